Source: an optimization exercise on an open RTL-to-GDS flow (aim: small area). Production flows keep margins and buffers that such runs may drop.
The RTL was checked by simulation tests, not by an equivalence proof against the original design.
Order is by start time. A run may have started before the one above it ended, and the first run may already hold edits.
Not every run is shown, and edits may drop behaviour that the tests do not exercise.
The clock input has no modelled driver; a real chip could not lean on it and would need a root buffer or a full tree.
Power figures rest on the tool's default switching activity, not on a simulated workload.

<file path="design.v">
`timescale 1ns / 1ps
module one_sec_gen(
    clk,
    reset,
	i_run_en,
	i_freq,
    o_one_sec_tick
    );
parameter P_COUNT_BIT = 30;  
input 						clk;
input 						reset;
input 						i_run_en;
input [P_COUNT_BIT-1:0]		i_freq;
output reg					o_one_sec_tick;
	reg 	[P_COUNT_BIT-1:0] 	r_counter; 
	always @(posedge clk) begin
	    if(reset) begin
			r_counter <= {P_COUNT_BIT{1'b0}};
			o_one_sec_tick <= 1'b0;
	    end else if (i_run_en) begin
			if(r_counter == i_freq -1) begin
				r_counter <= 0;
				o_one_sec_tick <= 1'b1;
			end else begin
				r_counter <= r_counter + 1'b1;
				o_one_sec_tick <= 1'b0;
			end
		end else begin
			o_one_sec_tick <= 1'b0;
		end
	end
endmodule
`timescale 1ns / 1ps
module watch_top(
    clk,
    reset,
	i_run_en,
	i_freq,
    o_sec,
    o_min,
    o_hour
    );
parameter P_COUNT_BIT = 30;  
parameter P_SEC_BIT	 = 6;  
parameter P_MIN_BIT	 = 6;  
parameter P_HOUR_BIT = 5;  
input 							clk;
input 							reset;
input 							i_run_en;
input		[P_COUNT_BIT-1:0]	i_freq;
output reg 	[P_SEC_BIT-1:0]		o_sec;
output reg 	[P_MIN_BIT-1:0]		o_min;
output reg 	[P_HOUR_BIT-1:0]	o_hour;
wire w_one_sec_tick;
one_sec_gen 
# (
	.P_COUNT_BIT	(P_COUNT_BIT) 
) u_one_sec_gen(
	.clk 				(clk			),
	.reset 				(reset			),
	.i_run_en			(i_run_en		),
	.i_freq				(i_freq			),
	.o_one_sec_tick 	(w_one_sec_tick	)
);
reg [17-1:0] r_sec_cnt;  
wire [6-1:0] sec_val = r_sec_cnt % 60;
wire [6-1:0] min_val = (r_sec_cnt/60) % 60;
wire [5-1:0] hour_val = (r_sec_cnt/(60*60)) % 24;
	always @(posedge clk) begin
	    if(reset) begin
			o_sec		<= 0;
			o_min		<= 0;
			o_hour		<= 0;
			r_sec_cnt 	<= 0;
		end else if(w_one_sec_tick) begin
			if (r_sec_cnt == 24*60*60-1)  begin
				r_sec_cnt 	<= 0;
			end else begin
				r_sec_cnt <= r_sec_cnt + 1'b1;
			end
			o_sec		<= sec_val ;
			o_min		<= min_val ;
			o_hour		<= hour_val;
		end
	end
endmodule
</file>
<file path="run.sh">
#!/bin/bash
# synth_recipe.tcl (not shown) runs the flow's synth.tcl, then flattens the netlist and writes it again
# the make line also repeats each setting of config.mk as NAME=value (left out here)
make -C /OpenROAD-flow-scripts/flow DESIGN_CONFIG=/design/flow/config.mk WORK_HOME=/design/flow/orfs CLKGATE_MAP_FILE= SYNTH_SCRIPT=/design/flow/synth_recipe.tcl finish
</file>
<file path="config.mk">
export PLATFORM = sky130hd
export DESIGN_NAME = watch_top
export DESIGN_NICKNAME = watch_top
export VERILOG_FILES = /design/flow/design.v
export SDC_FILE = /design/flow/constraint.sdc
export NUM_CORES = 4
export LEC_CHECK = 0
export CAP_MARGIN = 20
export CORE_MARGIN = 2
export CORE_UTILIZATION = 40
export SLEW_MARGIN = 20
</file>
<file path="constraint.sdc">
create_clock -name core_clock -period 10.0 [get_ports {clk}]
set_input_delay 2.0000 -clock core_clock [delete_from_list [all_inputs] [get_ports {clk}]]
set_output_delay 2.0000 -clock core_clock [all_outputs]
set_load 0.01 [all_outputs]
</file>
==> reports/metrics.csv, run 1 <==
metric,value,unit
clkLatencyLatePin,0.34,ns
min_delay_path_depth,2,
timing.critical_path.slowest_cell_delay,0.71,ns
cp_max_stage_cell,nand2_1,
fmax,150,MHz
setup_repair_after_global_routing_missed_its_margin,no,
post_cts_clock_slew_at_the_launch_and_capture_registers_of_the_worst_setup_and_hold_paths,0.06,ns
yosys.area.top_type,dfxtp_1,
synth-main-ff-cell,dfxtp_1,
total_power,678,uW
preCtsSetupSlack,2.94,ns
post_synth.cell_area_avg,7.47,sq um
finalWorstSetupSlack,3.35,ns
critical_path_arrival,6.83,ns
crit_chain,"clkdlybuf4s50_1, or4_1, or3_1, or2_2, or3_1, nor4_1, nand3b_1, nor4b_1, xnor2_1, o21ai_0, a2111oi_0, and4_1, nand2_1, nand2_1, nor2_1",
power_density,90.6,mW/mm^2
cts_resized,0,
io_pins,50,
slew_violations,0,
syn-instance-count,873,
cts.hold.buffers_added,0,
synth_area,0.00653,sq mm
antenna_found_initial,0,
finalHoldViolations,0,
die_height,132,um
antenna_diode_count,0,
pwr-share-comb,6.4,%
worstPathRequired,10.18,ns
finalNetCount,938,
globalplace.congestion,0.890,
dr.first_iter.drc_count,525,
tritoncts.num_buffers,9,
timing.max_slew.rel_slack,37.0,%
vias_per_cell,5.80,
synth_cell_types,102,
grtUsageTotal,19.6,%
postRouteAntennaNets,0,
drt_first_pass_iters,5,
seq_area_frac_synth,19.9,%
grt_first_pass_wirelength,28900,um
yosys-top-cells-area,"dfxtp_1, xnor2_1, nor2_1",
crit_path_max_fanout,29,
ctsRootBufferMaster,clkbuf_16,
intPower,528,uW
postLayoutCellArea,0.00748,sq mm
synth.yosys.warnings,2,
dp.final_hpwl,13000,um
numPortBuffers,49,
clkSinkCount,65,
setup_violations,0,
startpoint_class_of_the_critical_path,input pin,
cap_violations,0,
placed_cell_area,0.00713,sq mm
max_clock_buf_depth,2,
post_cts.repair.setup_buffers,0,
area.growth.synth_to_final,14.7,%
route.vias.total,6493,
setup_total_negative_slack,0,ns
die_area,0.0174,sq mm
grt_total_ovfl,0,
cell_depth_of_the_worst_flop_to_flop_path,17,
grt_pass1_vias,6027,
clkPwrFrac,55.1,%
yosys_register_bits,65,
power.static_leakage,0.00245,uW
drt_wl_total,17100,um
ctsHtreeMaxLevel,3,
outcome,no timing/DRC/antenna violations,
grt_start_max_net_pins,32,
fraction_of_layout_cells_with_a_size_suffix_above_1,7.09,%
postSynthNetCount,913,
worst_clock_skew,0.00741,ns
starting_density_of_the_core,40.9,%
synthArstFlopShare,0,%
seq_power_share,38.5,%
final_routed_drc_violation_total,0,
p_sw_share,22.2,%
timing.setup.critical_path_class,input pin to flip-flop,
endpoint_kind,flip-flop,
row_count,46,
yosys.area.top_type_share,19.9,%
min_period,6.65,ns
p_switching,150,uW
avgRoutedWirePerCell,15.2,um
worst_ir_drop_vdd,72.7,uV
core_area,0.0159,sq mm
chipWidth,132,um
cts_tree,done,
synth_enable_flop_cells,0,
hold_path_class,flip-flop to flip-flop,
transition_at_the_pin_with_the_smallest_max_transition_slack,0.943,ns
period_share,66.5,%
flip-flops by register name (all words and copies together), names as in the netlist:
name / count
o_min: 6
u_one_sec_gen.r_counter: 30
u_one_sec_gen.o_one_sec_tick: 1
r_sec_cnt: 17
o_sec: 6
o_hour: 5
layer usage:
metal / track usage [%] / share of wire, %
met2: 32.7 / 46
met4: 6.22 / 1.8
met5: 0 / 0
met3: 3.32 / 4.3
met1: 25.9 / 47
kinds of logic (layout without fill, tap and decap cells):
family	Yosys count	in the layout	synth area share, %
compound gates	247	247	29.8
flops	65	65	19.9
buf+inv	66	96	4.26
simple gates	370	370	28.2
fa+ha+maj	9	9	1.67
xor+xnor	100	100	13.4
mux	16	16	2.78
path summary, 6_finish.rpt:
check / from / to / slack, ns
min reg2reg: o_min[3]$_SDFFE_PP0P_ / o_min[3]$_SDFFE_PP0P_ / 0.47
max: i_freq[3] / u_one_sec_gen.r_counter[19]$_SDFFE_PP0P_ / 3.35
min: o_min[3]$_SDFFE_PP0P_ / o_min[3]$_SDFFE_PP0P_ / 0.47
max reg2reg: r_sec_cnt[12]$_SDFFE_PP0P_ / o_sec[2]$_SDFFE_PP0P_ / 3.85
Yosys cell counts (all sizes together), types with 5 or more instances:
| cell | number |
|---|---|
| nor2 | 111 |
| a211oi | 18 |
| xor2 | 41 |
| and3 | 12 |
| ha | 7 |
| nor4 | 16 |
| buf | 17 |
| a21oi | 39 |
| o211a | 9 |
| o211ai | 19 |
| o21ai | 41 |
| a21o | 12 |
| inv | 25 |
| a31oi | 11 |
| clkbuf | 20 |
| nand2b | 6 |
| a211o | 7 |
| o22ai | 6 |
| o221ai | 6 |
| nor3b | 5 |
| or3 | 8 |
| nor2b | 8 |
| and2 | 11 |
| o21a | 7 |
| o32ai | 6 |
| or2 | 6 |
| nand3 | 29 |
| nand2 | 86 |
| o2111ai | 5 |
| nand4 | 20 |
| dfxtp | 65 |
| o31ai | 10 |
| xnor2 | 59 |
| nor3 | 34 |
| mux2i | 12 |
power by group through the flow:
stage	logic (uW)	registers [uW]	clock network (uW)
6_report	43.1	261	374
3_5_place_dp	43.3	267	0
5_1_grt	48.0	261	390
4_1_cts	43.5	261	382
3_3_place_gp	43.5	267	0
2_1_floorplan	20.5	266	0
critical path: cells and delay by family:
kind,cells,cell delay [ns]
AOI/OAI and AO/OA,2,0.42
and+or+nand+nor,11,3.75
buffers and inverters,1,0.49
xor gates and xnor gates,1,0.16
cells in the final DEF (no fill, tap or decap), types with 15 or more instances in the layout:
| cell | netlist | final |
|---|---|---|
| nor2_1 | 109 | 109 |
| nand2_1 | 86 | 86 |
| dfxtp_1 | 65 | 65 |
| xnor2_1 | 59 | 59 |
| clkdlybuf4s50_1 | 0 | 49 |
| xor2_1 | 41 | 41 |
| a21oi_1 | 38 | 38 |
| nor3_1 | 33 | 33 |
| o21ai_0 | 33 | 33 |
| nand3_1 | 28 | 28 |
| inv_1 | 25 | 25 |
| nand4_1 | 20 | 20 |
| o211ai_1 | 17 | 17 |
| nor4_1 | 15 | 15 |
per-stage QoR:
step           instances  hold slack, ns  util, %
5_1_grt             1119           0.499     46.9
4_1_cts             1119           0.467     46.9
3_3_place_gp        1103           0.454     44.7
6_report            1119           0.468     46.9
3_5_place_dp        1103           0.454     44.7
2_1_floorplan        873           0.483        -
final cells by class:
cell class,count,area (sq um)
Fill cell,1609,8460
Multi-Input combinational cell,742,4950
Sequential cell,65,1300
Timing Repair Buffer,51,505
Tap cell,216,270
Clock buffer,9,225
Clock inverter,7,126
Inverter,29,109
==> run 2, diff against run 1 <==
==> design.v (replaced) <==
`timescale 1ns / 1ps
module one_sec_gen(
    clk,
    reset,
	i_run_en,
	i_freq,
    o_one_sec_tick
    );
parameter P_COUNT_BIT = 30;  
input 						clk;
input 						reset;
input 						i_run_en;
input [P_COUNT_BIT-1:0]		i_freq;
output reg					o_one_sec_tick;
	reg 	[P_COUNT_BIT-1:0] 	r_left;
	wire w_upper_zero = ~|r_left[P_COUNT_BIT-1:1];
	wire w_wrap = i_run_en & w_upper_zero & r_left[0];
	wire w_load = reset | (w_upper_zero & (i_run_en | ~r_left[0]));
	always @(posedge clk) begin
		r_left <= w_load ? i_freq : r_left - {{(P_COUNT_BIT-1){1'b0}}, i_run_en};
		o_one_sec_tick <= ~reset & w_wrap;
	end
endmodule
`timescale 1ns / 1ps
module watch_top(
    clk,
    reset,
	i_run_en,
	i_freq,
    o_sec,
    o_min,
    o_hour
    );
parameter P_COUNT_BIT = 30;  
parameter P_SEC_BIT	 = 6;  
parameter P_MIN_BIT	 = 6;  
parameter P_HOUR_BIT = 5;  
input 							clk;
input 							reset;
input 							i_run_en;
input		[P_COUNT_BIT-1:0]	i_freq;
output reg 	[P_SEC_BIT-1:0]		o_sec;
output reg 	[P_MIN_BIT-1:0]		o_min;
output reg 	[P_HOUR_BIT-1:0]	o_hour;
wire w_one_sec_tick;
one_sec_gen 
# (
	.P_COUNT_BIT	(P_COUNT_BIT) 
) u_one_sec_gen(
	.clk 				(clk			),
	.reset 				(reset			),
	.i_run_en			(i_run_en		),
	.i_freq				(i_freq			),
	.o_one_sec_tick 	(w_one_sec_tick	)
);
reg r_started;
wire w_sec_last  = &{o_sec[5:3], o_sec[1:0]};
wire w_min_last  = &{o_min[5:3], o_min[1:0]};
wire w_hour_last = &{o_hour[4], o_hour[2:0]};
	always @(posedge clk) begin
	    if(reset) begin
			o_sec		<= 0;
			o_min		<= 0;
			o_hour		<= 0;
			r_started	<= 1'b0;
		end else if(w_one_sec_tick) begin
			r_started	<= 1'b1;
			if (r_started) begin
				if (w_sec_last) begin
					o_sec <= 0;
					if (w_min_last) begin
						o_min <= 0;
						if (w_hour_last)
							o_hour <= 0;
						else
							o_hour <= o_hour + 1'b1;
					end else begin
						o_min <= o_min + 1'b1;
					end
				end else begin
					o_sec <= o_sec + 1'b1;
				end
			end
		end
	end
endmodule
==> flow/run.sh (new file) <==
#!/bin/bash
# Standard layout, unchanged.
bash standard.sh > standard.log 2>&1
==> standard.sh (new file) <==
#!/bin/bash
# synth_recipe.tcl (not shown) runs the flow's synth.tcl, then flattens the netlist and writes it again
# the make line also repeats each setting of config.mk as NAME=value (left out here)
make -C /OpenROAD-flow-scripts/flow DESIGN_CONFIG=/design/flow/config.mk WORK_HOME=/design/flow/orfs CLKGATE_MAP_FILE= SYNTH_SCRIPT=/design/flow/synth_recipe.tcl "${@:-finish}"
removed: run.sh
==> run 2 against run 1 <==
  * Wire length down 73%
  * Design area down 60%
  * Total power is 40% lower
  * Largest cell class unchanged
  * Via count fell by 70%
  * Utilization rose by 5.2 points
==> reports/metrics.csv, run 2 <==
metric,value,unit
outcome,no timing/DRC/antenna violations,
layout.area.seq,981,sq um
io_pins,50,
synth_area,0.00237,sq mm
setup_repair_after_global_routing_missed_its_margin,no,
multiInputGateArea,0.00133,sq mm
synthXorXnorAreaFrac,13.7,%
total_power,410,uW
finalWorstSetupSlack,5.72,ns
numPortBuffers,49,
ctsRootBufferMaster,clkbuf_8,
final_routed_drc_violation_total,0,
postSynthNetCount,315,
vias_per_cell,4.97,
period_share,42.8,%
postRouteAntennaNets,0,
synthArstFlopShare,0,%
synth_compound_area_share,9.50,%
post_cts.repair.setup_buffers,0,
crit_path_max_fanout,8,
transition_at_the_pin_with_the_smallest_max_transition_slack,0.933,ns
worst_path_most_repeated_cell,ha_1,
synth.most_common_cell,dfxtp_1,
synth-main-ff-cell,dfxtp_1,
seq_area_frac_synth,41.4,%
cts_tree,done,
yosys-top-cells-count,"dfxtp_1, nand2_1, o21ai_0",
synthMuxAreaShare,0.422,%
setup_total_negative_slack,0,ns
chipWidth,81.0,um
yosys-top-cells-area,"dfxtp_1, xor2_1, nand2_1",
clkLatencyLatePin,0.31,ns
syn-instance-count,276,
die_height,81.0,um
die_area,0.00656,sq mm
grtUsageTotal,14.9,%
finalHoldViolations,0,
endpoint_of_the_worst_hold_path,o_hour[3]$_SDFFE_PP0P_,
post_cts_clock_slew_at_the_launch_and_capture_registers_of_the_worst_setup_and_hold_paths,0.09,ns
worst_clock_skew,0.0124,ns
clkSinkCount,49,
post_synth.cell_area_avg,8.59,sq um
hold_path.startpoint,o_hour[3]$_SDFFE_PP0P_,
cp_max_stage_cell,or4b_1,
grt_first_pass_wirelength,7730,um
hold_path_class,flip-flop to flip-flop,
grt_total_ovfl,0,
antenna_diode_count,0,
crit_chain,"clkdlybuf4s50_1, ha_1, ha_1, or4b_1, nor4_4, and4bb_2, xnor2_1, o21ai_1",
drt_wl_total,4650,um
core_area,0.00582,sq mm
slew_violations,0,
post-place-cells,390,
yosys_register_bits,49,
largest_register_ffs,30,
finalNetCount,361,
antenna_found_initial,0,
area.growth.synth_to_final,27.8,%
cts.hold.buffers_added,0,
combinational_family_with_the_most_area_after_synthesis,simple AND/OR/NAND/NOR gates,
fraction_of_layout_cells_with_a_size_suffix_above_1,5.26,%
dr.first_iter.drc_count,70,
max_clock_buf_depth,2,
cap_violations,0,
final_cell_mix,"clkdlybuf4s50_1, dfxtp_1, nand2_1, o21ai_0, xor2_1",
min_period,4.28,ns
cts_resized,0,
globalplace.congestion,0.715,
setup_violations,0,
r2r_start,u_one_sec_gen.r_left[6]$_DFF_P_,
yosys.area.top_type,dfxtp_1,
cell_depth_of_the_worst_flop_to_flop_path,6,
post-route-util,52.1,%
reg2reg_to,u_one_sec_gen.r_left[26]$_DFF_P_,
starting_density_of_the_core,40.8,%
worstPathRequired,10.19,ns
avgRoutedWirePerCell,11.7,um
worst_ir_drop_vdd,64.1,uV
filler_cell_count,609,
synth_enable_flop_cells,0,
grt_start_max_net_pins,41,
tritoncts.num_buffers,5,
fmax,233,MHz
dp.final_hpwl,3320,um
timing.critical_path.slowest_cell_delay,0.61,ns
synth_adder_area_share,3.17,%
power_density,135,mW/mm^2
reg.largest.list,"u_one_sec_gen.r_left x30, o_min x6, o_sec x6",
preCtsSetupSlack,5.38,ns
endpoint_kind,flip-flop,
timing.setup.critical_path_class,input pin to flip-flop,
worst-r2r-setup-slack,7.23,ns
startpoint_class_of_the_critical_path,input pin,
min_delay_path_depth,2,
drt_first_pass_iters,4,
grt_pass1_vias,1847,
number_of_cells_in_the_finished_layout_apart_from_fillers,398,
ctsHtreeMaxLevel,2,
synth.yosys.warnings,2,
synth_simple_gate_area_share,28.8,%
yosys.area.top_type_share,41.4,%
row_count,28,
synth_cell_types,38,
max_flop_register,u_one_sec_gen.r_left,
route.vias.total,1980,
timing.max_slew.rel_slack,37.6,%
power.static_leakage,0.00109,uW
critical_path_arrival,4.47,ns
## run 2: routing by layer
metal | GRT usage (%) | vias to the layer above | part of all wire, %
li1 | - | 1060 | -
met1 | 18.9 | 881 | 51
met2 | 24.9 | 34 | 44
met3 | 3.78 | 5 | 4.5
met4 | 4.58 | 0 | 1.1
met5 | 0 | - | 0
## run 2: worst max-delay path: cells and delay by family
kind            cells  cell delay, ns
xor+xnor            1            0.12
buf+inv             1            0.52
compound gates      1            0.07
simple gates        3            1.31
fa+ha+maj           2            0.45
## run 2: cell type report
class,instances,share of cell area (%)
Inverter,5,0.619
Timing Repair Buffer,50,16.4
Clock inverter,2,1.28
Clock buffer,6,2.39
Tap cell,75,3.10
Sequential cell,49,32.4
Multi-Input combinational cell,211,43.8
## run 2: cell families after synthesis
family,after synthesis
DFF,49
AOI/OAI and AO/OA,42
buffers and inverters,16
muxes,1
xor gates and xnor gates,37
and+or+nand+nor,125
adders and majority gates,6
## run 2: worst max path at each step
stage                   from                          endpoint  slack [ns]  depth (start not counted)
floorplan           i_run_en  u_one_sec_gen.r_left[28]$_DFF_P_        6.23                          8
global placement    i_run_en  u_one_sec_gen.r_left[28]$_DFF_P_        5.45                          8
detailed placement  i_run_en  u_one_sec_gen.r_left[28]$_DFF_P_        5.38                          8
CTS                 i_run_en  u_one_sec_gen.r_left[28]$_DFF_P_        5.70                          8
global route        i_run_en  u_one_sec_gen.r_left[28]$_DFF_P_        5.54                          8
finish              i_run_en  u_one_sec_gen.r_left[28]$_DFF_P_        5.72                          8
## run 2: per-stage QoR
step	cell area (sq um)	hold WS (ns)
after floorplan	2370	0.466
after global placement	2920	0.485
after detailed placement	2920	0.491
after CTS	3030	0.507
after global routing	3030	0.540
final	3030	0.504
## run 2: power breakdown
part           internal [uW]  switching [uW]
clock                   75.1            66.2
combinational           27.2            20.9
sequential               208            12.5
==> run 3, diff against run 2 <==
==> run.sh (new file) <==
#!/bin/bash
# synth_recipe.tcl (not shown) runs the flow's synth.tcl, then flattens the netlist and writes it again
# the make line also repeats each setting of config.mk as NAME=value (left out here)
make -C /OpenROAD-flow-scripts/flow DESIGN_CONFIG=/design/flow/config.mk WORK_HOME=/design/flow/orfs CLKGATE_MAP_FILE= SYNTH_SCRIPT=/design/flow/synth_recipe.tcl finish
removed: flow/run.sh
removed: standard.sh
==> run 3 against run 2 <==
  * Combinational power barely moved
  * Utilization did not move
  * Maximum frequency did not move
  * Via count did not move
  * Non-clock buffer count did not move
  * Design area did not move
  * Worst setup slack did not move
  * Critical path depth did not move
  * Sequential cell count did not move
  * Critical path type unchanged
  * Largest cell class unchanged
  * Highest routed layer unchanged
==> reports/metrics.csv, run 3 <==
metric,value,unit
timing.max_slew.rel_slack,37.6,%
synth_area,0.00237,sq mm
power.static_leakage,0.00109,uW
period_share,42.8,%
fraction_of_layout_cells_with_a_size_suffix_above_1,5.26,%
outcome,no timing/DRC/antenna violations,
final_cell_mix,"clkdlybuf4s50_1, dfxtp_1, nand2_1, o21ai_0, xor2_1",
synth_enable_flop_cells,0,
min_period,4.28,ns
dp.final_hpwl,3320,um
vias_per_cell,4.97,
crit_path_start,i_run_en,
yosys.area.top_type_share,41.4,%
max_clock_buf_depth,2,
io_pins,50,
starting_density_of_the_core,40.8,%
final_routed_drc_violation_total,0,
dr.first_iter.drc_count,70,
filler_cell_count,609,
worst_ir_drop_vdd,64.1,uV
finalHoldViolations,0,
numPortBuffers,49,
grt_pass1_vias,1847,
postRouteAntennaNets,0,
yosys_register_bits,49,
hold_path_class,flip-flop to flip-flop,
max_flop_register,u_one_sec_gen.r_left,
clkSinkCount,49,
reg.largest.list,"u_one_sec_gen.r_left x30, o_min x6, o_sec x6",
antenna_found_initial,0,
largest_register_ffs,30,
grt_start_max_net_pins,41,
r2r_start,u_one_sec_gen.r_left[6]$_DFF_P_,
post_synth.cell_area_avg,8.59,sq um
grt_total_ovfl,0,
synth.yosys.warnings,2,
setup_violations,0,
drt_first_pass_iters,4,
critical_path_arrival,4.47,ns
worst_path_most_repeated_cell,ha_1,
avgRoutedWirePerCell,11.7,um
tritoncts.num_buffers,5,
cp_max_stage_cell,or4b_1,
setup_total_negative_slack,0,ns
syn-instance-count,276,
fmax,233,MHz
power_density,135,mW/mm^2
startpoint_class_of_the_critical_path,input pin,
seq_area_frac_synth,41.4,%
ctsHtreeMaxLevel,2,
post_cts_clock_slew_at_the_launch_and_capture_registers_of_the_worst_setup_and_hold_paths,0.09,ns
die_height,81.0,um
yosys-top-cells-count,"dfxtp_1, nand2_1, o21ai_0",
timing.critical_path.slowest_cell_delay,0.61,ns
cap_violations,0,
core_area,0.00582,sq mm
postSynthNetCount,315,
hold_path.startpoint,o_hour[3]$_SDFFE_PP0P_,
total_power,410,uW
setup_repair_after_global_routing_missed_its_margin,no,
chipWidth,81.0,um
worstPathRequired,10.19,ns
yosys-top-cells-area,"dfxtp_1, xor2_1, nand2_1",
worst_clock_skew,0.0124,ns
area.growth.synth_to_final,27.8,%
die_area,0.00656,sq mm
finalNetCount,361,
grtUsageTotal,14.9,%
yosys.area.top_type,dfxtp_1,
cts.hold.buffers_added,0,
finalHoldWorstSlack,0.504,ns
timing.setup.critical_path_class,input pin to flip-flop,
globalplace.congestion,0.715,
crit_chain,"clkdlybuf4s50_1, ha_1, ha_1, or4b_1, nor4_4, and4bb_2, xnor2_1, o21ai_1",
cts_resized,0,
crit_path_max_fanout,8,
synth.most_common_cell,dfxtp_1,
slew_violations,0,
ctsRootBufferMaster,clkbuf_8,
cts_tree,done,
endpoint_kind,flip-flop,
drt_wl_total,4650,um
synth-main-ff-cell,dfxtp_1,
row_count,28,
antenna_diode_count,0,
grt_first_pass_wirelength,7730,um
synthArstFlopShare,0,%
route.vias.total,1980,
synth_cell_types,38,
transition_at_the_pin_with_the_smallest_max_transition_slack,0.933,ns
post_cts.repair.setup_buffers,0,
clkLatencyLatePin,0.31,ns
==> run 3: cell type report <==
type / instances / area [sq um] / area share, %
Inverter: 5 / 18.8 / 0.619
Tap cell: 75 / 93.8 / 3.10
Multi-Input combinational cell: 211 / 1330 / 43.8
Clock inverter: 2 / 38.8 / 1.28
Timing Repair Buffer: 50 / 498 / 16.4
Sequential cell: 49 / 981 / 32.4
Clock buffer: 6 / 72.6 / 2.39
==> run 3: cells by family (layout without fill, tap and decap cells) <==
group                    Yosys count  after routing  synth area share [%]
multiplexers                       1              1                 0.422
AND/OR/NAND/NOR                  125            125                  28.8
AO/OA/AOI/OAI                     42             42                  9.50
buffers and inverters             16             63                  3.11
XOR/XNOR                          37             37                  13.7
flip-flops                        49             49                  41.4
adder cells (fa/ha/maj)            6              6                  3.17
==> run 3: stage by stage <==
step	instance area, sq um	utilization, %	setup WS, ns	std cells
after floorplan	2370	-	6.23	276
after global placement	2920	50.2	5.45	390
after detailed placement	2920	50.2	5.38	390
after CTS	3030	52.1	5.70	398
after global routing	3030	52.1	5.54	398
final	3030	52.1	5.72	398
==> run 3: path summary, 6_finish.rpt <==
kind,cells after the start,slack [ns],end
worst max register to register,6,7.23,u_one_sec_gen.r_left[26]$_DFF_P_
worst min-delay path,2,0.50,o_hour[3]$_SDFFE_PP0P_
worst max-delay path,8,5.72,u_one_sec_gen.r_left[28]$_DFF_P_
worst min register to register,2,0.50,o_hour[3]$_SDFFE_PP0P_
==> run 3: power by group <==
part / switching [uW] / internal [uW] / leakage [uW] / total, uW
registers: 12.5 / 208 / 0.000406 / 220
clock network: 66.2 / 75.1 / 0.0000554 / 141
logic: 20.9 / 27.2 / 0.000631 / 48.1
total: 99.6 / 310 / 0.00109 / 410
==> run 3: critical path, delay by kind of cell <==
kind,cells,cell delay (ns)
and+or+nand+nor,3,1.31
buffers and inverters,1,0.52
adders and majority gates,2,0.45
xor gates and xnor gates,1,0.12
AOI/OAI and AO/OA,1,0.07
==> run 3: metal layers <==
metal / track usage, % / up-vias / routed length [um]
li1: - / 1060 / -
met1: 18.9 / 881 / 2360
met2: 24.9 / 34 / 2030
met3: 3.78 / 5 / 207
met4: 4.58 / 0 / 49
met5: 0 / - / 0
==> run 4, diff against run 3 <==
==> flow/run.sh (new file) <==
#!/bin/bash
# Standard synthesis, then an area re-mapping of its combinational logic,
# then the standard layout with small port buffers and a small clock tree.
set -euo pipefail
W=$PWD
RES=$W/orfs/results/$FLOW_PLATFORM/watch_top/base
LIB=$FLOW_HOME/platforms/$FLOW_PLATFORM/lib/sky130_fd_sc_hd__tt_025C_1v80.lib

# 1. the standard synthesis, unchanged
bash standard.sh $RES/1_2_yosys.v > $W/synth.log 2>&1

# 2. re-map the combinational logic for area
cp $RES/1_2_yosys.v $W/1_2_yosys_std.v
seq=$(grep -o 'sky130_fd_sc_hd__[a-z0-9]*_[0-9]*' $W/1_2_yosys_std.v | sort -u | grep -E '__(df|edf|sdf|dl)' || true)
bb=""; for c in $seq; do bb="$bb blackbox $c;"; done
sed -e "s#@LIB@#$LIB#g" -e "s#@BLACKBOX@#$bb#" -e "s#@IN@#$W/1_2_yosys_std.v#" \
    -e "s#@TOP@#$FLOW_TOP#" -e "s#@ABC@#$W/flow/area.abc#" -e "s#@STAT@#$W/resyn_stat.txt#" \
    -e "s#@OUT@#$RES/1_2_yosys.v#" $W/flow/resyn.ys.in > $W/resyn.ys
yosys -s $W/resyn.ys > $W/resyn.log 2>&1

# 3. the standard layout from the re-mapped netlist
bash standard.sh finish \
  BUFFER_PORTS_ARGS="-buffer_cell sky130_fd_sc_hd__buf_1" \
  CTS_ARGS="-sink_clustering_enable -repair_clock_nets -dont_use_dummy_load -buf_list {sky130_fd_sc_hd__clkbuf_4 sky130_fd_sc_hd__clkbuf_8} -root_buf sky130_fd_sc_hd__clkbuf_8" \
  > $W/layout.log 2>&1
==> flow/area.abc (new file) <==
strash
&get -n
&st
&dch
&nf -R 1000
&put
topo
==> flow/resyn.ys.in (new file) <==
# Re-map the combinational logic of the standard synthesis netlist for area.
# The flip-flop cells are kept as black boxes, so every register keeps its
# instance name and cell type.
read_liberty -ignore_miss_func @LIB@
@BLACKBOX@
read_verilog @IN@
hierarchy -top @TOP@
flatten
opt -purge
abc -script @ABC@ -liberty @LIB@ -dont_use *probe* -dont_use *lpflow* -D 10000
read_liberty -lib -ignore_redef @LIB@
opt_clean -purge
splitnets
opt_clean -purge
hilomap -singleton -hicell sky130_fd_sc_hd__conb_1 HI -locell sky130_fd_sc_hd__conb_1 LO
check -assert -mapped
tee -o @STAT@ stat -liberty @LIB@
write_verilog -noattr -nohex -nodec @OUT@
==> standard.sh (new file) <==
#!/bin/bash
# synth_recipe.tcl (not shown) runs the flow's synth.tcl, then flattens the netlist and writes it again
# the make line also repeats each setting of config.mk as NAME=value (left out here)
make -C /OpenROAD-flow-scripts/flow DESIGN_CONFIG=/design/flow/config.mk WORK_HOME=/design/flow/orfs CLKGATE_MAP_FILE= SYNTH_SCRIPT=/design/flow/synth_recipe.tcl "${@:-finish}"
removed: run.sh
==> run 4 against run 3 <==
  * Die area down 15%
  * Register-to-register slack worse by 0.27 ns
  * Critical endpoint is now u_one_sec_gen.r_left[12]$_DFF_P_
  * Count of clock-buffer cells in the layout down 1
  * First-iteration DRC count down 29%
  * Sequential cell count unchanged
  * Design area down 22%
  * Clock skew up 0.0033 ns
  * Clock power down 26%
  * Global-route usage up 0.34 points
  * Highest routed layer unchanged
  * Sequential share of layout area up 9.4 points
  * Still clean
  * Final cell count down 12%
==> reports/metrics.csv, run 4 <==
metric,value,unit
worst-path-buf-inv,1,
crit_chain,"buf_1, nand2b_1, or2_0, or4_1, or4_1, nor3_1, nand2b_1, o21ai_0, a31oi_1",
postSynthNetCount,263,
startpoint_class_of_the_critical_path,input pin,
finalWorstSetupSlack,5.86,ns
cts_tree,done,
ctsRootBufferMaster,clkbuf_8,
mostFrequentLayoutCell,nor2_1,
drt_wl_total,3830,um
postRouteAntennaNets,0,
die_height,74.6,um
route.vias.total,1713,
final_cell_mix,"nor2_1, buf_1, dfxtp_1, a21oi_1, xnor2_1",
grt_first_pass_wirelength,6560,um
numPortBuffers,49,
finalHoldViolations,0,
post_synth.cell_area_avg,8.67,sq um
setup_total_negative_slack,0,ns
io_pins,50,
worstPathRequired,10.16,ns
critical_path_arrival,4.30,ns
outcome,no timing/DRC/antenna violations,
max_clock_buf_depth,2,
setup_violations,0,
antenna_diode_count,0,
cts_resized,0,
avgRoutedWirePerCell,10.9,um
worst_ir_drop_vdd,95.9,uV
fraction_of_layout_cells_with_a_size_suffix_above_1,2.46,%
starting_density_of_the_core,41.9,%
post_cts.repair.setup_buffers,0,
min_period,4.14,ns
row_count,25,
largest_register_ffs,30,
synth_area,0.00199,sq mm
globalplace.congestion,0.743,
cap_violations,0,
power_density,149,mW/mm^2
reg.largest.list,"u_one_sec_gen.r_left x30, o_min x6, o_sec x6",
timing.max_slew.rel_slack,54.4,%
grt_start_max_net_pins,61,
die_area,0.00557,sq mm
timing.critical_path.slowest_cell_delay,0.53,ns
synth.yosys.warnings,2,
area.growth.synth_to_final,17.8,%
transition_at_the_pin_with_the_smallest_max_transition_slack,0.677,ns
chipWidth,74.6,um
clkSinkCount,49,
setup_repair_after_global_routing_missed_its_margin,no,
power.static_leakage,0.000792,uW
tritoncts.num_buffers,5,
clkLatencyLatePin,0.30,ns
core_area,0.00475,sq mm
endpoint_kind,flip-flop,
hold_path_class,flip-flop to flip-flop,
finalNetCount,320,
grtUsageTotal,15.2,%
cts.hold.buffers_added,0,
vias_per_cell,4.87,
post_cts_clock_slew_at_the_launch_and_capture_registers_of_the_worst_setup_and_hold_paths,0.09,ns
crit_path_max_fanout,6,
final_routed_drc_violation_total,0,
drt_first_pass_iters,4,
max_flop_register,u_one_sec_gen.r_left,
cp_max_stage_cell,or4_1,
dr.first_iter.drc_count,50,
grt_total_ovfl,0,
ctsHtreeMaxLevel,2,
antenna_found_initial,0,
slew_violations,0,
timing.critical_path.max_delay_family,simple AND/OR/NAND/NOR gates,
preCtsSetupSlack,5.53,ns
syn-instance-count,230,
worst_clock_skew,0.0157,ns
grt_pass1_vias,1556,
timing.setup.critical_path_class,input pin to flip-flop,
period_share,41.4,%
fmax,242,MHz
dp.final_hpwl,2720,um
==> run 4: changes by cell type in the layout (fill, tap and decap cells not counted), sizes merged, moves of 13 or more <==
cell           before  now
o21ai              32    2
nor2               16   52
xor2               22    9
nand2              43    4
clkdlybuf4s50      49    0
buf                 1   50
a21oi               7   34
==> run 4: layout make-up <==
cell class                      count  area [sq um]
Timing Repair Buffer               50           191
Tap cell                           67          83.8
Inverter                            1          3.75
Fill cell                         512          2400
Multi-Input combinational cell    180          1020
Clock buffer                        5          68.8
Sequential cell                    49           981
==> run 4: report_power, final <==
part | internal, uW | total, uW | switching [uW]
clock | 45.2 | 104 | 58.4
sequential | 207 | 217 | 10.2
combinational | 15.2 | 29.9 | 14.7
==> run 4: final timing paths <==
kind              cells past startpoint  slack (ns)                        startpoint                          endpoint
setup / recovery                      9        5.86                          i_run_en  u_one_sec_gen.r_left[12]$_DFF_P_
hold / removal                        2        0.49            r_started$_SDFFE_PP0P_            r_started$_SDFFE_PP0P_
setup reg to reg                      9        6.96  u_one_sec_gen.r_left[15]$_DFF_P_  u_one_sec_gen.r_left[12]$_DFF_P_
hold reg to reg                       2        0.49            r_started$_SDFFE_PP0P_            r_started$_SDFFE_PP0P_
==> run 4: tightest hold or removal path, stage by stage, from the launching register on <==
cell     delay (ns)
dfxtp_1        0.32
nor2_1         0.08
nor2_1         0.04
==> run 4: layer usage <==
| metal | wire length, um | global-route usage, % | vias up |
|---|---|---|---|
| met3 | 193 | 4.28 | 8 |
| met2 | 1660 | 25.8 | 35 |
| met4 | 72 | 5.95 | 0 |
| met1 | 1900 | 18.4 | 739 |
| li1 | - | - | 931 |
| met5 | 0 | 0 | - |
==> run 4: metrics by stage <==
step	cells	cell area [sq um]	util, %	total power (uW)	hold WS (ns)
finish	352	2350	49.4	351	0.486
global route	352	2350	49.4	371	0.524
CTS	352	2350	49.4	356	0.485
detailed placement	347	2280	48.0	252	0.470
global placement	347	2280	48.0	251	0.463
floorplan	230	1990	-	241	0.449
==> run 5, diff against run 4 <==
--- a/design.v
+++ b/design.v
@@ -13,10 +13,23 @@
 input [P_COUNT_BIT-1:0]		i_freq;
 output reg					o_one_sec_tick;
-	reg 	[P_COUNT_BIT-1:0] 	r_left;
+	localparam [P_COUNT_BIT-1:0] P_INV = {(P_COUNT_BIT/2+1){2'b10}};
+	reg 	[P_COUNT_BIT-1:0] 	r_left_q;
+	wire	[P_COUNT_BIT-1:0] 	r_left = r_left_q ^ P_INV;
 	wire w_upper_zero = ~|r_left[P_COUNT_BIT-1:1];
+	wire w_zero = w_upper_zero & ~r_left[0];
 	wire w_wrap = i_run_en & w_upper_zero & r_left[0];
-	wire w_load = reset | (w_upper_zero & (i_run_en | ~r_left[0]));
+	wire w_load = reset | w_wrap | w_zero;
+	wire [P_COUNT_BIT:0] w_borrow;
+	wire [P_COUNT_BIT-1:0] w_next;
+	assign w_borrow[0] = i_run_en & ~w_zero;
+	genvar i;
+	generate
+		for (i = 0; i < P_COUNT_BIT; i = i + 1) begin : g_bit
+			assign w_borrow[i+1] = w_borrow[i] & ~r_left[i];
+			assign w_next[i] = w_borrow[i+1] | (r_left[i] & ~w_borrow[i]);
+		end
+	endgenerate
 	always @(posedge clk) begin
-		r_left <= w_load ? i_freq : r_left - {{(P_COUNT_BIT-1){1'b0}}, i_run_en};
+		r_left_q <= ((w_next & {P_COUNT_BIT{~reset}}) | (i_freq & {P_COUNT_BIT{w_load}})) ^ P_INV;
 		o_one_sec_tick <= ~reset & w_wrap;
 	end
==> flow/run.sh (replaced) <==
#!/bin/bash
# Standard synthesis; then the tick divider re-written as hand-mapped cells
# (proved equivalent to the standard netlist, else an abc area re-mapping is
# used); then the standard layout with small port buffers and clock tree.
set -euo pipefail
W=$PWD
RES=$W/orfs/results/$FLOW_PLATFORM/watch_top/base
LIB=$FLOW_HOME/platforms/$FLOW_PLATFORM/lib/sky130_fd_sc_hd__tt_025C_1v80.lib
sub() { sed -e "s#@LIB@#$LIB#g" -e "s#@TOP@#$FLOW_TOP#g" -e "s#@ABC@#$W/flow/area.abc#g" "$@"; }

# 1. the standard synthesis, unchanged
bash standard.sh $RES/1_2_yosys.v > $W/synth.log 2>&1
cp $RES/1_2_yosys.v $W/1_2_yosys_std.v

ok=0
if python3 $W/flow/handmap.py $W/1_2_yosys_std.v $W/hand.v > $W/handmap.log 2>&1; then
  sub -e "s#@IN@#$W/hand.v#" -e "s#@STAT@#$W/hand_stat.txt#" -e "s#@OUT@#$W/hand_mapped.v#" \
    $W/flow/map.ys.in > $W/map.ys
  sub -e "s#@GOLD@#$W/1_2_yosys_std.v#" -e "s#@GATE@#$W/hand_mapped.v#" $W/flow/eq.ys.in > $W/eq.ys
  if yosys -s $W/map.ys > $W/map.log 2>&1 && yosys -s $W/eq.ys > $W/eq.log 2>&1; then
    ok=1
  fi
fi
if [ $ok = 1 ]; then
  echo "using the hand-mapped netlist" > $W/netlist_choice.txt
  cp $W/hand_mapped.v $RES/1_2_yosys.v
else
  echo "using the abc re-mapped netlist" > $W/netlist_choice.txt
  seq=$(grep -o 'sky130_fd_sc_hd__[a-z0-9]*_[0-9]*' $W/1_2_yosys_std.v | sort -u | grep -E '__(df|edf|sdf|dl)' || true)
  bb=""; for c in $seq; do bb="$bb blackbox $c;"; done
  sub -e "s#@BLACKBOX@#$bb#" -e "s#@IN@#$W/1_2_yosys_std.v#" -e "s#@STAT@#$W/resyn_stat.txt#" \
    -e "s#@OUT@#$RES/1_2_yosys.v#" $W/flow/resyn.ys.in > $W/resyn.ys
  yosys -s $W/resyn.ys > $W/resyn.log 2>&1
fi

# 3. the standard layout from the new netlist
bash standard.sh finish \
  BUFFER_PORTS_ARGS="-buffer_cell sky130_fd_sc_hd__buf_1" \
  CTS_ARGS="-sink_clustering_enable -repair_clock_nets -dont_use_dummy_load -buf_list sky130_fd_sc_hd__clkbuf_8 -root_buf sky130_fd_sc_hd__clkbuf_8" \
  > $W/layout.log 2>&1
==> flow/area.abc (replaced) <==
strash
&get -n
&st
&deepsyn -T 20
&dch -f
&nf -p -R 1000
&put
topo
==> flow/eq.ys.in (new file) <==
# Prove the hand-mapped netlist equivalent to the standard synthesis netlist,
# register for register (the flip-flops keep their instance names).
read_liberty -ignore_miss_func @LIB@
read_verilog @GOLD@
rename @TOP@ gold
read_verilog @GATE@
rename @TOP@ gate
flatten
opt_clean
equiv_make gold gate equiv
hierarchy -top equiv
equiv_simple
equiv_induct
equiv_status -assert
==> flow/handmap.py (new file) <==
#!/usr/bin/env python3
"""Write the watch_top netlist with a hand-mapped tick divider.

usage: handmap.py STD_NETLIST OUT_NETLIST

STD_NETLIST is the standard synthesis netlist (1_2_yosys.v). Its flip-flop
instances are kept with the same names and cell types; their D inputs are
driven by the logic written here. The divider (r_left_q, odd bits stored
inverted, and the tick flop) is written as sky130 cells; the display is
written as plain assigns for yosys/abc to map.
"""
import re, sys

std, out = sys.argv[1], sys.argv[2]
txt = open(std).read()
flops = re.findall(r'(sky130_fd_sc_hd__\w*df\w*)\s+(\\\S+|\w+)\s*\(', txt)
N = 30
P = 'sky130_fd_sc_hd__'
cells = []
wires = set()
def w(n):
    wires.add(n); return n
cnt = [0]
def cell(typ, **pins):
    cnt[0] += 1
    name = f'hm_{cnt[0]}'
    cells.append(f'  {P}{typ} {name} (' + ', '.join(f'.{p}({v})' for p, v in pins.items()) + ');')

# flip-flops: name -> (cell, D, Q)
ffs = []
for typ, inst in flops:
    nm = inst.lstrip('\\').split('$')[0]
    m = re.fullmatch(r'u_one_sec_gen\.r_left_q\[(\d+)\]', nm)
    if m:
        i = int(m.group(1)); d, q = f'dv_d{i}', f'dv_q{i}'
    elif nm == 'u_one_sec_gen.o_one_sec_tick':
        d, q = 'tick_d', 'tick_q'
    elif nm == 'r_started':
        d, q = 'st_d', 'st_q'
    else:
        m = re.fullmatch(r'(o_sec|o_min|o_hour)\[(\d+)\]', nm)
        assert m, nm
        d, q = f'{m.group(1)}_d{m.group(2)}', f'{m.group(1)}[{m.group(2)}]'
    if not q.startswith('o_'):
        w(q)
    w(d)
    ffs.append((typ, inst, d, q))
assert len(ffs) == 49, len(ffs)

q = [f'dv_q{i}' for i in range(N)]
f = [f'i_freq[{i}]' for i in range(N)]
R, E = 'reset', 'i_run_en'

# upper bits zero: odd q all 1, even q (2..28) all 0
odd = list(range(1, N, 2)); even = list(range(2, N, 2))
a = []
for k in range(0, len(odd), 4):
    g = odd[k:k+4]; o = w(f'uz_a{k}'); a.append(o)
    t = {4: 'nand4_1', 3: 'nand3_1', 2: 'nand2_1'}[len(g)]
    cell(t, **{p: q[i] for p, i in zip('ABCD', g)}, Y=o)
b = []
for k in range(0, len(even), 4):
    g = even[k:k+4]; o = w(f'uz_b{k}'); b.append(o)
    t = {4: 'nor4_1', 3: 'nor3_1', 2: 'nor2_1'}[len(g)]
    cell(t, **{p: q[i] for p, i in zip('ABCD', g)}, Y=o)
assert len(a) == 4 and len(b) == 4
c0, c1, nuz = w('uz_c0'), w('uz_c1'), w('nuz')
cell('nor4_1', A=a[0], B=a[1], C=a[2], D=a[3], Y=c0)      # odd bits all 1
cell('nand4_1', A=b[0], B=b[1], C=b[2], D=b[3], Y=c1)     # low: even bits all 0
cell('nand2b_1', A_N=c1, B=c0, Y=nuz)                     # ~upper_zero
# tick: ~reset & run_en & upper_zero & r0
cell('and4bb_1', A_N=R, B_N=nuz, C=E, D=q[0], X='tick_d')
# load = reset | upper_zero & (run_en | ~r0)
k, L = w('ld_k'), w('ld')
cell('nor2b_1', A=E, B_N=q[0], Y=k)                       # ~run_en & r0
cell('o21bai_1', A1=nuz, A2=k, B1_N=R, Y=L)
nR = w('nreset')
cell('inv_1', A=R, Y=nR)
# borrow into bit 0: run_en & ~(upper_zero & ~r0)
nb = w('nb0')
cell('o21ai_0', A1=nuz, A2=q[0], B1=E, Y=nb)
bb = None
for i in range(N):
    if i % 2 == 0:          # stored true; borrow in as nb
        bn = w(f'b{i+1}'); xn = w(f'xn{i}'); lf = w(f'nlf{i}')
        cell('nor2_1', A=nb, B=q[i], Y=bn)
        cell('a21oi_1', A1=q[i], A2=nb, B1=bn, Y=xn)
        cell('nand2_1', A=L, B=f[i], Y=lf)
        cell('o21ai_0', A1=xn, A2=R, B1=lf, Y=f'dv_d{i}')
        bb = bn
    else:                   # stored inverted; borrow in as bb (true)
        nbn = w(f'nb{i+1}'); x = w(f'x{i}')
        cell('nand2_1', A=bb, B=q[i], Y=nbn)
        cell('o21ai_0', A1=q[i], A2=bb, B1=nbn, Y=x)
        cell('a22oi_1', A1=x, A2=nR, B1=L, B2=f[i], Y=f'dv_d{i}')
        nb = nbn

# display (plain logic)
disp = '''
  wire adv = tick_q & st_q;
  assign st_d = ~reset & (tick_q | st_q);
  wire sec_last  = &{o_sec[5:3], o_sec[1:0]};
  wire min_last  = &{o_min[5:3], o_min[1:0]};
  wire hour_last = &{o_hour[4], o_hour[2:0]};
  wire [5:0] sec_n  = reset ? 6'd0 : !adv ? o_sec : sec_last ? 6'd0 : o_sec + 6'd1;
  wire adv_m = adv & sec_last;
  wire [5:0] min_n  = reset ? 6'd0 : !adv_m ? o_min : min_last ? 6'd0 : o_min + 6'd1;
  wire adv_h = adv_m & min_last;
  wire [4:0] hour_n = reset ? 5'd0 : !adv_h ? o_hour : hour_last ? 5'd0 : o_hour + 5'd1;
'''
for i in range(6):
    disp += f'  assign o_sec_d{i} = sec_n[{i}];\n  assign o_min_d{i} = min_n[{i}];\n'
for i in range(5):
    disp += f'  assign o_hour_d{i} = hour_n[{i}];\n'

o = ['module watch_top(clk, reset, i_run_en, i_freq, o_sec, o_min, o_hour);',
     '  input clk;', '  input reset;', '  input i_run_en;', '  input [29:0] i_freq;',
     '  output [5:0] o_sec;', '  output [5:0] o_min;', '  output [4:0] o_hour;']
o += [f'  wire {n};' for n in sorted(wires)]
for typ, inst, d, qq in ffs:
    o.append(f'  {typ} {inst} (.CLK(clk), .D({d}), .Q({qq}));')
o += cells
o.append(disp)
o.append('endmodule')
open(out, 'w').write('\n'.join(o) + '\n')
==> flow/map.ys.in (new file) <==
# Map the display logic of the hand-written netlist; the divider cells and
# the flip-flops are already cells of the library and stay as written.
read_liberty -lib @LIB@
read_verilog @IN@
hierarchy -top @TOP@
proc; opt_expr; opt_clean
techmap; opt -fast
abc -script @ABC@ -liberty @LIB@ -dont_use *probe* -dont_use *lpflow* -D 10000
opt_clean -purge
splitnets
opt_clean -purge
hilomap -singleton -hicell sky130_fd_sc_hd__conb_1 HI -locell sky130_fd_sc_hd__conb_1 LO
check -assert -mapped
tee -o @STAT@ stat -liberty @LIB@
write_verilog -noattr -nohex -nodec @OUT@
==> run 5 against run 4 <==
  * Sequential share of layout area up 2.9 points
  * Still clean
  * Hold slack worse by 0.0033 ns
  * Register-to-register slack worse by 2.2 ns
  * Utilization rose by 0.35 points
  * Global-route usage up 0.16 points
  * Critical endpoint is now u_one_sec_gen.r_left_q[29]$_DFF_P_
  * Largest power group unchanged
==> reports/metrics.csv, run 5 <==
metric,value,unit
intPower,266,uW
pwr-share-comb,8.2,%
setup_repair_after_global_routing_missed_its_margin,no,
fraction_of_layout_cells_with_a_size_suffix_above_1,2.88,%
crit_path_start,i_run_en,
period_share,63.9,%
r2r_start,u_one_sec_gen.r_left_q[18]$_DFF_P_,
min_period,6.39,ns
crit_path_max_fanout,3,
area.growth.synth_to_final,18.1,%
tritoncts.num_buffers,5,
finalHoldWorstSlack,0.483,ns
largest_register_ffs,30,
worst_ir_drop_vdd,67.2,uV
grt_first_pass_wirelength,6260,um
cts.hold.buffers_added,0,
reg2reg_to,u_one_sec_gen.r_left_q[29]$_DFF_P_,
global_route.peak_usage_layer,met2,
grt_util_met1,20.7,%
cp_max_stage_cell,nor2_1,
finalHoldViolations,0,
cap_violations,0,
post-place-cells,325,
outcome,no timing/DRC/antenna violations,
cell_depth_of_the_worst_flop_to_flop_path,36,
post_cts.repair.setup_buffers,0,
antenna_diode_count,0,
use_met2,23.2,%
number_of_cells_in_the_finished_layout_apart_from_fillers,330,
setup_violations,0,
worst_clock_skew,0.00599,ns
numPortBuffers,49,
cts_resized,0,
timing.setup.critical_path_class,input pin to flip-flop,
io_pins,50,
starting_density_of_the_core,42.1,%
worst-r2r-setup-slack,4.73,ns
ctsRootBufferMaster,clkbuf_8,
p_sw_share,23.5,%
max_flop_register,u_one_sec_gen.r_left_q,
postSynthNetCount,255,
avgRoutedWirePerCell,11.7,um
post_synth.cell_area_avg,8.38,sq um
drt_wl_total,3870,um
post-route-util,49.8,%
vias_per_cell,5.11,
hold_path_class,flip-flop to flip-flop,
slew_violations,0,
finalNetCount,313,
final_routed_drc_violation_total,0,
syn-instance-count,222,
hold_path.startpoint,o_hour[4]$_SDFFE_PP0P_,
row_count,24,
grt_total_ovfl,0,
cts_tree,done,
ctsHtreeMaxLevel,2,
max_clock_buf_depth,2,
core_area,0.00441,sq mm
dr.first_iter.drc_count,65,
setup_total_negative_slack,0,ns
timing.critical_path.slowest_cell_delay,0.18,ns
grt_pass1_vias,1461,
grt_use_met3,4.72,%
post_cts_clock_slew_at_the_launch_and_capture_registers_of_the_worst_setup_and_hold_paths,0.08,ns
transition_at_the_pin_with_the_smallest_max_transition_slack,0.514,ns
clkPwrFrac,29.6,%
endpoint_kind,flip-flop,
p_switching,81.6,uW
seq_power_share,62.2,%
finalWorstSetupSlack,3.61,ns
globalplace.congestion,0.734,
chipWidth,72.2,um
grt_start_max_net_pins,30,
postRouteAntennaNets,0,
fmax,157,MHz
power.static_leakage,0.000800,uW
power_density,158,mW/mm^2
drt_first_pass_iters,4,
final_cell_mix,"buf_1, dfxtp_1, o21ai_0, nand2_1, nor2_1",
preCtsSetupSlack,3.33,ns
clkSinkCount,49,
dp.final_hpwl,2760,um
worstPathRequired,10.16,ns
reg.largest.list,"u_one_sec_gen.r_left_q x30, o_min x6, o_sec x6",
clkLatencyLatePin,0.29,ns
timing.max_slew.rel_slack,65.7,%
route.vias.total,1686,
grtUsageTotal,15.4,%
die_area,0.00521,sq mm
startpoint_class_of_the_critical_path,input pin,
die_height,72.2,um
antenna_found_initial,0,
critical_path_arrival,6.55,ns
synth.yosys.warnings,2,
critPathCapture,u_one_sec_gen.r_left_q[29]$_DFF_P_,
synth_area,0.00186,sq mm
run 5: cell types whose count changed in the layout (fill, tap and decap cells not counted), moves of 3 or more:
cell,previous run,this run
a22oi_1,0,15
a31oi_1,6,0
nand2b_1,6,2
xnor2_1,16,4
nand2_1,4,32
nor2_1,52,30
or4_1,6,0
a21oi_1,33,22
nand4_1,1,5
o31ai_1,3,0
o21ai_0,2,33
nor3_1,14,7
xor2_1,9,0
run 5: layer usage:
layer	part of all wire, %	wire (um)
met5	0	0
met4	1.2	46
met3	4.6	178
met2	45	1750
met1	49	1900
run 5: worst min-delay path by stage:
stage / cells past startpoint / end / slack (ns)
CTS: 2 / o_hour[4]$_SDFFE_PP0P_ / 0.49
detailed placement: 2 / o_hour[4]$_SDFFE_PP0P_ / 0.47
global placement: 2 / r_started$_SDFFE_PP0P_ / 0.47
floorplan: 2 / r_started$_SDFFE_PP0P_ / 0.45
finish: 2 / o_hour[4]$_SDFFE_PP0P_ / 0.48
global route: 2 / r_started$_SDFFE_PP0P_ / 0.52
run 5: stage by stage:
step,total power [uW],area (sq um)
floorplan,236,1860
global placement,249,2130
detailed placement,249,2130
CTS,352,2200
global route,364,2200
finish,347,2200
run 5: cell type report:
class	instances	area [sq um]
tap	52	65.1
sequential	49	981
multi-input combinational	170	872
fill	463	2220
inverter	3	11.3
clock buffer	5	68.8
timing repair buffer	51	199
run 5: power by group through the flow:
| stage | Combinational [uW] | Clock, uW | Sequential (uW) |
|---|---|---|---|
| after global routing | 33.0 | 113 | 218 |
| after detailed placement | 28.8 | 0 | 220 |
| after global placement | 28.6 | 0 | 220 |
| after CTS | 28.9 | 107 | 216 |
| after floorplan | 18.0 | 0 | 218 |
| final | 28.6 | 103 | 216 |
run 5: critical path: cells and delay by family:
| kind | cells | cell delay, ns |
|---|---|---|
| buffers and inverters | 1 | 0.11 |
| AOI/OAI and AO/OA | 3 | 0.29 |
| and+or+nand+nor | 30 | 4.14 |
==> run 6, diff against run 5 <==
--- a/flow/run.sh
+++ b/flow/run.sh
@@ -37,4 +37,4 @@
 bash standard.sh finish \
   BUFFER_PORTS_ARGS="-buffer_cell sky130_fd_sc_hd__buf_1" \
-  CTS_ARGS="-sink_clustering_enable -repair_clock_nets -dont_use_dummy_load -buf_list sky130_fd_sc_hd__clkbuf_8 -root_buf sky130_fd_sc_hd__clkbuf_8" \
+  CTS_ARGS="-sink_clustering_enable -repair_clock_nets -dont_use_dummy_load -buf_list sky130_fd_sc_hd__clkbuf_4 -root_buf sky130_fd_sc_hd__clkbuf_8" \
   > $W/layout.log 2>&1
--- a/config.mk
+++ b/config.mk
@@ -8,4 +8,4 @@
 export CAP_MARGIN = 20
 export CORE_MARGIN = 2
-export CORE_UTILIZATION = 40
+export CORE_UTILIZATION = 65
 export SLEW_MARGIN = 20
==> run 6 against run 5 <==
  * Still clean on timing, DRC and antenna
  * Global-route usage up 9.6 points
  * First-iteration DRC count increased by 52%
  * Via count up 2.8%
  * Die area decreased by 37%
  * Sequential share of layout area grew 0.54 points
  * Sequential power about the same
  * Final cell count shrank 6.7%
  * Largest cell class unchanged
  * Highest routed layer unchanged
==> reports/metrics.csv, run 6 <==
metric,value,unit
outcome,no timing/DRC/antenna violations,
post_cts_clock_slew_at_the_launch_and_capture_registers_of_the_worst_setup_and_hold_paths,0.07,ns
max_clock_buf_depth,2,
starting_density_of_the_core,68.1,%
dp.final_hpwl,2710,um
syn-instance-count,222,
cts.hold.buffers_added,0,
synth_area,0.00186,sq mm
post_synth.cell_area_avg,8.38,sq um
crit_path_max_fanout,3,
endpoint_kind,flip-flop,
globalplace.congestion,0.817,
timing.critical_path.slowest_cell_delay,0.20,ns
grt_pass1_vias,1537,
route.vias.total,1734,
power.static_leakage,0.000796,uW
timing.max_slew.rel_slack,54.4,%
postRouteAntennaNets,0,
fmax,154,MHz
worst_ir_drop_vdd,151,uV
io_pins,50,
max_flop_register,u_one_sec_gen.r_left_q,
setup_total_negative_slack,0,ns
transition_at_the_pin_with_the_smallest_max_transition_slack,0.683,ns
largest_register_ffs,30,
period_share,64.8,%
chipWidth,57.5,um
timing.critical_path.max_delay_family,simple AND/OR/NAND/NOR gates,
avgRoutedWirePerCell,12.3,um
total_power,346,uW
grt_start_max_net_pins,31,
clkLatencyLatePin,0.31,ns
startpoint_class_of_the_critical_path,input pin,
timing.setup.critical_path_class,input pin to flip-flop,
cp_max_stage_cell,nor2_1,
setup_violations,0,
die_height,57.5,um
finalHoldWorstSlack,0.487,ns
power_density,159,mW/mm^2
slew_violations,0,
vias_per_cell,5.63,
critical_path_arrival,6.62,ns
final_routed_drc_violation_total,0,
cts_resized,0,
core_area,0.00273,sq mm
r2r_start,u_one_sec_gen.r_left_q[18]$_DFF_P_,
drt_first_pass_iters,4,
reg.largest.list,"u_one_sec_gen.r_left_q x30, o_min x6, o_sec x6",
numPortBuffers,49,
grt_first_pass_wirelength,6410,um
finalNetCount,312,
post-route-util,79.4,%
die_area,0.00331,sq mm
final_cell_mix,"buf_1, dfxtp_1, o21ai_0, nand2_1, nor2_1",
hold_path.startpoint,o_hour[4]$_SDFFE_PP0P_,
grtUsageTotal,25.0,%
hold_path_class,flip-flop to flip-flop,
ctsHtreeMaxLevel,2,
area.growth.synth_to_final,16.7,%
crit_path_start,i_run_en,
fraction_of_layout_cells_with_a_size_suffix_above_1,2.53,%
grt_total_ovfl,0,
drt_wl_total,3800,um
antenna_found_initial,0,
cap_violations,0,
worst_clock_skew,0.0202,ns
post-place-cells,303,
synth.yosys.warnings,2,
dr.first_iter.drc_count,99,
ctsRootBufferMaster,clkbuf_8,
cts_tree,done,
antenna_diode_count,0,
postSynthNetCount,255,
worst-r2r-setup-slack,4.57,ns
worstPathRequired,10.14,ns
post_cts.repair.setup_buffers,0,
finalHoldViolations,0,
row_count,19,
clkSinkCount,49,
tritoncts.num_buffers,5,
setup_repair_after_global_routing_missed_its_margin,no,
min_period,6.48,ns
worst-path-buf-inv,1,
number_of_cells_in_the_finished_layout_apart_from_fillers,308,
run 6: changes by cell type in the layout (fill, tap and decap cells not counted), sizes merged:
cell / previous run / this run
buf: 51 / 50
run 6: layer usage:
layer,track usage [%],wire length (um),vias up
li1,-,-,912
met3,7.94,324,7
met4,8.97,53,0
met5,0,0,-
met2,40.3,1730,59
met1,31.6,1680,756
run 6: cell type report:
class | count | area [sq um]
clock buffer | 5 | 68.8
fill | 207 | 563
inverter | 3 | 11.3
multi-input combinational | 170 | 880
sequential | 49 | 981
tap | 31 | 38.8
timing repair buffer | 50 | 191
run 6: final timing paths:
kind | end | cells past startpoint
worst max-delay path | u_one_sec_gen.r_left_q[29]$_DFF_P_ | 34
worst min-delay path | o_hour[4]$_SDFFE_PP0P_ | 2
worst max register to register | u_one_sec_gen.r_left_q[29]$_DFF_P_ | 36
worst min register to register | o_hour[4]$_SDFFE_PP0P_ | 2
run 6: per-stage QoR:
stage | instance area [sq um] | setup WS [ns]
3_3_place_gp | 2090 | 3.56
2_1_floorplan | 1860 | 3.96
6_report | 2170 | 3.52
5_1_grt | 2170 | 2.63
3_5_place_dp | 2090 | 3.25
4_1_cts | 2160 | 3.54
run 6: worst min-delay path, delay by kind of cell, from the launching register on:
| kind | cells | cell delay [ns] |
|---|---|---|
| compound gates | 1 | 0.06 |
| flops | 1 | 0.33 |
| simple gates | 1 | 0.05 |
run 6: report_power, final:
part	leakage (uW)	total (uW)	internal (uW)	switching, uW
clock	0.0000359	101	45.1	56.1
sequential	0.000406	216	207	9.11
combinational	0.000354	28.7	13.3	15.4
total	0.000796	346	266	80.6
==> run 7, diff against run 6 <==
--- a/flow/run.sh
+++ b/flow/run.sh
@@ -37,4 +37,4 @@
 bash standard.sh finish \
   BUFFER_PORTS_ARGS="-buffer_cell sky130_fd_sc_hd__buf_1" \
-  CTS_ARGS="-sink_clustering_enable -repair_clock_nets -dont_use_dummy_load -buf_list sky130_fd_sc_hd__clkbuf_4 -root_buf sky130_fd_sc_hd__clkbuf_8" \
+  CTS_ARGS="-sink_clustering_enable -repair_clock_nets -dont_use_dummy_load -buf_list sky130_fd_sc_hd__clkbuf_4 -root_buf sky130_fd_sc_hd__clkbuf_8 -tree_buf sky130_fd_sc_hd__clkbuf_4" \
   > $W/layout.log 2>&1
==> run 7 against run 6 <==
  * Still clean
  * First-iteration DRC count is the same
  * Design area stayed put
  * Sequential cell count stayed put
  * Hold slack did not move
  * Via count stayed put
  * Global-route usage stayed put
  * Clock power hardly changed
  * Critical path depth is the same
  * Count of clock-buffer cells in the layout unchanged
  * Largest power group unchanged
==> reports/metrics.csv, run 7 <==
metric,value,unit
postLayoutCellArea,0.00217,sq mm
setup_repair_after_global_routing_missed_its_margin,no,
cp_max_stage_cell,nor2_1,
postRouteAntennaNets,0,
grt_total_ovfl,0,
power.static_leakage,0.000796,uW
die_area,0.00331,sq mm
min_period,6.48,ns
core_area,0.00273,sq mm
io_pins,50,
dr.first_iter.drc_count,99,
largest_register_ffs,30,
setup_total_negative_slack,0,ns
grtUsageTotal,25.0,%
max_clock_buf_depth,2,
preCtsSetupSlack,3.25,ns
setup_violations,0,
vias_per_cell,5.63,
slew_violations,0,
final_cell_mix,"buf_1, dfxtp_1, o21ai_0, nand2_1, nor2_1",
antenna_found_initial,0,
starting_density_of_the_core,68.1,%
timing.max_slew.rel_slack,54.4,%
worst-path-buf-inv,1,
cts_resized,0,
timing.critical_path.max_delay_family,simple AND/OR/NAND/NOR gates,
min_delay_path_depth,2,
antenna_diode_count,0,
die_height,57.5,um
avgRoutedWirePerCell,12.3,um
grt_start_max_net_pins,31,
synth_area,0.00186,sq mm
post_cts.repair.setup_buffers,0,
finalHoldViolations,0,
max_flop_register,u_one_sec_gen.r_left_q,
hold_path_class,flip-flop to flip-flop,
post_cts_clock_slew_at_the_launch_and_capture_registers_of_the_worst_setup_and_hold_paths,0.07,ns
syn-instance-count,222,
timing.critical_path.slowest_cell_delay,0.20,ns
clkLatencyLatePin,0.31,ns
startpoint_class_of_the_critical_path,input pin,
numPortBuffers,49,
period_share,64.8,%
worst_ir_drop_vdd,151,uV
row_count,19,
filler_cell_count,207,
post-place-cells,303,
layout.area.seq,981,sq um
multiInputGateArea,880,sq um
critical_path_arrival,6.62,ns
globalplace.congestion,0.817,
area.growth.synth_to_final,16.7,%
synth.yosys.warnings,2,
ctsRootBufferMaster,clkbuf_8,
placed_cell_area,0.00209,sq mm
tritoncts.num_buffers,5,
power_density,159,mW/mm^2
post_synth.cell_area_avg,8.38,sq um
dp.final_hpwl,2710,um
chipWidth,57.5,um
worstPathRequired,10.14,ns
grt_first_pass_wirelength,6410,um
crit_path_max_fanout,3,
finalWorstSetupSlack,3.52,ns
outcome,no timing/DRC/antenna violations,
finalNetCount,312,
route.vias.total,1734,
timing.setup.critical_path_class,input pin to flip-flop,
grt_pass1_vias,1537,
postSynthNetCount,255,
cell_depth_of_the_worst_flop_to_flop_path,36,
fraction_of_layout_cells_with_a_size_suffix_above_1,2.53,%
worst_clock_skew,0.0202,ns
drt_first_pass_iters,4,
cap_violations,0,
cts_tree,done,
drt_wl_total,3800,um
crit_cells,34,
reg.largest.list,"u_one_sec_gen.r_left_q x30, o_min x6, o_sec x6",
fmax,154,MHz
number_of_cells_in_the_finished_layout_apart_from_fillers,308,
endpoint_kind,flip-flop,
final_routed_drc_violation_total,0,
transition_at_the_pin_with_the_smallest_max_transition_slack,0.683,ns
clkSinkCount,49,
ctsHtreeMaxLevel,2,
cts.hold.buffers_added,0,
[run 7: worst paths after layout]
check	from	end	slack (ns)
worst min register to register	o_hour[4]$_SDFFE_PP0P_	o_hour[4]$_SDFFE_PP0P_	0.49
worst min-delay path	o_hour[4]$_SDFFE_PP0P_	o_hour[4]$_SDFFE_PP0P_	0.49
worst max register to register	u_one_sec_gen.r_left_q[18]$_DFF_P_	u_one_sec_gen.r_left_q[29]$_DFF_P_	4.57
worst max-delay path	i_run_en	u_one_sec_gen.r_left_q[29]$_DFF_P_	3.52
[run 7: area by class of cell]
class / instances / share of cell area [%]
clock buffers: 5 / 3.17
inverters: 3 / 0.519
multi-input cells: 170 / 40.5
flip-flops and latches: 49 / 45.2
well taps: 31 / 1.79
repair buffers: 50 / 8.82
[run 7: metrics by stage]
stage	hold WS [ns]	utilization (%)	power, uW
after floorplan	0.449	-	236
after global placement	0.462	76.6	248
after detailed placement	0.474	76.6	249
after CTS	0.487	79.1	350
after global routing	0.532	79.4	363
final	0.487	79.4	346
[run 7: power by group]
| group | internal, uW | switching (uW) | leakage, uW |
|---|---|---|---|
| clock network | 45.1 | 56.1 | 0.0000359 |
| registers | 207 | 9.11 | 0.000406 |
| logic | 13.3 | 15.4 | 0.000354 |
[run 7: layer usage]
metal | track usage [%] | up-vias | share of wire, %
met2 | 40.3 | 59 | 46
li1 | - | 912 | -
met4 | 8.97 | 0 | 1.4
met1 | 31.6 | 756 | 44
met5 | 0 | - | 0
met3 | 7.94 | 7 | 8.5
[run 7: tightest hold or removal path: cells and delay by family, from the launching register on]
kind             cells  cell delay [ns]
flip-flops           1             0.33
AND/OR/NAND/NOR      1             0.05
AO/OA/AOI/OAI        1             0.06
==> run 8, diff against run 7 <==
--- a/flow/run.sh
+++ b/flow/run.sh
@@ -2,5 +2,6 @@
 # Standard synthesis; then the tick divider re-written as hand-mapped cells
 # (proved equivalent to the standard netlist, else an abc area re-mapping is
-# used); then the standard layout with small port buffers and clock tree.
+# used); then the standard layout with small port buffers and a one-level
+# clock tree (flow/cts_post.tcl replaces the tree that CTS builds).
 set -euo pipefail
 W=$PWD
@@ -37,4 +38,5 @@
 bash standard.sh finish \
   BUFFER_PORTS_ARGS="-buffer_cell sky130_fd_sc_hd__buf_1" \
-  CTS_ARGS="-sink_clustering_enable -repair_clock_nets -dont_use_dummy_load -buf_list sky130_fd_sc_hd__clkbuf_4 -root_buf sky130_fd_sc_hd__clkbuf_8 -tree_buf sky130_fd_sc_hd__clkbuf_4" \
+  CTS_ARGS="-sink_clustering_enable -repair_clock_nets -dont_use_dummy_load -buf_list sky130_fd_sc_hd__clkbuf_8 -root_buf sky130_fd_sc_hd__clkbuf_8" \
+  POST_CTS_TCL=$W/flow/cts_post.tcl \
   > $W/layout.log 2>&1
==> flow/cts_post.tcl (new file) <==
# Replace the clock tree that CTS built with one level of clock buffers:
# the flip-flops are split into CTS_K groups along the longer side of their
# bounding box, and each group gets one buffer at its centre. The clock port
# then drives only these buffers.
set cts_k 3
set cts_cell sky130_fd_sc_hd__clkbuf_8
set old {}
foreach b [get_cells -quiet clkbuf_*] { lappend old [get_full_name $b] }
puts "cts_post: removing [llength $old] CTS buffers: $old"
if { [llength $old] > 0 } { remove_buffers $old }
set dbu [[ord::get_db_tech] getDbUnitsPerMicron]
set pts {}
foreach i [[ord::get_db_block] getInsts] {
  set net [$i findITerm CLK]
  if { $net == "NULL" } { continue }
  if { ![string match "sky130_fd_sc_hd__df*" [[$i getMaster] getName]] } { continue }
  set bb [$i getBBox]
  lappend pts [list [$i getName] [expr {([$bb xMin] + [$bb xMax]) / 2.0 / $dbu}] \
    [expr {([$bb yMin] + [$bb yMax]) / 2.0 / $dbu}]]
}
set xs [lsort -real [lmap p $pts {lindex $p 1}]]
set ys [lsort -real [lmap p $pts {lindex $p 2}]]
set ax [expr {([lindex $xs end] - [lindex $xs 0]) >= ([lindex $ys end] - [lindex $ys 0]) ? 1 : 2}]
set pts [lsort -real -index $ax $pts]
set n [llength $pts]
for {set g 0} {$g < $cts_k} {incr g} {
  set lo [expr {$g * $n / $cts_k}]
  set hi [expr {($g + 1) * $n / $cts_k - 1}]
  set pins {}; set sx 0; set sy 0
  foreach p [lrange $pts $lo $hi] {
    lappend pins [get_pins -of_objects [get_cells [lindex $p 0]] -filter "name == CLK"]
    set sx [expr {$sx + [lindex $p 1]}]
    set sy [expr {$sy + [lindex $p 2]}]
  }
  set m [expr {$hi - $lo + 1}]
  insert_buffer -buffer_cell $cts_cell -net clk -load_pins $pins \
    -buffer_name clkbuf_leaf_$g -net_name clknet_leaf_$g \
    -location [list [expr {$sx / $m}] [expr {$sy / $m}]]

}
foreach g [get_nets clknet_leaf_*] {
  [[ord::get_db_block] findNet [get_full_name $g]] setSigType CLOCK
}
detailed_placement
estimate_parasitics -placement
set worst 0
foreach p [get_pins -of_objects [get_cells -filter "ref_name =~ sky130_fd_sc_hd__df*"] -filter "name == CLK"] {
  set s [get_property $p slew_max]
  if { $s > $worst } { set worst $s }
}
puts "cts_post: [llength [get_pins -of_objects [get_nets clk]]] pins on clk, worst flip-flop clock slew $worst"
report_checks -path_delay min -digits 3 -format end
report_checks -path_delay max -digits 3 -format end
--- a/config.mk
+++ b/config.mk
@@ -8,4 +8,4 @@
 export CAP_MARGIN = 20
 export CORE_MARGIN = 2
-export CORE_UTILIZATION = 65
+export CORE_UTILIZATION = 40
 export SLEW_MARGIN = 20
==> run 8 against run 7 <==
  * Clock power fell by 24%
  * Utilization fell by 35 points
  * Sequential cell count did not move
  * Hold slack improved by 0.0053 ns
  * Critical path depth fell by 1
  * Synthesized cell count did not move
  * Register-to-register slack improved by 0.08 ns
  * Area after synthesis did not move
  * First-iteration DRC count rose by 36%
  * Final cell count fell by 10%
  * Worst setup slack improved by 0.090 ns
  * Largest power group unchanged
==> reports/metrics.csv, run 8 <==
metric,value,unit
outcome,no timing/DRC/antenna violations,
placed_cell_area,0.00213,sq mm
cap_violations,0,
post_synth.cell_area_avg,8.38,sq um
grtUsageTotal,18.0,%
die_height,72.2,um
setup_repair_after_global_routing_missed_its_margin,no,
drt_wl_total,3920,um
core_area,0.00441,sq mm
period_share,63.9,%
chipWidth,72.2,um
postLayoutCellArea,0.00198,sq mm
grt_first_pass_wirelength,6130,um
r2r_start,u_one_sec_gen.r_left_q[18]$_DFF_P_,
synth_area,0.00186,sq mm
clkSinkCount,49,
antenna_found_initial,0,
crit_path_max_fanout,3,
timing.setup.critical_path_class,input pin to flip-flop,
post-route-util,44.8,%
hold_path_class,flip-flop to flip-flop,
startpoint_class_of_the_critical_path,input pin,
number_of_cells_in_the_finished_layout_apart_from_fillers,277,
critical_path_arrival,6.40,ns
final_cell_mix,"dfxtp_1, o21ai_0, nand2_1, nor2_1, a21oi_1",
mostFrequentLayoutCell,dfxtp_1,
io_pins,50,
crit_cells,33,
clkLatencyLatePin,0.16,ns
globalplace.congestion,0.734,
route.vias.total,1583,
dp.final_hpwl,2760,um
syn-instance-count,222,
fraction_of_layout_cells_with_a_size_suffix_above_1,1.78,%
grt_total_ovfl,0,
finalWorstSetupSlack,3.61,ns
filler_cell_count,465,
grt_pass1_vias,1379,
largest_register_ffs,30,
worst-r2r-setup-slack,4.65,ns
power_density,159,mW/mm^2
power.static_leakage,0.000719,uW
synth.yosys.warnings,2,
setup_violations,0,
timing.critical_path.max_delay_family,simple AND/OR/NAND/NOR gates,
reg2reg_to,u_one_sec_gen.r_left_q[29]$_DFF_P_,
min_period,6.39,ns
postSynthNetCount,255,
endpoint_kind,flip-flop,
final_routed_drc_violation_total,0,
dr.first_iter.drc_count,135,
crit_path_start,i_run_en,
slew_violations,0,
cp_max_stage_cell,nor2_1,
worst_clock_skew,0.00728,ns
die_area,0.00521,sq mm
avgRoutedWirePerCell,14.1,um
antenna_diode_count,0,
vias_per_cell,5.71,
setup_total_negative_slack,0,ns
worstPathRequired,10.01,ns
reg.largest.list,"u_one_sec_gen.r_left_q x30, o_min x6, o_sec x6",
max_flop_register,u_one_sec_gen.r_left_q,
transition_at_the_pin_with_the_smallest_max_transition_slack,0.698,ns
post-place-cells,325,
preCtsSetupSlack,3.33,ns
fmax,157,MHz
numPortBuffers,49,
row_count,24,
cell_depth_of_the_worst_flop_to_flop_path,36,
area.growth.synth_to_final,6.32,%
finalNetCount,260,
critPathCapture,u_one_sec_gen.r_left_q[29]$_DFF_P_,
worst_ir_drop_vdd,66.6,uV
worst-path-buf-inv,0,
timing.max_slew.rel_slack,53.3,%
grt_start_max_net_pins,31,
finalHoldViolations,0,
post_cts_clock_slew_at_the_launch_and_capture_registers_of_the_worst_setup_and_hold_paths,0.10,ns
starting_density_of_the_core,42.1,%
timing.critical_path.slowest_cell_delay,0.18,ns
postRouteAntennaNets,0,
drt_first_pass_iters,5,
-- run 8: cell types whose count changed in the layout (fill, tap and decap cells not counted), sizes merged --
cell	change
clkbuf	-2
buf	-50
-- run 8: worst min path at each step --
stage,start,to,slack [ns],cells past startpoint
2_1_floorplan,r_started$_SDFFE_PP0P_,r_started$_SDFFE_PP0P_,0.45,2
3_3_place_gp,r_started$_SDFFE_PP0P_,r_started$_SDFFE_PP0P_,0.47,2
3_5_place_dp,o_hour[4]$_SDFFE_PP0P_,o_hour[4]$_SDFFE_PP0P_,0.47,2
5_1_grt,r_started$_SDFFE_PP0P_,r_started$_SDFFE_PP0P_,0.52,2
6_report,r_started$_SDFFE_PP0P_,r_started$_SDFFE_PP0P_,0.49,2
-- run 8: layout make-up, clock buffers not listed --
class | instances | area, sq um | share of cell area [%]
multi-input cells | 170 | 880 | 44.5
inverters | 3 | 11.3 | 0.569
flip-flops and latches | 49 | 981 | 49.6
well taps | 52 | 65.1 | 3.29
-- run 8: metal layers --
layer | global-route usage (%) | vias up | wire length (um)
li1 | - | 810 | -
met1 | 27.0 | 711 | 1820
met2 | 26.4 | 58 | 1710
met3 | 3.89 | 4 | 361
met4 | 4.40 | 0 | 24
met5 | 0 | - | 0
-- run 8: stage by stage --
step                      total power [uW]  hold slack (ns)
after floorplan                        236            0.449
after global placement                 249            0.467
after detailed placement               249            0.473
after global routing                   330            0.522
final                                  315            0.492
-- run 8: tightest hold or removal path, stage by stage, from the launching register on --
cell,delay [ns]
dfxtp_1,0.33
nor2_1,0.09
nor2_1,0.04
-- run 8: power breakdown --
part,leakage [uW],switching [uW],internal (uW)
registers,0.000406,8.75,207
clock network,0.0000216,48.6,27.9
logic,0.000292,11.8,10.4
==> run 9, diff against run 8 <==
--- a/flow/cts_post.tcl
+++ b/flow/cts_post.tcl
@@ -8,5 +8,9 @@
 foreach b [get_cells -quiet clkbuf_*] { lappend old [get_full_name $b] }
 puts "cts_post: removing [llength $old] CTS buffers: $old"
-if { [llength $old] > 0 } { remove_buffers $old }
+set ninst_before [llength [[ord::get_db_block] getInsts]]
+if { [llength $old] > 0 } { remove_buffers {*}$old }
+if { [llength [[ord::get_db_block] getInsts]] != $ninst_before - [llength $old] } {
+  error "cts_post: removing the CTS buffers removed other cells too"
+}
 set dbu [[ord::get_db_tech] getDbUnitsPerMicron]
 set pts {}
==> run 9 against run 8 <==
  * Wire length is 1.0% higher
  * Via count grew 8.3%
  * Worst setup slack got worse by 0.14 ns
  * Hold slack worse by 0.00088 ns
  * Maximum frequency decreased by 2.1%
  * Combinational power grew 29%
  * Sequential share of layout area decreased by 4.4 points
  * Utilization up 4.3 points
  * Sequential cell count stayed put
  * Area after synthesis unchanged
  * Design area rose by 9.7%
  * Clock skew about the same
  * Critical path type unchanged
==> reports/metrics.csv, run 9 <==
metric,value,unit
multiInputGateArea,872,sq um
filler_cell_count,464,
worstPathRequired,10.03,ns
fraction_of_layout_cells_with_a_size_suffix_above_1,2.17,%
timing.critical_path.slowest_cell_delay,0.18,ns
postSynthNetCount,255,
timing.setup.critical_path_class,input pin to flip-flop,
power.static_leakage,0.000785,uW
grt_first_pass_wirelength,6230,um
avgRoutedWirePerCell,12.1,um
syn-instance-count,222,
timing.max_slew.rel_slack,65.4,%
clkSinkCount,49,
clkLatencyLatePin,0.16,ns
min_period,6.53,ns
synth.yosys.warnings,2,
starting_density_of_the_core,42.1,%
grt_pass1_vias,1446,
die_height,72.2,um
antenna_diode_count,0,
layout.area.seq,981,sq um
dr.first_iter.drc_count,130,
post_synth.cell_area_avg,8.38,sq um
antenna_found_initial,0,
area.growth.synth_to_final,16.6,%
largest_register_ffs,30,
outcome,no timing/DRC/antenna violations,
setup_repair_after_global_routing_missed_its_margin,no,
crit_path_max_fanout,3,
post_cts_clock_slew_at_the_launch_and_capture_registers_of_the_worst_setup_and_hold_paths,0.10,ns
worst_clock_skew,0.00737,ns
row_count,24,
worst_ir_drop_vdd,67.1,uV
globalplace.congestion,0.734,
setup_violations,0,
route.vias.total,1714,
max_flop_register,u_one_sec_gen.r_left_q,
power_density,148,mW/mm^2
final_cell_mix,"buf_1, dfxtp_1, o21ai_0, nand2_1, nor2_1",
chipWidth,72.2,um
grtUsageTotal,18.2,%
finalHoldViolations,0,
io_pins,50,
grt_total_ovfl,0,
reg.largest.list,"u_one_sec_gen.r_left_q x30, o_min x6, o_sec x6",
synth_area,0.00186,sq mm
critical_path_arrival,6.56,ns
slew_violations,0,
startpoint_class_of_the_critical_path,input pin,
total_power,322,uW
core_area,0.00441,sq mm
cap_violations,0,
endpoint_kind,flip-flop,
cp_max_stage_cell,nor2_1,
vias_per_cell,5.23,
grt_start_max_net_pins,30,
drt_first_pass_iters,5,
hold_path_class,flip-flop to flip-flop,
dp.final_hpwl,2760,um
drt_wl_total,3960,um
final_routed_drc_violation_total,0,
postRouteAntennaNets,0,
numPortBuffers,49,
period_share,65.3,%
fmax,153,MHz
setup_total_negative_slack,0,ns
finalNetCount,311,
transition_at_the_pin_with_the_smallest_max_transition_slack,0.518,ns
die_area,0.00521,sq mm
## run 9: cell count changes in the layout (fill, tap and decap cells not counted), sizes merged
cell	before	now
buf	0	51
## run 9: metal layers
| metal | track usage [%] | part of all wire, % | routed length, um | vias to the layer above |
|---|---|---|---|---|
| li1 | - | - | - | 904 |
| met1 | 27.6 | 48 | 1880 | 746 |
| met2 | 27.6 | 45 | 1770 | 60 |
| met3 | 2.22 | 7.0 | 278 | 4 |
| met4 | 4.40 | 0.61 | 24 | 0 |
| met5 | 0 | 0 | 0 | - |
## run 9: area by class of cell, clock buffers not listed
type	count	area share, %
inverter	3	0.519
multi-input combinational	170	40.2
sequential	49	45.2
tap	52	3.00
timing repair buffer	51	9.17
## run 9: power by group
| part | total (uW) | switching, uW | internal, uW |
|---|---|---|---|
| Clock | 77.2 | 49.3 | 27.9 |
| Combinational | 28.7 | 15.4 | 13.3 |
| Sequential | 216 | 8.74 | 207 |
| Total | 322 | 73.5 | 248 |
## run 9: critical path, delay by kind of cell
kind            cells  cell delay, ns
buf+inv             1            0.12
compound gates      3            0.29
simple gates       30            4.13
## run 9: final timing paths
check	start	to	slack (ns)	cells after the start
max	i_run_en	u_one_sec_gen.r_left_q[29]$_DFF_P_	3.48	34
min	o_hour[3]$_SDFFE_PP0P_	o_hour[4]$_SDFFE_PP0P_	0.49	2
max reg2reg	u_one_sec_gen.r_left_q[18]$_DFF_P_	u_one_sec_gen.r_left_q[29]$_DFF_P_	4.73	36
min reg2reg	o_hour[3]$_SDFFE_PP0P_	o_hour[4]$_SDFFE_PP0P_	0.49	2
## run 9: per-stage QoR
stage	hold slack (ns)	area (sq um)	worst slack (ns)	cells	util, %
final	0.491	2170	3.48	328	49.1
after global routing	0.526	2170	2.45	328	49.1
after detailed placement	0.473	2130	3.33	325	48.2
after global placement	0.467	2130	3.50	325	48.2
after floorplan	0.449	1860	3.96	222	-
==> run 10, diff against run 9 <==
--- a/flow/cts_post.tcl
+++ b/flow/cts_post.tcl
@@ -1,4 +1,4 @@
 # Replace the clock tree that CTS built with one level of clock buffers:
-# the flip-flops are split into CTS_K groups along the longer side of their
+# the flip-flops are split into cts_k groups along the longer side of their
 # bounding box, and each group gets one buffer at its centre. The clock port
 # then drives only these buffers.
==> run 10 against run 9 <==
  * Still clean on timing, DRC and antenna
  * Register-to-register slack hardly changed
  * Largest power group unchanged
  * Hold slack is the same
  * Combinational power hardly changed
  * First-iteration DRC count unchanged
  * Global-route usage unchanged
  * Highest routed layer unchanged
==> reports/metrics.csv, run 10 <==
metric,value,unit
fraction_of_layout_cells_with_a_size_suffix_above_1,2.17,%
critical_path_arrival,6.56,ns
synth.yosys.warnings,2,
synth_area,0.00186,sq mm
die_area,0.00521,sq mm
seq_power_share,67.1,%
setup_total_negative_slack,0,ns
filler_cell_count,464,
timing.critical_path.slowest_cell_delay,0.18,ns
final_cell_mix,"buf_1, dfxtp_1, o21ai_0, nand2_1, nor2_1",
vias_per_cell,5.23,
r2r_start,u_one_sec_gen.r_left_q[18]$_DFF_P_,
setup_repair_after_global_routing_missed_its_margin,no,
intPower,248,uW
grt_pass1_vias,1446,
antenna_diode_count,0,
hold_path_class,flip-flop to flip-flop,
finalNetCount,311,
setup_violations,0,
post_cts_clock_slew_at_the_launch_and_capture_registers_of_the_worst_setup_and_hold_paths,0.10,ns
transition_at_the_pin_with_the_smallest_max_transition_slack,0.518,ns
reg2reg_to,u_one_sec_gen.r_left_q[29]$_DFF_P_,
postSynthNetCount,255,
io_pins,50,
syn-instance-count,222,
worst-r2r-setup-slack,4.73,ns
dp.final_hpwl,2760,um
timing.setup.critical_path_class,input pin to flip-flop,
grtUsageTotal,18.2,%
worst_ir_drop_vdd,67.1,uV
min_delay_path_depth,2,
startpoint_class_of_the_critical_path,input pin,
chipWidth,72.2,um
max_flop_register,u_one_sec_gen.r_left_q,
area.growth.synth_to_final,16.6,%
fmax,153,MHz
post_synth.cell_area_avg,8.38,sq um
final_routed_drc_violation_total,0,
dr.first_iter.drc_count,130,
largest_register_ffs,30,
postLayoutCellArea,0.00217,sq mm
finalWorstSetupSlack,3.48,ns
finalHoldWorstSlack,0.491,ns
worstPathRequired,10.03,ns
hold_path.startpoint,o_hour[3]$_SDFFE_PP0P_,
preCtsSetupSlack,3.33,ns
clkPwrFrac,24.0,%
starting_density_of_the_core,42.1,%
placed_cell_area,0.00213,sq mm
globalplace.congestion,0.734,
endpoint_kind,flip-flop,
power_density,148,mW/mm^2
cell_depth_of_the_worst_flop_to_flop_path,36,
multiInputGateArea,872,sq um
cp_max_stage_cell,nor2_1,
core_area,0.00441,sq mm
grt_first_pass_wirelength,6230,um
postRouteAntennaNets,0,
clkLatencyLatePin,0.16,ns
timing.max_slew.rel_slack,65.4,%
reg.largest.list,"u_one_sec_gen.r_left_q x30, o_min x6, o_sec x6",
antenna_found_initial,0,
power.static_leakage,0.000785,uW
period_share,65.3,%
grt_start_max_net_pins,30,
layout.area.seq,981,sq um
worst_clock_skew,0.00737,ns
slew_violations,0,
p_switching,73.5,uW
outcome,no timing/DRC/antenna violations,
drt_first_pass_iters,5,
endpoint_of_the_worst_hold_path,o_hour[4]$_SDFFE_PP0P_,
pwr-share-comb,8.9,%
row_count,24,
clkSinkCount,49,
drt_wl_total,3960,um
die_height,72.2,um
finalHoldViolations,0,
cap_violations,0,
grt_total_ovfl,0,
crit_path_max_fanout,3,
min_period,6.53,ns
avgRoutedWirePerCell,12.1,um
numPortBuffers,49,
p_sw_share,22.8,%
route.vias.total,1714,
run 10: stage by stage:
stage,power (uW),std cells,util [%]
after floorplan,236,222,-
after global placement,249,325,48.2
after detailed placement,249,325,48.2
after global routing,338,328,49.1
final,322,328,49.1
run 10: metal layers:
metal	up-vias	track usage [%]	routed length, um
met5	-	0	0
met4	0	4.40	24
met3	4	2.22	278
met2	60	27.6	1770
met1	746	27.6	1880
li1	904	-	-
run 10: layout make-up, clock buffers not listed:
cell class | count | share of cell area, %
Sequential cell | 49 | 45.2
Multi-Input combinational cell | 170 | 40.2
Timing Repair Buffer | 51 | 9.17
Tap cell | 52 | 3.00
Inverter | 3 | 0.519
run 10: worst max-delay path by stage:
stage | start | endpoint | slack, ns | depth (start not counted)
final | i_run_en | u_one_sec_gen.r_left_q[29]$_DFF_P_ | 3.48 | 34
after global routing | i_run_en | u_one_sec_gen.r_left_q[29]$_DFF_P_ | 2.45 | 34
after detailed placement | i_run_en | u_one_sec_gen.r_left_q[29]$_DFF_P_ | 3.33 | 34
after global placement | i_run_en | u_one_sec_gen.r_left_q[29]$_DFF_P_ | 3.50 | 34
after floorplan | i_run_en | u_one_sec_gen.r_left_q[29]$_DFF_P_ | 3.96 | 33
run 10: power by group through the flow:
stage               clock, uW  combinational [uW]  sequential, uW
floorplan                   0                18.0             218
global placement            0                28.6             220
detailed placement          0                28.8             220
global route             86.8                33.0             218
finish                   77.2                28.7             216
run 10: worst max-delay path, delay by kind of cell:
kind | cells | cell delay (ns)
buffers and inverters | 1 | 0.12
AND/OR/NAND/NOR | 30 | 4.13
AO/OA/AOI/OAI | 3 | 0.29
==> run 11, diff against run 10 <==
==> flow/cts_post.tcl (replaced) <==
# Replace the clock tree that CTS built with one level of clock buffers.
# The flip-flops are split into K strips of equal count along x or y, each
# strip gets one clock buffer at its centre, and the clock port drives
# only these buffers. The options are tried from the smallest total buffer
# area up; the first whose worst flip-flop clock slew (placement estimate)
# is under cts_slew_limit is kept.
set cts_options {
  {2 sky130_fd_sc_hd__clkbuf_8 1}
  {2 sky130_fd_sc_hd__clkbuf_8 2}
  {4 sky130_fd_sc_hd__clkbuf_4 1}
  {4 sky130_fd_sc_hd__clkbuf_4 2}
  {3 sky130_fd_sc_hd__clkbuf_8 1}
  {3 sky130_fd_sc_hd__clkbuf_8 2}
  {4 sky130_fd_sc_hd__clkbuf_8 1}
}
set cts_slew_limit 0.118
set block [ord::get_db_block]

set old {}
foreach b [get_cells -quiet clkbuf_*] { lappend old [get_full_name $b] }
puts "cts_post: removing [llength $old] CTS buffers: $old"
set ninst_before [llength [$block getInsts]]
if { [llength $old] > 0 } { remove_buffers {*}$old }
if { [llength [$block getInsts]] != $ninst_before - [llength $old] } {
  error "cts_post: removing the CTS buffers removed other cells too"
}

set dbu [[ord::get_db_tech] getDbUnitsPerMicron]
set pts {}
foreach i [$block getInsts] {
  if { ![string match "sky130_fd_sc_hd__df*" [[$i getMaster] getName]] } { continue }
  set bb [$i getBBox]
  lappend pts [list [$i getName] [expr {([$bb xMin] + [$bb xMax]) / 2.0 / $dbu}] \
    [expr {([$bb yMin] + [$bb yMax]) / 2.0 / $dbu}]]
}
set n [llength $pts]

# split the flip-flops into k strips of equal count along axis ax (1 x, 2 y)
proc cts_groups { pts k ax } {
  set s [lsort -real -index $ax $pts]
  set n [llength $s]
  set out {}
  for {set g 0} {$g < $k} {incr g} {
    set grp [lrange $s [expr {$g * $n / $k}] [expr {($g + 1) * $n / $k - 1}]]
    set c [list [expr {[tcl::mathop::+ {*}[lmap p $grp {lindex $p 1}]] / [llength $grp]}] \
      [expr {[tcl::mathop::+ {*}[lmap p $grp {lindex $p 2}]] / [llength $grp]}]]
    lappend out [list $c $grp]
  }
  return $out
}

proc cts_worst_slew { } {
  set worst 0
  foreach p [get_pins -of_objects [get_cells -filter "ref_name =~ sky130_fd_sc_hd__df*"] -filter "name == CLK"] {
    set s [get_property $p slew_max]
    if { $s > $worst } { set worst $s }
  }
  return $worst
}

set done 0
foreach opt $cts_options {
  lassign $opt k cell ax
  set groups [cts_groups $pts $k $ax]
  if { [llength $groups] != $k } { continue }
  set g 0
  foreach grp $groups {
    lassign $grp c members
    set pins [lmap p $members {get_pins -of_objects [get_cells [lindex $p 0]] -filter "name == CLK"}]
    insert_buffer -buffer_cell $cell -net clk -load_pins $pins \
      -buffer_name clkbuf_leaf_$g -net_name clknet_leaf_$g -location $c
    incr g
  }
  foreach nt [get_nets clknet_leaf_*] {
    [$block findNet [get_full_name $nt]] setSigType CLOCK
  }
  detailed_placement
  estimate_parasitics -placement
  set w [cts_worst_slew]
  puts "cts_post: $k x $cell along axis $ax: worst flip-flop clock slew $w"
  if { $w < $cts_slew_limit || $opt eq [lindex $cts_options end] } {
    set done 1
    break
  }
  remove_buffers {*}[lmap b [get_cells clkbuf_leaf_*] {get_full_name $b}]
}
puts "cts_post: [llength [get_pins -of_objects [get_nets clk]]] pins on clk"
report_checks -path_delay min -digits 3 -format end
report_checks -path_delay max -digits 3 -format end
--- a/config.mk
+++ b/config.mk
@@ -9,3 +9,4 @@
 export CORE_MARGIN = 2
 export CORE_UTILIZATION = 40
+export PLACE_DENSITY = 0.85
 export SLEW_MARGIN = 20
==> run 11 against run 10 <==
  * Still clean
  * Total power about the same
  * Final cell count stayed put
  * Sequential power is essentially flat
  * Critical endpoint unchanged
  * Highest routed layer unchanged
==> reports/metrics.csv, run 11 <==
metric,value,unit
outcome,no timing/DRC/antenna violations,
finalHoldViolations,0,
core_area,0.00441,sq mm
endpoint_kind,flip-flop,
final_routed_drc_violation_total,0,
filler_cell_count,445,
postRouteAntennaNets,0,
grt_start_max_net_pins,30,
hold_path_class,flip-flop to flip-flop,
die_height,72.2,um
fraction_of_layout_cells_with_a_size_suffix_above_1,2.17,%
chipWidth,72.2,um
multiInputGateArea,872,sq um
startpoint_class_of_the_critical_path,input pin,
drt_first_pass_iters,7,
grtUsageTotal,19.0,%
clkLatencyLatePin,0.16,ns
total_power,322,uW
area.growth.synth_to_final,17.0,%
synth_area,0.00186,sq mm
cp_max_stage_cell,nor2_1,
slew_violations,0,
antenna_found_initial,0,
finalNetCount,311,
synth.yosys.warnings,2,
route.vias.total,1757,
crit_path_start,i_run_en,
final_cell_mix,"buf_1, dfxtp_1, o21ai_0, nand2_1, nor2_1",
min_period,6.69,ns
vias_per_cell,5.36,
layout.area.seq,981,sq um
setup_violations,0,
max_flop_register,u_one_sec_gen.r_left_q,
hold_path.startpoint,r_started$_SDFFE_PP0P_,
worst_clock_skew,0.00765,ns
antenna_diode_count,0,
transition_at_the_pin_with_the_smallest_max_transition_slack,0.692,ns
worst_ir_drop_vdd,67.3,uV
io_pins,50,
power_density,148,mW/mm^2
row_count,24,
numPortBuffers,49,
grt_pass1_vias,1567,
worstPathRequired,10.00,ns
cap_violations,0,
clkSinkCount,49,
postSynthNetCount,255,
crit_path_max_fanout,3,
post_cts_clock_slew_at_the_launch_and_capture_registers_of_the_worst_setup_and_hold_paths,0.10,ns
largest_register_ffs,30,
drt_wl_total,4190,um
setup_total_negative_slack,0,ns
timing.max_slew.rel_slack,53.9,%
grt_total_ovfl,0,
syn-instance-count,222,
timing.critical_path.slowest_cell_delay,0.19,ns
dp.final_hpwl,3010,um
dr.first_iter.drc_count,190,
fmax,150,MHz
setup_repair_after_global_routing_missed_its_margin,no,
starting_density_of_the_core,42.1,%
timing.setup.critical_path_class,input pin to flip-flop,
globalplace.congestion,0.797,
r2r_start,u_one_sec_gen.r_left_q[10]$_DFF_P_,
grt_first_pass_wirelength,6770,um
critical_path_arrival,6.69,ns
die_area,0.00521,sq mm
avgRoutedWirePerCell,12.8,um
power.static_leakage,0.000788,uW
period_share,66.9,%
post_synth.cell_area_avg,8.38,sq um
reg.largest.list,"u_one_sec_gen.r_left_q x30, o_min x6, o_sec x6",
==> run 11: power by group <==
| part | leakage (uW) | internal (uW) | switching (uW) |
|---|---|---|---|
| registers | 0.000406 | 207 | 9.10 |
| logic | 0.000361 | 13.6 | 15.8 |
| clock network | 0.0000216 | 27.8 | 48.1 |
| total | 0.000788 | 249 | 72.9 |
==> run 11: final timing paths <==
check / endpoint / slack (ns) / depth (start not counted)
setup / recovery: u_one_sec_gen.r_left_q[29]$_DFF_P_ / 3.31 / 34
hold / removal: r_started$_SDFFE_PP0P_ / 0.49 / 2
setup reg to reg: u_one_sec_gen.r_left_q[29]$_DFF_P_ / 4.51 / 36
hold reg to reg: r_started$_SDFFE_PP0P_ / 0.49 / 2
==> run 11: through the flow <==
step           area, sq um  setup slack [ns]  util [%]  hold WS [ns]  instances
2_1_floorplan         1860              3.96         -         0.449        222
3_3_place_gp          2120              3.50      48.0         0.464        324
3_5_place_dp          2140              3.22      48.4         0.476        325
5_1_grt               2180              2.45      49.3         0.535        328
6_report              2180              3.31      49.3         0.494        328
==> run 11: critical path, delay by kind of cell <==
| kind | cells | cell delay [ns] |
|---|---|---|
| buffers and inverters | 1 | 0.12 |
| and+or+nand+nor | 30 | 4.28 |
| AOI/OAI and AO/OA | 3 | 0.29 |
==> run 11: routing by layer <==
metal  vias to the layer above  global-route usage, %  part of all wire [%]
met1                       783                   23.9                    43
met2                        61                   34.1                    48
met3                        10                   3.33                   6.8
met4                         0                   3.98                   1.5
li1                        903                      -                     -
met5                         -                      0                     0
==> run 11: layout make-up, clock buffers not listed <==
type,count,area share (%)
Sequential cell,49,45.1
Multi-Input combinational cell,170,40.1
Timing Repair Buffer,51,9.48
Tap cell,52,2.99
Inverter,3,0.517
==> run 12, diff against run 11 <==
==> flow/cts_post.tcl: back to that of run 10 <==
--- a/config.mk
+++ b/config.mk
@@ -6,7 +6,6 @@
 export NUM_CORES = 4
 export LEC_CHECK = 0
-export CAP_MARGIN = 20
+export CAP_MARGIN = 0
 export CORE_MARGIN = 2
 export CORE_UTILIZATION = 40
-export PLACE_DENSITY = 0.85
-export SLEW_MARGIN = 20
+export SLEW_MARGIN = 0
==> run 12 against run 11 <==
  * Still clean
  * Clock skew hardly changed
  * Wire length is 5.5% lower
  * Synthesized cell count stayed put
  * Largest cell class unchanged
  * Largest power group unchanged
  * Highest routed layer unchanged
==> reports/metrics.csv, run 12 <==
metric,value,unit
outcome,no timing/DRC/antenna violations,
total_power,322,uW
seq_power_share,67.1,%
power.static_leakage,0.000785,uW
grt_total_ovfl,0,
finalNetCount,311,
timing.setup.critical_path_class,input pin to flip-flop,
grt_pass1_vias,1446,
area.growth.synth_to_final,16.6,%
vias_per_cell,5.23,
cell_depth_of_the_worst_flop_to_flop_path,36,
cp_max_stage_cell,nor2_1,
reg.largest.list,"u_one_sec_gen.r_left_q x30, o_min x6, o_sec x6",
io_pins,50,
filler_cell_count,464,
hold_path.startpoint,o_hour[3]$_SDFFE_PP0P_,
drt_wl_total,3960,um
postSynthNetCount,255,
clkLatencyLatePin,0.16,ns
critical_path_arrival,6.56,ns
cap_violations,0,
post_cts_clock_slew_at_the_launch_and_capture_registers_of_the_worst_setup_and_hold_paths,0.10,ns
endpoint_kind,flip-flop,
setup_repair_after_global_routing_missed_its_margin,no,
power_density,148,mW/mm^2
antenna_diode_count,0,
p_sw_share,22.8,%
largest_register_ffs,30,
min_period,6.53,ns
multiInputGateArea,872,sq um
transition_at_the_pin_with_the_smallest_max_transition_slack,0.518,ns
antenna_found_initial,0,
final_cell_mix,"buf_1, dfxtp_1, o21ai_0, nand2_1, nor2_1",
p_switching,73.5,uW
postRouteAntennaNets,0,
core_area,0.00441,sq mm
synth_area,0.00186,sq mm
avgRoutedWirePerCell,12.1,um
timing.max_slew.rel_slack,65.4,%
route.vias.total,1714,
worstPathRequired,10.03,ns
chipWidth,72.2,um
starting_density_of_the_core,42.1,%
globalplace.congestion,0.734,
fraction_of_layout_cells_with_a_size_suffix_above_1,2.17,%
dr.first_iter.drc_count,130,
final_routed_drc_violation_total,0,
fmax,153,MHz
finalHoldViolations,0,
layout.area.seq,981,sq um
preCtsSetupSlack,3.33,ns
r2r_start,u_one_sec_gen.r_left_q[18]$_DFF_P_,
row_count,24,
endpoint_of_the_worst_hold_path,o_hour[4]$_SDFFE_PP0P_,
dp.final_hpwl,2760,um
hold_path_class,flip-flop to flip-flop,
reg2reg_to,u_one_sec_gen.r_left_q[29]$_DFF_P_,
synth.yosys.warnings,2,
drt_first_pass_iters,5,
grtUsageTotal,18.2,%
numPortBuffers,49,
post_synth.cell_area_avg,8.38,sq um
clkPwrFrac,24.0,%
intPower,248,uW
syn-instance-count,222,
grt_start_max_net_pins,30,
max_flop_register,u_one_sec_gen.r_left_q,
slew_violations,0,
setup_violations,0,
timing.critical_path.slowest_cell_delay,0.18,ns
die_area,0.00521,sq mm
worst_ir_drop_vdd,67.1,uV
period_share,65.3,%
setup_total_negative_slack,0,ns
clkSinkCount,49,
crit_path_max_fanout,3,
die_height,72.2,um
worst-r2r-setup-slack,4.73,ns
startpoint_class_of_the_critical_path,input pin,
pwr-share-comb,8.9,%
worst_clock_skew,0.00737,ns
finalWorstSetupSlack,3.48,ns
grt_first_pass_wirelength,6230,um
min_delay_path_depth,2,
run 12: worst max-delay path by stage:
stage                        start                                 end  slack, ns  cells past startpoint
final                     i_run_en  u_one_sec_gen.r_left_q[29]$_DFF_P_       3.48                     34
after global routing      i_run_en  u_one_sec_gen.r_left_q[29]$_DFF_P_       2.45                     34
after detailed placement  i_run_en  u_one_sec_gen.r_left_q[29]$_DFF_P_       3.33                     34
after global placement    i_run_en  u_one_sec_gen.r_left_q[29]$_DFF_P_       3.50                     34
after floorplan           i_run_en  u_one_sec_gen.r_left_q[29]$_DFF_P_       3.96                     33
run 12: per-stage QoR:
step	area, sq um	instances	utilization (%)	hold slack, ns
6_report	2170	328	49.1	0.491
5_1_grt	2170	328	49.1	0.526
3_5_place_dp	2130	325	48.2	0.473
3_3_place_gp	2130	325	48.2	0.467
2_1_floorplan	1860	222	-	0.449
run 12: metal layers:
layer	part of all wire (%)	global-route usage, %	up-vias
met5	0	0	-
met4	0.61	4.40	0
met3	7.0	2.22	4
met2	45	27.6	60
met1	48	27.6	746
li1	-	-	904
run 12: power groups by stage:
stage               registers, uW  clock network, uW  logic [uW]
floorplan                     218                  0        18.0
global placement              220                  0        28.6
finish                        216               77.2        28.7
global route                  218               86.8        33.0
detailed placement            220                  0        28.8
run 12: worst max-delay path, delay by kind of cell:
kind / cells / cell delay (ns)
simple gates: 30 / 4.13
buf+inv: 1 / 0.12
compound gates: 3 / 0.29
run 12: layout make-up, clock buffers not listed:
cell class | count | share of cell area [%]
Sequential cell | 49 | 45.2
Multi-Input combinational cell | 170 | 40.2
Timing Repair Buffer | 51 | 9.17
Tap cell | 52 | 3.00
Inverter | 3 | 0.519
==> run 13, diff against run 12 <==
--- a/flow/handmap.py
+++ b/flow/handmap.py
@@ -70,5 +70,7 @@
 cell('nand2b_1', A_N=c1, B=c0, Y=nuz)                     # ~upper_zero
 # tick: ~reset & run_en & upper_zero & r0
-cell('and4bb_1', A_N=R, B_N=nuz, C=E, D=q[0], X='tick_d')
+ne0 = w('nen_r0')
+cell('nand2_1', A=E, B=q[0], Y=ne0)
+cell('nor3_1', A=R, B=nuz, C=ne0, Y='tick_d')
 # load = reset | upper_zero & (run_en | ~r0)
 k, L = w('ld_k'), w('ld')
--- a/config.mk
+++ b/config.mk
@@ -6,6 +6,6 @@
 export NUM_CORES = 4
 export LEC_CHECK = 0
-export CAP_MARGIN = 0
+export CAP_MARGIN = 20
 export CORE_MARGIN = 2
 export CORE_UTILIZATION = 40
-export SLEW_MARGIN = 0
+export SLEW_MARGIN = 20
==> run 13 against run 12 <==
  * Combinational power barely moved
  * First-iteration DRC count up 32%
  * Register-to-register slack lost 0.06 ns
  * Clock skew shrank 0.0013 ns
  * Global-route usage grew 0.28 points
  * Wire length fell by 0.28%
  * Hold slack got worse by 0.0062 ns
  * Sequential share of layout area is 0.078 points higher
  * Still clean on timing, DRC and antenna
==> reports/metrics.csv, run 13 <==
metric,value,unit
critical_path_arrival,6.60,ns
dr.first_iter.drc_count,171,
period_share,65.6,%
worst_ir_drop_vdd,61.2,uV
transition_at_the_pin_with_the_smallest_max_transition_slack,0.500,ns
setup_total_negative_slack,0,ns
antenna_diode_count,0,
avgRoutedWirePerCell,12.0,um
timing.critical_path.slowest_cell_delay,0.19,ns
worstPathRequired,10.04,ns
grtUsageTotal,18.5,%
post_synth.cell_area_avg,8.33,sq um
clkPwrFrac,24.2,%
setup_violations,0,
max_flop_register,u_one_sec_gen.r_left_q,
grt_start_max_net_pins,30,
grt_pass1_vias,1390,
setup_repair_after_global_routing_missed_its_margin,no,
drt_first_pass_iters,6,
core_area,0.00441,sq mm
area.growth.synth_to_final,16.6,%
io_pins,50,
placed_cell_area,0.00212,sq mm
worst_clock_skew,0.00602,ns
postLayoutCellArea,0.00217,sq mm
pwr-share-comb,8.9,%
fraction_of_layout_cells_with_a_size_suffix_above_1,2.17,%
finalNetCount,312,
synth.yosys.warnings,2,
dp.final_hpwl,2730,um
globalplace.congestion,0.793,
die_height,72.1,um
synth_area,0.00186,sq mm
intPower,248,uW
power.static_leakage,0.000780,uW
post_cts_clock_slew_at_the_launch_and_capture_registers_of_the_worst_setup_and_hold_paths,0.10,ns
syn-instance-count,223,
total_power,323,uW
p_sw_share,23.1,%
largest_register_ffs,30,
p_switching,74.4,uW
fmax,152,MHz
min_period,6.56,ns
crit_path_max_fanout,3,
route.vias.total,1709,
timing.max_slew.rel_slack,66.6,%
finalHoldViolations,0,
slew_violations,0,
final_routed_drc_violation_total,0,
clkLatencyLatePin,0.16,ns
finalHoldWorstSlack,0.485,ns
starting_density_of_the_core,42.1,%
final_cell_mix,"buf_1, dfxtp_1, nand2_1, o21ai_0, nor2_1",
reg.largest.list,"u_one_sec_gen.r_left_q x30, o_min x6, o_sec x6",
postRouteAntennaNets,0,
postSynthNetCount,256,
grt_total_ovfl,0,
drt_wl_total,3950,um
numPortBuffers,49,
seq_power_share,66.8,%
timing.setup.critical_path_class,input pin to flip-flop,
cap_violations,0,
clkSinkCount,49,
antenna_found_initial,0,
cp_max_stage_cell,nor2_1,
hold_path_class,flip-flop to flip-flop,
die_area,0.00520,sq mm
chipWidth,72.1,um
startpoint_class_of_the_critical_path,input pin,
vias_per_cell,5.19,
power_density,149,mW/mm^2
outcome,no timing/DRC/antenna violations,
endpoint_kind,flip-flop,
grt_first_pass_wirelength,6130,um
row_count,24,
==> run 13: power by group through the flow <==
stage / Sequential, uW / Clock [uW] / Combinational [uW]
final: 216 / 78.2 / 28.8
after global routing: 218 / 90.6 / 32.9
after detailed placement: 220 / 0 / 28.9
after global placement: 220 / 0 / 28.7
after floorplan: 218 / 0 / 18.0
==> run 13: routing by layer <==
layer / up-vias / global-route usage (%) / wire length (um) / part of all wire (%)
met3: 5 / 2.78 / 324 / 8.2
met4: 0 / 4.40 / 45 / 1.1
met5: - / 0 / 0 / 0
met2: 68 / 25.3 / 1720 / 43
met1: 727 / 30.0 / 1860 / 47
li1: 909 / - / - / -
==> run 13: cell type report, clock buffers not listed <==
class	count	area, sq um
Multi-Input combinational cell	171	868
Timing Repair Buffer	51	199
Tap cell	52	65.1
Sequential cell	49	981
Fill cell	439	2250
Inverter	3	11.3
==> run 13: worst max-delay path, delay by kind of cell <==
kind	cells	cell delay (ns)
buffers and inverters	1	0.12
AOI/OAI and AO/OA	3	0.31
and+or+nand+nor	30	4.15
==> run 13: worst paths after layout <==
| check | start | endpoint | slack, ns | depth (start not counted) |
|---|---|---|---|---|
| setup / recovery | i_run_en | u_one_sec_gen.r_left_q[29]$_DFF_P_ | 3.44 | 34 |
| setup reg to reg | u_one_sec_gen.r_left_q[20]$_DFF_P_ | u_one_sec_gen.r_left_q[29]$_DFF_P_ | 4.67 | 36 |
| hold / removal | r_started$_SDFFE_PP0P_ | r_started$_SDFFE_PP0P_ | 0.48 | 2 |
| hold reg to reg | r_started$_SDFFE_PP0P_ | r_started$_SDFFE_PP0P_ | 0.48 | 2 |
==> run 13: stage by stage <==
step / util [%] / setup slack, ns / cells
after floorplan: - / 3.96 / 223
after detailed placement: 48.1 / 3.27 / 326
after global placement: 48.1 / 3.52 / 326
final: 49.1 / 3.44 / 329
after global routing: 49.1 / 2.58 / 329
==> run 14, diff against run 13 <==
--- a/config.mk
+++ b/config.mk
@@ -9,3 +9,4 @@
 export CORE_MARGIN = 2
 export CORE_UTILIZATION = 40
+export GPL_TIMING_DRIVEN = 0
 export SLEW_MARGIN = 20
==> run 14 against run 13 <==
  * Die area is the same
  * Critical endpoint unchanged
  * Total power shrank 0.60%
  * First-iteration DRC count shrank 5.8%
==> reports/metrics.csv, run 14 <==
metric,value,unit
transition_at_the_pin_with_the_smallest_max_transition_slack,0.693,ns
max_flop_register,u_one_sec_gen.r_left_q,
post_synth.cell_area_avg,8.33,sq um
route.vias.total,1696,
power_density,149,mW/mm^2
postSynthNetCount,256,
cp_max_stage_cell,nor2_1,
postRouteAntennaNets,0,
worstPathRequired,10.01,ns
timing.max_slew.rel_slack,53.7,%
starting_density_of_the_core,42.1,%
timing.setup.critical_path_class,input pin to flip-flop,
fraction_of_layout_cells_with_a_size_suffix_above_1,1.82,%
timing.critical_path.slowest_cell_delay,0.19,ns
finalHoldViolations,0,
clkLatencyLatePin,0.16,ns
setup_violations,0,
largest_register_ffs,30,
synth_area,0.00186,sq mm
grtUsageTotal,19.0,%
reg.largest.list,"u_one_sec_gen.r_left_q x30, o_min x6, o_sec x6",
dp.final_hpwl,2750,um
hold_path_class,flip-flop to flip-flop,
power.static_leakage,0.000774,uW
drt_first_pass_iters,5,
antenna_found_initial,0,
final_cell_mix,"dfxtp_1, buf_1, nand2_1, o21ai_0, nor2_1",
fmax,153,MHz
row_count,24,
area.growth.synth_to_final,16.3,%
io_pins,50,
mostFrequentLayoutCell,dfxtp_1,
grt_pass1_vias,1454,
timing.critical_path.max_delay_family,simple AND/OR/NAND/NOR gates,
setup_repair_after_global_routing_missed_its_margin,no,
outcome,no timing/DRC/antenna violations,
worst_ir_drop_vdd,56.7,uV
numPortBuffers,49,
setup_total_negative_slack,0,ns
post-route-util,48.9,%
worst_clock_skew,0.00635,ns
vias_per_cell,5.19,
min_period,6.55,ns
endpoint_kind,flip-flop,
slew_violations,0,
final_routed_drc_violation_total,0,
core_area,0.00441,sq mm
antenna_diode_count,0,
die_area,0.00520,sq mm
crit_path_max_fanout,3,
drt_wl_total,3990,um
worst-r2r-setup-slack,4.66,ns
filler_cell_count,476,
chipWidth,72.1,um
avgRoutedWirePerCell,12.2,um
clkSinkCount,49,
synth.yosys.warnings,2,
finalNetCount,310,
syn-instance-count,223,
grt_total_ovfl,0,
die_height,72.1,um
globalplace.congestion,0.763,
grt_start_max_net_pins,31,
critical_path_arrival,6.56,ns
grt_first_pass_wirelength,6470,um
post_cts_clock_slew_at_the_launch_and_capture_registers_of_the_worst_setup_and_hold_paths,0.10,ns
cap_violations,0,
period_share,65.5,%
startpoint_class_of_the_critical_path,input pin,
dr.first_iter.drc_count,161,
worst-path-buf-inv,1,
total_power,321,uW
## run 14: per-layer routing
metal	wire length, um	global-route usage (%)	up-vias
met5	0	0	-
met2	1780	27.8	45
met1	1910	29.6	746
met4	46	4.40	0
met3	244	2.22	5
li1	-	-	900
## run 14: per-stage QoR
stage / cells / hold slack (ns) / instance area (sq um) / worst slack (ns)
6_report: 327 / 0.487 / 2160 / 3.45
5_1_grt: 327 / 0.532 / 2160 / 2.18
3_5_place_dp: 324 / 0.473 / 2120 / 3.28
3_3_place_gp: 324 / 0.469 / 2110 / 3.26
2_1_floorplan: 223 / 0.449 / 1860 / 3.96
## run 14: path summary, 6_finish.rpt
| check | end | cells after the start | startpoint |
|---|---|---|---|
| setup / recovery | u_one_sec_gen.r_left_q[29]$_DFF_P_ | 34 | i_run_en |
| hold / removal | r_started$_SDFFE_PP0P_ | 2 | r_started$_SDFFE_PP0P_ |
| setup reg to reg | u_one_sec_gen.r_left_q[29]$_DFF_P_ | 36 | u_one_sec_gen.r_left_q[24]$_DFF_P_ |
| hold reg to reg | r_started$_SDFFE_PP0P_ | 2 | r_started$_SDFFE_PP0P_ |
## run 14: worst register-to-register path, delay by kind of cell (launching register included)
kind | cells | cell delay (ns)
AOI/OAI and AO/OA | 3 | 0.33
DFF | 1 | 0.37
and+or+nand+nor | 33 | 4.48
## run 14: power breakdown
group	internal [uW]	switching [uW]	total, uW
clock network	27.9	48.6	76.4
logic	13.1	15.6	28.7
registers	207	8.57	216
## run 14: cell type report, clock buffers not listed
class                   count  area [sq um]  share of cell area, %
flip-flops and latches     49           981                   45.4
inverters                   3          11.3                  0.521
multi-input cells         171           876                   40.6
well taps                  52          65.1                   3.01
repair buffers             49           185                   8.57
==> run 15, diff against run 14 <==
--- a/flow/run.sh
+++ b/flow/run.sh
@@ -8,5 +8,5 @@
 RES=$W/orfs/results/$FLOW_PLATFORM/watch_top/base
 LIB=$FLOW_HOME/platforms/$FLOW_PLATFORM/lib/sky130_fd_sc_hd__tt_025C_1v80.lib
-sub() { sed -e "s#@LIB@#$LIB#g" -e "s#@TOP@#$FLOW_TOP#g" -e "s#@ABC@#$W/flow/area.abc#g" "$@"; }
+sub() { sed -e "s#@LIB@#$LIB#g" -e "s#@TOP@#$FLOW_TOP#g" -e "s#@ABC@#$W/flow/area_s2.abc#g" "$@"; }
 
 # 1. the standard synthesis, unchanged
@@ -16,16 +16,30 @@
 ok=0
 if python3 $W/flow/handmap.py $W/1_2_yosys_std.v $W/hand.v > $W/handmap.log 2>&1; then
-  sub -e "s#@IN@#$W/hand.v#" -e "s#@STAT@#$W/hand_stat.txt#" -e "s#@OUT@#$W/hand_mapped.v#" \
-    $W/flow/map.ys.in > $W/map.ys
-  sub -e "s#@GOLD@#$W/1_2_yosys_std.v#" -e "s#@GATE@#$W/hand_mapped.v#" $W/flow/eq.ys.in > $W/eq.ys
-  if yosys -s $W/map.ys > $W/map.log 2>&1 && yosys -s $W/eq.ys > $W/eq.log 2>&1; then
-    ok=1
+  best=""; best_area=""
+  for s in 1 2 6; do
+    sed -e "s#@LIB@#$LIB#g" -e "s#@TOP@#$FLOW_TOP#g" -e "s#@ABC@#$W/flow/area_s$s.abc#g" \
+      -e "s#@IN@#$W/hand.v#" -e "s#@STAT@#$W/hand_stat_s$s.txt#" -e "s#@OUT@#$W/hand_mapped_s$s.v#" \
+      $W/flow/map.ys.in > $W/map_s$s.ys
+    if yosys -s $W/map_s$s.ys > $W/map_s$s.log 2>&1; then
+      a=$(awk '/Chip area/ {print $NF}' $W/hand_stat_s$s.txt)
+      echo "seed $s: area $a" >> $W/netlist_choice.txt
+      if [ -z "$best" ] || awk -v a="$a" -v b="$best_area" 'BEGIN {exit !(a < b)}'; then
+        best=$s; best_area=$a
+      fi
+    fi
+  done
+  if [ -n "$best" ]; then
+    cp $W/hand_mapped_s$best.v $W/hand_mapped.v
+    sub -e "s#@GOLD@#$W/1_2_yosys_std.v#" -e "s#@GATE@#$W/hand_mapped.v#" $W/flow/eq.ys.in > $W/eq.ys
+    if yosys -s $W/eq.ys > $W/eq.log 2>&1; then
+      ok=1
+    fi
   fi
 fi
 if [ $ok = 1 ]; then
-  echo "using the hand-mapped netlist" > $W/netlist_choice.txt
+  echo "using the hand-mapped netlist (seed $best)" >> $W/netlist_choice.txt
   cp $W/hand_mapped.v $RES/1_2_yosys.v
 else
-  echo "using the abc re-mapped netlist" > $W/netlist_choice.txt
+  echo "using the abc re-mapped netlist" >> $W/netlist_choice.txt
   seq=$(grep -o 'sky130_fd_sc_hd__[a-z0-9]*_[0-9]*' $W/1_2_yosys_std.v | sort -u | grep -E '__(df|edf|sdf|dl)' || true)
   bb=""; for c in $seq; do bb="$bb blackbox $c;"; done
==> flow/area_s1.abc (new file) <==
strash
&get -n
&st
&deepsyn -T 20 -S 1
&dch -f
&nf -p -R 1000
&put
topo
==> flow/area_s2.abc (new file) <==
strash
&get -n
&st
&deepsyn -T 20 -S 2
&dch -f
&nf -p -R 1000
&put
topo
==> flow/area_s6.abc (new file) <==
strash
&get -n
&st
&deepsyn -T 20 -S 6
&dch -f
&nf -p -R 1000
&put
topo
removed: flow/area.abc
==> run 15 against run 14 <==
  * Still clean on timing, DRC and antenna
  * Via count rose by 2.1%
  * Sequential power barely moved
  * Worst setup slack improved by 0.037 ns
  * Clock skew shrank 0.0019 ns
  * Synthesized cell count down 1.3%
  * Sequential cell count unchanged
  * Register-to-register slack about the same
  * Critical path depth unchanged
  * Largest cell class unchanged
  * Highest routed layer unchanged
==> reports/metrics.csv, run 15 <==
metric,value,unit
worst_clock_skew,0.00443,ns
core_area,0.00441,sq mm
critical_path_arrival,6.52,ns
globalplace.congestion,0.747,
worstPathRequired,10.01,ns
post_synth.cell_area_avg,8.41,sq um
grt_total_ovfl,0,
finalHoldViolations,0,
power_density,150,mW/mm^2
grt_start_max_net_pins,32,
hold_path_class,flip-flop to flip-flop,
finalNetCount,307,
starting_density_of_the_core,41.9,%
drt_first_pass_iters,6,
grt_use_met3,2.92,%
clkSinkCount,49,
final_routed_drc_violation_total,0,
vias_per_cell,5.34,
die_area,0.00519,sq mm
grt_util_met1,26.5,%
endpoint_kind,flip-flop,
cell_depth_of_the_worst_flop_to_flop_path,36,
row_count,24,
r2r_start,u_one_sec_gen.r_left_q[10]$_DFF_P_,
slew_violations,0,
reg2reg_to,u_one_sec_gen.r_left_q[29]$_DFF_P_,
post_cts_clock_slew_at_the_launch_and_capture_registers_of_the_worst_setup_and_hold_paths,0.10,ns
cap_violations,0,
reg.largest.list,"u_one_sec_gen.r_left_q x30, o_min x6, o_sec x6",
chipWidth,72.0,um
hold_path.startpoint,u_one_sec_gen.r_left_q[0]$_DFF_P_,
dp.final_hpwl,2710,um
clkLatencyLatePin,0.16,ns
route.vias.total,1731,
grt_first_pass_wirelength,6000,um
max_flop_register,u_one_sec_gen.r_left_q,
setup_repair_after_global_routing_missed_its_margin,no,
min_period,6.52,ns
endpoint_of_the_worst_hold_path,u_one_sec_gen.o_one_sec_tick$_DFF_P_,
synth_area,0.00185,sq mm
area.growth.synth_to_final,16.4,%
worst_ir_drop_vdd,73.4,uV
period_share,65.2,%
post-route-util,48.8,%
grt_pass1_vias,1397,
mostFrequentLayoutCell,dfxtp_1,
drt_wl_total,3970,um
finalWorstSetupSlack,3.48,ns
power.static_leakage,0.000779,uW
timing.max_slew.rel_slack,52.3,%
fraction_of_layout_cells_with_a_size_suffix_above_1,1.84,%
preCtsSetupSlack,3.30,ns
outcome,no timing/DRC/antenna violations,
finalHoldWorstSlack,0.477,ns
filler_cell_count,462,
fmax,153,MHz
postRouteAntennaNets,0,
final_cell_mix,"dfxtp_1, buf_1, nand2_1, o21ai_0, a21oi_1",
largest_register_ffs,30,
cp_max_stage_cell,nor2_1,
setup_total_negative_slack,0,ns
dr.first_iter.drc_count,184,
numPortBuffers,49,
die_height,72.0,um
startpoint_class_of_the_critical_path,input pin,
antenna_found_initial,0,
antenna_diode_count,0,
worst-r2r-setup-slack,4.66,ns
transition_at_the_pin_with_the_smallest_max_transition_slack,0.714,ns
crit_path_max_fanout,3,
min_delay_path_depth,2,
synth.yosys.warnings,2,
grtUsageTotal,17.6,%
timing.critical_path.slowest_cell_delay,0.19,ns
timing.setup.critical_path_class,input pin to flip-flop,
global_route.peak_usage_layer,met1,
postSynthNetCount,253,
setup_violations,0,
syn-instance-count,220,
use_met2,26.1,%
avgRoutedWirePerCell,12.2,um
io_pins,50,
run 15: metal layers:
| layer | share of wire, % | vias up |
|---|---|---|
| met1 | 46 | 741 |
| met4 | 1.3 | 0 |
| li1 | - | 908 |
| met5 | 0 | - |
| met2 | 44 | 75 |
| met3 | 8.7 | 7 |
run 15: layout make-up, clock buffers not listed:
| cell class | instances | area [sq um] | share of cell area (%) |
|---|---|---|---|
| multi-input cells | 170 | 877 | 40.7 |
| inverters | 1 | 3.75 | 0.174 |
| well taps | 52 | 65.1 | 3.02 |
| repair buffers | 49 | 185 | 8.60 |
| flip-flops and latches | 49 | 981 | 45.6 |
run 15: worst max path at each step:
stage                  start                                 end  depth (start not counted)
floorplan           i_run_en  u_one_sec_gen.r_left_q[29]$_DFF_P_                         33
global placement    i_run_en  u_one_sec_gen.r_left_q[29]$_DFF_P_                         34
detailed placement  i_run_en  u_one_sec_gen.r_left_q[29]$_DFF_P_                         34
global route        i_run_en  u_one_sec_gen.r_left_q[29]$_DFF_P_                         34
finish              i_run_en  u_one_sec_gen.r_left_q[29]$_DFF_P_                         34
run 15: through the flow:
| stage | power, uW | instances | cell area (sq um) |
|---|---|---|---|
| 5_1_grt | 337 | 324 | 2150 |
| 6_report | 322 | 324 | 2150 |
| 3_5_place_dp | 249 | 321 | 2110 |
| 2_1_floorplan | 236 | 220 | 1850 |
| 3_3_place_gp | 249 | 321 | 2100 |
run 15: power by group:
part           switching (uW)  total (uW)  internal [uW]  leakage [uW]
registers                8.79         216            207      0.000406
logic                    15.5        28.7           13.1      0.000352
clock network            49.4        77.3           27.9     0.0000216
run 15: worst max-delay path: cells and delay by family:
kind	cells	cell delay, ns
AND/OR/NAND/NOR	30	4.13
AO/OA/AOI/OAI	3	0.29
buffers and inverters	1	0.10
==> run 16, diff against run 15 <==
--- a/flow/handmap.py
+++ b/flow/handmap.py
@@ -74,9 +74,12 @@
 cell('nor3_1', A=R, B=nuz, C=ne0, Y='tick_d')
 # load = reset | upper_zero & (run_en | ~r0)
-k, L = w('ld_k'), w('ld')
+# (L drives 30 gates: made as its inverse, then a strong inverter)
+k, t, nL, L = w('ld_k'), w('ld_t'), w('nld'), w('ld')
 cell('nor2b_1', A=E, B_N=q[0], Y=k)                       # ~run_en & r0
-cell('o21bai_1', A1=nuz, A2=k, B1_N=R, Y=L)
+cell('nor2_1', A=nuz, B=k, Y=t)                           # upper_zero & (run_en | ~r0)
+cell('nor2_1', A=R, B=t, Y=nL)
+cell('inv_4', A=nL, Y=L)
 nR = w('nreset')
-cell('inv_1', A=R, Y=nR)
+cell('inv_2', A=R, Y=nR)
 # borrow into bit 0: run_en & ~(upper_zero & ~r0)
 nb = w('nb0')
==> run 16 against run 15 <==
  * Still clean
  * First-iteration DRC count down 20%
  * Sequential cell count is the same
  * Die area up 0.32%
  * Area after synthesis grew 0.34%
  * Clock skew fell by 0.00075 ns
  * Total power is 0.44% higher
  * Hold slack better by 0.0089 ns
  * Synthesized cell count rose by 0.91%
  * Wire length up 0.96%
  * Critical path depth unchanged
  * Critical path type unchanged
  * Critical endpoint unchanged
  * Largest power group unchanged
==> reports/metrics.csv, run 16 <==
metric,value,unit
outcome,no timing/DRC/antenna violations,
finalNetCount,309,
final_routed_drc_violation_total,0,
timing.max_slew.rel_slack,61.9,%
grt_first_pass_wirelength,6240,um
post_cts_clock_slew_at_the_launch_and_capture_registers_of_the_worst_setup_and_hold_paths,0.10,ns
worst_ir_drop_vdd,66.1,uV
setup_repair_after_global_routing_missed_its_margin,no,
post_synth.cell_area_avg,8.36,sq um
drt_wl_total,4000,um
drt_first_pass_iters,6,
synth_area,0.00186,sq mm
dr.first_iter.drc_count,148,
period_share,65.1,%
timing.setup.critical_path_class,input pin to flip-flop,
setup_total_negative_slack,0,ns
fraction_of_layout_cells_with_a_size_suffix_above_1,2.19,%
postSynthNetCount,255,
postLayoutCellArea,0.00215,sq mm
die_height,72.1,um
starting_density_of_the_core,42.1,%
global_route.peak_usage_layer,met2,
largest_register_ffs,30,
mostFrequentLayoutCell,dfxtp_1,
cap_violations,0,
grt_total_ovfl,0,
total_power,323,uW
area.growth.synth_to_final,15.7,%
io_pins,50,
grt_use_met3,3.06,%
finalHoldViolations,0,
min_period,6.51,ns
endpoint_kind,flip-flop,
power_density,151,mW/mm^2
avgRoutedWirePerCell,12.3,um
layout.area.seq,981,sq um
antenna_diode_count,0,
clkLatencyLatePin,0.16,ns
reg.largest.list,"u_one_sec_gen.r_left_q x30, o_min x6, o_sec x6",
power.static_leakage,0.000780,uW
crit_path_max_fanout,3,
chipWidth,72.1,um
worst_clock_skew,0.00368,ns
fmax,154,MHz
startpoint_class_of_the_critical_path,input pin,
die_area,0.00520,sq mm
synth.yosys.warnings,2,
grt_util_met1,27.1,%
final_cell_mix,"dfxtp_1, buf_1, nand2_1, o21ai_0, nor2_1",
timing.critical_path.slowest_cell_delay,0.19,ns
filler_cell_count,463,
route.vias.total,1728,
numPortBuffers,49,
setup_violations,0,
transition_at_the_pin_with_the_smallest_max_transition_slack,0.572,ns
max_flop_register,u_one_sec_gen.r_left_q,
antenna_found_initial,0,
worstPathRequired,10.04,ns
grt_pass1_vias,1436,
dp.final_hpwl,2730,um
multiInputGateArea,866,sq um
syn-instance-count,222,
globalplace.congestion,0.751,
grt_start_max_net_pins,32,
critical_path_arrival,6.55,ns
postRouteAntennaNets,0,
row_count,24,
clkSinkCount,49,
use_met2,27.7,%
placed_cell_area,0.00211,sq mm
vias_per_cell,5.30,
hold_path_class,flip-flop to flip-flop,
grtUsageTotal,18.2,%
core_area,0.00441,sq mm
slew_violations,0,
cp_max_stage_cell,nor2_1,
## run 16: critical path: cells and delay by family
family / cells / cell delay, ns
simple gates: 30 / 4.14
compound gates: 3 / 0.28
buf+inv: 1 / 0.11
## run 16: final timing paths
| path | start | endpoint | slack (ns) | cells after the start |
|---|---|---|---|---|
| setup / recovery | i_run_en | u_one_sec_gen.r_left_q[29]$_DFF_P_ | 3.49 | 34 |
| hold / removal | u_one_sec_gen.r_left_q[0]$_DFF_P_ | u_one_sec_gen.o_one_sec_tick$_DFF_P_ | 0.49 | 2 |
| setup reg to reg | u_one_sec_gen.r_left_q[10]$_DFF_P_ | u_one_sec_gen.r_left_q[29]$_DFF_P_ | 4.73 | 36 |
| hold reg to reg | u_one_sec_gen.r_left_q[0]$_DFF_P_ | u_one_sec_gen.o_one_sec_tick$_DFF_P_ | 0.49 | 2 |
## run 16: per-layer routing
metal	share of wire, %	routed length [um]
met5	0	0
met4	0.95	38
met3	10	417
met2	42	1680
met1	47	1870
## run 16: stage by stage
stage / cells / setup slack, ns / hold slack (ns) / util [%]
floorplan: 222 / 4.03 / 0.449 / -
global placement: 323 / 3.40 / 0.461 / 47.7
detailed placement: 323 / 3.31 / 0.465 / 47.7
global route: 326 / 2.72 / 0.520 / 48.7
finish: 326 / 3.49 / 0.486 / 48.7
## run 16: area by class of cell, clock buffers not listed
cell class / instances / area share, %
inverters: 2 / 0.466
well taps: 52 / 3.03
repair buffers: 49 / 8.62
flip-flops and latches: 49 / 45.7
multi-input cells: 171 / 40.3
## run 16: where the power goes
| part | internal [uW] | switching, uW | leakage [uW] | total, uW |
|---|---|---|---|---|
| Sequential | 207 | 8.79 | 0.000406 | 216 |
| Clock | 27.9 | 51.1 | 0.0000216 | 79.1 |
| Combinational | 12.9 | 15.4 | 0.000353 | 28.3 |
| Total | 248 | 75.3 | 0.000780 | 323 |
==> run 17, diff against run 16 <==
==> flow/cts_post.tcl (replaced) <==
# Replace the clock tree that CTS built with one level of clock buffers.
# The flip-flops are split into K strips of equal count along x or y, each
# strip gets one clock buffer at its centre, and the clock port drives
# only these buffers. The options are tried from the smallest total buffer
# area up; the first whose worst flip-flop clock slew (placement estimate)
# is under cts_slew_limit is kept.
set cts_options {
  {3 sky130_fd_sc_hd__buf_6 1}
  {3 sky130_fd_sc_hd__buf_6 2}
  {3 sky130_fd_sc_hd__clkbuf_8 1}
  {3 sky130_fd_sc_hd__clkbuf_8 2}
  {4 sky130_fd_sc_hd__clkbuf_8 1}
}
set cts_slew_limit 0.122
set block [ord::get_db_block]

set old {}
foreach b [get_cells -quiet clkbuf_*] { lappend old [get_full_name $b] }
puts "cts_post: removing [llength $old] CTS buffers: $old"
set ninst_before [llength [$block getInsts]]
if { [llength $old] > 0 } { remove_buffers {*}$old }
if { [llength [$block getInsts]] != $ninst_before - [llength $old] } {
  error "cts_post: removing the CTS buffers removed other cells too"
}

set dbu [[ord::get_db_tech] getDbUnitsPerMicron]
set pts {}
foreach i [$block getInsts] {
  if { ![string match "sky130_fd_sc_hd__df*" [[$i getMaster] getName]] } { continue }
  set bb [$i getBBox]
  lappend pts [list [$i getName] [expr {([$bb xMin] + [$bb xMax]) / 2.0 / $dbu}] \
    [expr {([$bb yMin] + [$bb yMax]) / 2.0 / $dbu}]]
}
set n [llength $pts]

# split the flip-flops into k strips of equal count along axis ax (1 x, 2 y)
proc cts_groups { pts k ax } {
  set s [lsort -real -index $ax $pts]
  set n [llength $s]
  set out {}
  for {set g 0} {$g < $k} {incr g} {
    set grp [lrange $s [expr {$g * $n / $k}] [expr {($g + 1) * $n / $k - 1}]]
    set c [list [expr {[tcl::mathop::+ {*}[lmap p $grp {lindex $p 1}]] / [llength $grp]}] \
      [expr {[tcl::mathop::+ {*}[lmap p $grp {lindex $p 2}]] / [llength $grp]}]]
    lappend out [list $c $grp]
  }
  return $out
}

proc cts_worst_slew { } {
  set worst 0
  foreach p [get_pins -of_objects [get_cells -filter "ref_name =~ sky130_fd_sc_hd__df*"] -filter "name == CLK"] {
    set s [get_property $p slew_max]
    if { $s > $worst } { set worst $s }
  }
  return $worst
}

set done 0
foreach opt $cts_options {
  lassign $opt k cell ax
  set groups [cts_groups $pts $k $ax]
  if { [llength $groups] != $k } { continue }
  set g 0
  foreach grp $groups {
    lassign $grp c members
    set pins [lmap p $members {get_pins -of_objects [get_cells [lindex $p 0]] -filter "name == CLK"}]
    insert_buffer -buffer_cell $cell -net clk -load_pins $pins \
      -buffer_name clkbuf_leaf_$g -net_name clknet_leaf_$g -location $c
    incr g
  }
  foreach nt [get_nets clknet_leaf_*] {
    [$block findNet [get_full_name $nt]] setSigType CLOCK
  }
  detailed_placement
  estimate_parasitics -placement
  set w [cts_worst_slew]
  puts "cts_post: $k x $cell along axis $ax: worst flip-flop clock slew $w"
  if { $w < $cts_slew_limit || $opt eq [lindex $cts_options end] } {
    set done 1
    break
  }
  remove_buffers {*}[lmap b [get_cells clkbuf_leaf_*] {get_full_name $b}]
}
puts "cts_post: [llength [get_pins -of_objects [get_nets clk]]] pins on clk"
report_checks -path_delay min -digits 3 -format end
report_checks -path_delay max -digits 3 -format end
==> run 17 against run 16 <==
  * Global-route usage shrank 0.088 points
  * Die area is the same
  * Highest routed layer unchanged
  * Still clean on timing, DRC and antenna
  * Sequential share of layout area grew 0.16 points
  * Utilization shrank 0.17 points
==> reports/metrics.csv, run 17 <==
metric,value,unit
row_count,24,
period_share,65.3,%
vias_per_cell,5.29,
outcome,no timing/DRC/antenna violations,
clkPwrFrac,23.2,%
p_sw_share,23.1,%
syn-instance-count,222,
finalHoldWorstSlack,0.468,ns
chipWidth,72.1,um
setup_repair_after_global_routing_missed_its_margin,no,
finalNetCount,309,
io_pins,50,
cp_max_stage_cell,nor2_1,
antenna_found_initial,0,
intPower,244,uW
grtUsageTotal,18.1,%
hold_path_class,flip-flop to flip-flop,
crit_path_max_fanout,3,
dp.final_hpwl,2730,um
min_period,6.53,ns
finalHoldViolations,0,
grt_start_max_net_pins,32,
die_height,72.1,um
postSynthNetCount,255,
largest_register_ffs,30,
timing.setup.critical_path_class,input pin to flip-flop,
endpoint_kind,flip-flop,
power_density,148,mW/mm^2
core_area,0.00441,sq mm
drt_wl_total,3990,um
mostFrequentLayoutCell,dfxtp_1,
avgRoutedWirePerCell,12.2,um
grt_first_pass_wirelength,6240,um
fmax,153,MHz
power.static_leakage,0.000777,uW
worst_ir_drop_vdd,95.2,uV
worst_clock_skew,0.0101,ns
final_cell_mix,"dfxtp_1, buf_1, nand2_1, o21ai_0, nor2_1",
globalplace.congestion,0.751,
fraction_of_layout_cells_with_a_size_suffix_above_1,2.19,%
grt_total_ovfl,0,
antenna_diode_count,0,
route.vias.total,1725,
final_routed_drc_violation_total,0,
cap_violations,0,
r2r_start,u_one_sec_gen.r_left_q[10]$_DFF_P_,
transition_at_the_pin_with_the_smallest_max_transition_slack,0.570,ns
reg.largest.list,"u_one_sec_gen.r_left_q x30, o_min x6, o_sec x6",
numPortBuffers,49,
die_area,0.00520,sq mm
synth_area,0.00186,sq mm
crit_path_start,i_run_en,
postRouteAntennaNets,0,
timing.max_slew.rel_slack,62.0,%
clkSinkCount,49,
timing.critical_path.slowest_cell_delay,0.19,ns
post_cts_clock_slew_at_the_launch_and_capture_registers_of_the_worst_setup_and_hold_paths,0.11,ns
setup_violations,0,
hold_path.startpoint,u_one_sec_gen.r_left_q[0]$_DFF_P_,
synth.yosys.warnings,2,
slew_violations,0,
starting_density_of_the_core,42.1,%
pwr-share-comb,8.9,%
worstPathRequired,10.01,ns
drt_first_pass_iters,5,
post_synth.cell_area_avg,8.36,sq um
grt_pass1_vias,1445,
area.growth.synth_to_final,15.3,%
setup_total_negative_slack,0,ns
p_switching,73.5,uW
seq_power_share,67.9,%
max_flop_register,u_one_sec_gen.r_left_q,
startpoint_class_of_the_critical_path,input pin,
dr.first_iter.drc_count,136,
critical_path_arrival,6.55,ns
clkLatencyLatePin,0.14,ns
[run 17: final timing paths]
path,end,slack (ns),cells after the start
worst max-delay path,u_one_sec_gen.r_left_q[29]$_DFF_P_,3.47,34
worst min-delay path,u_one_sec_gen.o_one_sec_tick$_DFF_P_,0.47,2
worst max register to register,u_one_sec_gen.r_left_q[29]$_DFF_P_,4.73,36
worst min register to register,u_one_sec_gen.o_one_sec_tick$_DFF_P_,0.47,2
[run 17: metrics by stage]
step	std cells	utilization [%]	total power [uW]	cell area [sq um]	setup WS, ns
2_1_floorplan	222	-	236	1860	4.03
3_3_place_gp	323	47.7	248	2110	3.40
3_5_place_dp	323	47.7	249	2110	3.31
5_1_grt	326	48.5	333	2140	2.70
6_report	326	48.5	318	2140	3.47
[run 17: area by class of cell, clock buffers not listed]
| class | instances | area (sq um) |
|---|---|---|
| fill | 462 | 2270 |
| sequential | 49 | 981 |
| multi-input combinational | 171 | 866 |
| timing repair buffer | 49 | 185 |
| tap | 52 | 65.1 |
| inverter | 2 | 10.0 |
[run 17: power by group through the flow]
stage	clock network [uW]	registers, uW	logic (uW)
after floorplan	0	218	18.1
final	73.6	216	28.2
after detailed placement	0	220	28.4
after global placement	0	220	28.1
after global routing	82.5	218	32.8
[run 17: routing by layer]
layer  track usage [%]  vias up  part of all wire (%)
li1                  -      926                     -
met1              24.8      730                    49
met2              29.3       64                    43
met3              4.72        5                   7.5
met4              3.14        0                  0.95
met5                 0        -                     0
[run 17: worst max-delay path, delay by kind of cell]
kind	cells	cell delay, ns
AO/OA/AOI/OAI	3	0.28
buffers and inverters	1	0.11
AND/OR/NAND/NOR	30	4.13

[static timing again, ports no longer ideal]
Ports are ideal in the flow. The routed layouts listed here were re-timed in OpenROAD.
Step 1 (the two cells are an assumption about what drives the block):
set clk [get_ports {clk}]
set_driving_cell -lib_cell sky130_fd_sc_hd__clkbuf_16 $clk
set_driving_cell -lib_cell sky130_fd_sc_hd__buf_2 [delete_from_list [all_inputs] $clk]
Step 2 times the ports against the registers' clock, not the clock port: input delays grow and output delays shrink by t, the midpoint of the rising clock arrivals with the driver on.
Three values: ideal ports, drivers, drivers and shift; two values: the first two.
run	t, ns	setup WS [ns]	worst register clock-pin slew, ns
run 1	0.374	3.349 / 3.370 / 2.996	0.06 / 0.06
run 2	0.326	5.717 / 5.718 / 5.392	0.09 / 0.09
run 3	0.326	5.717 / 5.718 / 5.392	0.09 / 0.09
run 4	0.318	5.862 / 5.862 / 5.544	0.09 / 0.09
run 5	0.315	3.613 / 3.614 / 3.299	0.08 / 0.08
run 6	0.321	3.521 / 3.522 / 3.202	0.09 / 0.09
run 7	0.321	3.521 / 3.522 / 3.202	0.09 / 0.09
run 8	0.197	3.611 / 3.595 / 3.398	0.10 / 0.10
run 9	0.197	3.475 / 3.491 / 3.295	0.10 / 0.10
run 10	0.197	3.475 / 3.491 / 3.295	0.10 / 0.10
run 11	0.197	3.313 / 3.333 / 3.136	0.10 / 0.10
run 12	0.197	3.475 / 3.491 / 3.295	0.10 / 0.10
run 13	0.197	3.435 / 3.452 / 3.255	0.10 / 0.10
run 14	0.197	3.447 / 3.463 / 3.266	0.10 / 0.10
run 15	0.198	3.484 / 3.494 / 3.297	0.10 / 0.10
run 16	0.200	3.492 / 3.501 / 3.301	0.10 / 0.10
run 17	0.181	3.468 / 3.481 / 3.300	0.11 / 0.11
After both steps setup and hold are still met in every run listed. For run 1, which loses most, drivers alone change the setup slack by +0.021 ns; drivers and shift together by -0.353 ns.
